Context: an optimization exercise on an open-source flow, tuned for small area and a short achievable clock period. The choices shown serve that exercise and are no tape-out recipe. Where RTL was checked, it was by simulation tests only, not by an equivalence proof against the original. Runs are listed by start time; runs that overlapped did not see each other's results, and the first one shown may already differ from the original design. Some runs may be left out. An edit can pass the tests and still lose a function that they never use. Only the layout flow was run in runs 1 and 6 to 11; the RTL was not checked for function there. The flow treats the clock pin as an ideal source, which a real chip does not have.

--- flow/design.v ---
module spi(
    input clk,
    input rst,
    input ss,
    input mosi,
    output miso,
    input sck,
    output done,
    input [7:0] din,
    output [7:0] dout
    );
reg mosi_d, mosi_q;
reg ss_d, ss_q;
reg sck_d, sck_q;
reg sck_old_d, sck_old_q;
reg [7:0] data_d, data_q;
reg done_d, done_q;
reg [2:0] bit_ct_d, bit_ct_q;
reg [7:0] dout_d, dout_q;
reg miso_d, miso_q;
assign miso = miso_q;
assign done = done_q;
assign dout = dout_q;
always @(*) begin
    ss_d = ss;
    mosi_d = mosi;
    miso_d = miso_q;
    sck_d = sck;
    sck_old_d = sck_q;
    data_d = data_q;
    done_d = 1'b0;
    bit_ct_d = bit_ct_q;
    dout_d = dout_q;
    if (ss_q) begin
        bit_ct_d = 3'b0;
        data_d = din;
        miso_d = data_q[7];
    end else begin
        if (!sck_old_q && sck_q) begin  
            data_d = {data_q[6:0], mosi_q};
            bit_ct_d = bit_ct_q + 1'b1;
            if (bit_ct_q == 3'b111) begin
                dout_d = {data_q[6:0], mosi_q};
                done_d = 1'b1;
                data_d = din;
            end
        end else if (sck_old_q && !sck_q) begin  
            miso_d = data_q[7];
        end
    end
end
always @(posedge clk) begin
    if (!rst) begin
        done_q <= 1'b0;
        bit_ct_q <= 3'b0;
        dout_q <= 8'b0;
        miso_q <= 1'b1;
    end else begin
        done_q <= done_d;
        bit_ct_q <= bit_ct_d;
        dout_q <= dout_d;
        miso_q <= miso_d;
    end
    sck_q <= sck_d;
    mosi_q <= mosi_d;
    ss_q <= ss_d;
    data_q <= data_d;
    sck_old_q <= sck_old_d;
end
endmodule
module Edge(
	input wire			nReset,                                                       
	input wire			Clk,    
   input wire        en,
	input wire 	[7:0]	PixelIn,	
	output reg	[7:0]	PixelOut
);
	parameter WIDTH   = 1000;
   parameter WIDTH2  = WIDTH*2;
   parameter BUFF    = WIDTH*2 + 10;
	reg [5:0] 	pixelDelay	[BUFF:0];
	generate
		genvar j;
		for (j=0; j < BUFF; j = j + 1) begin : delay_pixel
	      always @(posedge Clk) begin
				if(en) pixelDelay[j+1] <= 	pixelDelay[j];
         end
	    end
	endgenerate
   reg [4:0]      horz_bottom;
   reg [5:0]      horz_middle;
   reg [4:0]      horz_top;
   reg [4:0]      vert_left;
   reg [5:0]      vert_middle;
   reg [4:0]      vert_right;
   always @ (posedge Clk) begin
      if(en) begin
         pixelDelay[0] <= PixelIn >> 2; 
         if(pixelDelay[BUFF] > pixelDelay[BUFF-2])                horz_bottom <=    (pixelDelay[BUFF]          -     pixelDelay[BUFF-2])              >> 1; 
         else                                                     horz_bottom <=    (pixelDelay[BUFF-2]        -     pixelDelay[BUFF])                >> 1; 
         if(pixelDelay[BUFF-WIDTH] > pixelDelay[BUFF-WIDTH-2])    horz_middle <=    (pixelDelay[BUFF-WIDTH]    -     pixelDelay[BUFF-WIDTH-2])        >> 0; 
         else                                                     horz_middle <=    (pixelDelay[BUFF-WIDTH-2]  -     pixelDelay[BUFF-WIDTH])          >> 0; 
         if(pixelDelay[BUFF-WIDTH2] > pixelDelay[BUFF-WIDTH2-2])  horz_top <=       (pixelDelay[BUFF-WIDTH2]   -     pixelDelay[BUFF-WIDTH2-2])       >> 1; 
         else                                                     horz_top <=       (pixelDelay[BUFF-WIDTH2-2] -     pixelDelay[BUFF-WIDTH2])         >> 1; 
         if(pixelDelay[BUFF] > pixelDelay[BUFF-WIDTH2])           vert_right <=     (pixelDelay[BUFF]          -     pixelDelay[BUFF-WIDTH2])         >> 1; 
         else                                                     vert_right <=     (pixelDelay[BUFF-WIDTH2]   -     pixelDelay[BUFF])                >> 1;
         if(pixelDelay[BUFF-1] > pixelDelay[BUFF-WIDTH2-1])       vert_middle <=    (pixelDelay[BUFF-1]        -     pixelDelay[BUFF-WIDTH2-1])       >> 0;
         else                                                     vert_middle <=    (pixelDelay[BUFF-WIDTH2-1] -     pixelDelay[BUFF-1])              >> 0;    
         if(pixelDelay[BUFF-2] > pixelDelay[BUFF-WIDTH2-2])       vert_left <=      (pixelDelay[BUFF-2]        -     pixelDelay[BUFF-WIDTH2-2])       >> 1; 
         else                                                     vert_left <=      (pixelDelay[BUFF-WIDTH2-2] -     pixelDelay[BUFF-2])              >> 1; 
         PixelOut <= horz_bottom + horz_middle + horz_top + vert_left + vert_middle + vert_right;      
      end
   end
endmodule
module mojo_top(
   input          clk,               
   input          rst_n,             
   input          mosi,
   output         miso,
   input          sclk,
   input          cs
);
   wire  [7:0] din;
   wire  [7:0] dout;
   wire        done;
   spi spi(
      .clk  (clk     ),
      .rst  (rst_n   ),
      .ss   (cs      ),
      .mosi (mosi    ),
      .miso (miso    ),
      .sck  (sclk    ),
      .done (done    ),
      .din  (din     ),
      .dout (dout    )
   );
   Edge Edge(
      .nReset     (rst_n   ),
      .Clk        (clk     ),
      .en         (done    ),
      .PixelIn    (dout    ),
      .PixelOut   (din     )
   );
endmodule
--- flow/run.sh ---
#!/bin/bash
# synth_recipe.tcl (not shown) runs the flow's synth.tcl, then flattens the netlist and writes it again
# the make line also repeats each setting of config.mk as NAME=value (left out here)
make -C /OpenROAD-flow-scripts/flow DESIGN_CONFIG=/design/flow/config.mk WORK_HOME=/design/flow/orfs CLKGATE_MAP_FILE= SYNTH_SCRIPT=/design/flow/synth_recipe.tcl finish
--- flow/config.mk ---
export PLATFORM = sky130hd
export DESIGN_NAME = mojo_top
export DESIGN_NICKNAME = mojo_top
export VERILOG_FILES = /design/flow/design.v
export SDC_FILE = /design/flow/constraint.sdc
export NUM_CORES = 4
export LEC_CHECK = 0
export CAP_MARGIN = 20
export CORE_MARGIN = 2
export CORE_UTILIZATION = 50
export SLEW_MARGIN = 20
--- flow/constraint.sdc ---
create_clock -name core_clock -period 5.0 [get_ports {clk}]
set_input_delay 1.0000 -clock core_clock [delete_from_list [all_inputs] [get_ports {clk}]]
set_output_delay 1.0000 -clock core_clock [all_outputs]
set_load 0.01 [all_outputs]
==> summary.md, run 1 <==
| Metric | Value |
|---|---|
| Area Growth Syn to Fin | `14.3%` |
| Layout cells sized above 1 | `0.125` |
| Mux contribution to synthesized area | `0.00131` |
| Most common cell on crit path | `fa_1` |
| CP arrival | `5.33 ns` |
| DRC Markers | `0` |
| Slew margin rel. | `0.289` |
| Worst slack at placement | `0.533 ns` |
| CP max FO | `3` |
| Worst setup endpoint | `Edge.PixelOut[7]` |
| Avg Inst Size Synth | `29.3 um^2` |
| Grt ovf | `0` |
| Simple-gate share of the synthesized area | `0.00129` |
| GRT Util Overall | `0.118` |
| Post-Synth Adder-Cell Area | `0.00441` |
| Via count | `119,000` |
| Tmin final | `4.45 ns` |
| Synth Register Bits | `12,100` |
| R2R Path Start | `Edge.horz_bottom[0]` |
| Setup Skew | `0.0499 ns` |
| H-tree depth | `7` |
| Hold Vio Cnt, Final | `0` |
| Worst-path clk slew | `0.06 ns` |
| R2r worst-path depth | `14` |
| Largest net degree at the start of global routing | `191` |
| Initial antenna violation count | `12` |
| Fill count | `51,400` |
| Post-CTS Setup Bufs | `0` |
| Fin cells | `24,800` |
| Mapped Nets | `12,700` |
| Synth Area in Compound Gates | `0.00187` |
| Area of placed instances | `383,000 um^2` |
| Startpoint class of the critical path | `flip-flop` |
| Io pins | `6` |
| Pins Over Slew Limit | `0` |
| Cell Rows | `315` |
| Vias per cell | `4.80` |
| Post_cts resized | `0` |
| Critical Path Start | `Edge.horz_bottom[0]` |
| # port buffers | `5` |
| Fmax | `224 MHz` |
| Flop2flop setup slack | `0.55 ns` |
| Die area | `743,000 um^2` |
| R2R Path End | `Edge.PixelOut[7]` |
| Max_cap viols | `0` |
| Clk sinks | `12,100` |
| DPL Wire Length | `185,000 um` |
| Die Height | `862 um` |
| Leading cell type in the layout, fill and taps excluded | `edfxtp_1` |
| Most frequent cells in the layout | `edfxtp_1 (12,100), clkbuf_16 (1,275), clkinv_1 (255)` |
| Worst EP required | `5.88 ns` |
| RSZ-0062 raised after global routing | `false` |
| Post-Layout Inst Area | `421,000 um^2` |
| Final antenna-violating net count | `0` |
| Final setup viols | `0` |
| Nets@finish | `14,200` |
| WS Path Type | `flip-flop to flip-flop` |
| Register area | `364,000 um^2` |
| TritonCTS Buffers | `1,239` |
| Setup crit end kind | `flip-flop` |
| Post-synthesis cell area | `368,000 um^2` |
| Drt first pass iters | `5` |
| Tcrit/Tclk final | `0.891` |
| Library cells used by synthesis | `35` |
| Core area | `735,000 um^2` |
| WL per Instance | `17.8 um` |
| Clock Path Buffers | `5` |
| Largest family of logic cells by synthesized area | `adder cells` |
| Post-synthesis cell count | `12,600` |
| Slowest stage cell, crit path | `fa_1` |
| CP Cell Sequence | `ha_1, fa_1, buf_4, xor2_1, fa_1, fa_1, inv_1, fa_1, fa_1, nor2b_1, o21ai_1, a21boi_0, or4_1, nand3_1` |
| CTS tree | `done` |
| Final WL | `439,000 um` |
| Vias in the first global route | `120,000` |
| Register area share after synthesis | `0.989` |
| Initial core utilization | `0.501` |
| CTS Root Cell | `clkbuf_16` |
| Clk Latency, worst-skew pair | `1.19 ns` |
| DR iter-0 viols | `11,600` |
| Synth Area in XOR/XNOR | `0.000762` |
| Placed cell count | `22,700` |
| Highest cell delay on the worst timing path | `0.52 ns` |
| First-pass GRT wire length | `697,000 um` |
| Yosys warning total | `3` |
| Setup ws final | `0.545 ns` |
| Horiz. Die Dim | `862 um` |
| Status | `timing/DRC/antenna clean` |
| Hold crit path type | `input port to flip-flop` |
| CTS Hold Bufs | `0` |
| Multi-input gate area | `3550 um^2` |
| Setup TNS | `0 ns` |
| Routability Congestion | `0.718` |
| Worst-Margin Slew | `1.07 ns` |
==> stage by stage <==
stage	util	hold slack (ns)
6_report	0.573	0.303
5_1_grt	0.573	0.199
4_1_cts	0.573	0.145
3_5_place_dp	0.522	0.344
3_3_place_gp	0.522	0.347
2_1_floorplan	-	0.331
==> how the worst min path moves through the flow <==
| stage | startpoint | end | slack, ns | cells after the start |
|---|---|---|---|---|
| floorplan | spi.sck_q | spi.sck_old_q | 0.33 | 0 |
| global placement | spi.sck_q | spi.sck_old_q | 0.35 | 0 |
| detailed placement | spi.sck_q | spi.sck_old_q | 0.34 | 0 |
| CTS | cs | spi.ss_q | 0.15 | 1 |
| global route | cs | spi.ss_q | 0.20 | 1 |
| finish | cs | spi.ss_q | 0.30 | 1 |
==> layout make-up <==
| class | instances | share of cell area |
|---|---|---|
| diodes | 3 | 0.0000178 |
| clock buffers | 1526 | 0.0781 |
| clock inverters | 577 | 0.0107 |
| inverters | 84 | 0.000749 |
| multi-input cells | 359 | 0.00843 |
| flip-flops and latches | 12100 | 0.865 |
| well taps | 9827 | 0.0292 |
| repair buffers | 252 | 0.00752 |
==> worst max-delay path: cells and delay by family, from the launching register on <==
kind / cells / cell delay (ns)
AO/OA/AOI/OAI: 2 / 0.42
XOR/XNOR: 1 / 0.21
adder cells (fa/ha/maj): 6 / 2.58
buffers and inverters: 2 / 0.20
flip-flops: 1 / 0.41
AND/OR/NAND/NOR: 3 / 0.37
==> sequential cells by signal (all words and copies together), names as in the netlist, 3 cells and up <==
name / cells
Edge.vert_middle: 6
spi.bit_ct_q: 3
Edge.vert_right: 5
Edge.horz_bottom: 5
Edge.vert_left: 5
Edge.horz_top: 5
Edge.pixelDelay: 12066
spi.dout_q: 6
spi.data_q: 8
Edge.horz_middle: 6
Edge.PixelOut: 8
==> layer usage <==
| layer | track usage | wire length (um) |
|---|---|---|
| met1 | 0.197 | 231000 |
| met2 | 0.146 | 176000 |
| met3 | 0.0284 | 17000 |
| met4 | 0.0523 | 15600 |
| met5 | 0 | 0 |
==> cell usage after synthesis <==
cell / instances / area, um^2
dfxtp_1: 15 / 300
a221oi_1: 12 / 105
edfxtp_1: 12100 / 364000
nand2b_1: 1 / 6.26
o21ai_0: 2 / 10.0
o21bai_1: 1 / 7.51
a21oi_4: 6 / 97.6
ha_1: 85 / 1060
o22ai_1: 6 / 37.5
nand3b_1: 11 / 82.6
nand2_1: 20 / 75.1
buf_6: 6 / 67.6
fa_1: 28 / 561
xnor2_1: 13 / 114
nor2b_2: 6 / 52.6
a21o_1: 8 / 60.1
nor2_1: 21 / 78.8
nor2b_1: 8 / 50.1
mux2_2: 8 / 90.1
nand4_1: 6 / 37.5
a21boi_0: 1 / 7.51
o211ai_1: 1 / 7.51
nand3_1: 1 / 5.00
nor3_1: 1 / 5.00
inv_1: 84 / 315
o31ai_4: 6 / 128
or2_2: 1 / 6.26
mux2i_1: 39 / 390
nor4b_4: 1 / 23.8
a21oi_1: 25 / 125
and2_1: 7 / 43.8
xor2_1: 19 / 166
or4_1: 1 / 7.51
o21ai_1: 1 / 5.00
o21a_1: 13 / 97.6
==> logic make-up after synthesis <==
family,count (synthesis)
multiplexers,47
adder cells (fa/ha/maj),113
AO/OA/AOI/OAI,82
AND/OR/NAND/NOR,85
flip-flops,12100
XOR/XNOR,32
buffers and inverters,90
Power of run 1 is not shown: the default activity estimate is doubtful for this run.
==> run 2, diff against run 1 <==
==> flow/design.v (replaced) <==
module spi(
    input clk,
    input rst,
    input ss,
    input mosi,
    output miso,
    input sck,
    output done,
    output done_next,
    input [7:0] din,
    output [7:0] dout
    );
reg mosi_d, mosi_q;
reg ss_d, ss_q;
reg sck_d, sck_q;
reg sck_old_d, sck_old_q;
reg [7:0] data_d, data_q;
reg done_d, done_q;
reg [2:0] bit_ct_d, bit_ct_q;
reg [7:0] dout_d, dout_q;
reg miso_d, miso_q;
assign miso = miso_q;
assign done = done_q;
assign done_next = done_d;
assign dout = dout_q;
always @(*) begin
    ss_d = ss;
    mosi_d = mosi;
    miso_d = miso_q;
    sck_d = sck;
    sck_old_d = sck_q;
    data_d = data_q;
    done_d = 1'b0;
    bit_ct_d = bit_ct_q;
    dout_d = dout_q;
    if (ss_q) begin
        bit_ct_d = 3'b0;
        data_d = din;
        miso_d = data_q[7];
    end else begin
        if (!sck_old_q && sck_q) begin  
            data_d = {data_q[6:0], mosi_q};
            bit_ct_d = bit_ct_q + 1'b1;
            if (bit_ct_q == 3'b111) begin
                dout_d = {data_q[6:0], mosi_q};
                done_d = 1'b1;
                data_d = din;
            end
        end else if (sck_old_q && !sck_q) begin  
            miso_d = data_q[7];
        end
    end
end
always @(posedge clk) begin
    if (!rst) begin
        done_q <= 1'b0;
        bit_ct_q <= 3'b0;
        dout_q <= 8'b0;
        miso_q <= 1'b1;
    end else begin
        done_q <= done_d;
        bit_ct_q <= bit_ct_d;
        dout_q <= dout_d;
        miso_q <= miso_d;
    end
    sck_q <= sck_d;
    mosi_q <= mosi_d;
    ss_q <= ss_d;
    data_q <= data_d;
    sck_old_q <= sck_old_d;
end
endmodule
module Edge(
   input wire        nReset,
   input wire        Clk,
   input wire        en,         
   input wire        en_next,    
   input wire [7:0]  PixelIn,
   output reg [7:0]  PixelOut
);
   parameter WIDTH  = 1000;
   parameter WIDTH2 = WIDTH*2;
   parameter BUFF   = WIDTH*2 + 10;
   parameter P      = 30;                  
   localparam NR    = BUFF / P;            
   reg [4:0] c;
   reg       pend;
   reg       sh;                           
   wire      req  = en | pend;
   wire [4:0] c_n = (sh || c == P-1) ? 5'd0 : c + 5'd1;
   always @(posedge Clk) begin
      if (!nReset) begin
         c    <= 5'd0;
         pend <= 1'b0;
         sh   <= 1'b0;
      end else begin
         c    <= c_n;
         pend <= req & ~sh;
         sh   <= (en_next | (req & ~sh)) & (c_n == 5'd0);
      end
   end
   reg [6*(BUFF+1)-1:0] pd;
   generate
      genvar i;
      for (i = 0; i <= BUFF; i = i + 1) begin : slot
         if (i == 0) begin : first
            always @(posedge Clk)
               pd[5:0] <= sh ? PixelIn[7:2] : pd[6*(P-1) +: 6];
         end else if (i == BUFF) begin : last
            always @(posedge Clk)
               pd[6*i +: 6] <= sh ? pd[6*(i-1) +: 6] : pd[6*i +: 6];
         end else if (i % P == 0) begin : head
            always @(posedge Clk)
               pd[6*i +: 6] <= sh ? pd[6*(i-1) +: 6] : pd[6*(i+P-1) +: 6];
         end else begin : body
            always @(posedge Clk)
               pd[6*i +: 6] <= pd[6*(i-1) +: 6];
         end
      end
   endgenerate
   wire [5:0] b0 = pd[6*(BUFF)          +: 6];
   wire [5:0] b1 = pd[6*(BUFF-1)        +: 6];
   wire [5:0] b2 = pd[6*(BUFF-2)        +: 6];
   wire [5:0] m0 = pd[6*(BUFF-WIDTH)    +: 6];
   wire [5:0] m2 = pd[6*(BUFF-WIDTH-2)  +: 6];
   wire [5:0] t0 = pd[6*(BUFF-WIDTH2)   +: 6];
   wire [5:0] t1 = pd[6*(BUFF-WIDTH2-1) +: 6];
   wire [5:0] t2 = pd[6*(BUFF-WIDTH2-2) +: 6];
   function [5:0] absd;
      input [5:0] a;
      input [5:0] b;
      absd = (a > b) ? a - b : b - a;
   endfunction
   reg [4:0] horz_bottom, horz_top, vert_left, vert_right;
   reg [5:0] horz_middle, vert_middle;
   always @(posedge Clk) begin
      if (sh) begin
         horz_bottom <= absd(b0, b2) >> 1;
         horz_middle <= absd(m0, m2);
         horz_top    <= absd(t0, t2) >> 1;
         vert_right  <= absd(b0, t0) >> 1;
         vert_middle <= absd(b1, t1);
         vert_left   <= absd(b2, t2) >> 1;
      end
   end
   reg [6:0] s_a, s_b;
   reg [5:0] s_c;
   always @(posedge Clk) begin
      s_a <= horz_bottom + horz_middle;
      s_b <= vert_middle + vert_left;
      s_c <= horz_top + vert_right;
      if (en) PixelOut <= s_a + s_b + s_c;
   end
endmodule
module mojo_top(
   input          clk,               
   input          rst_n,             
   input          mosi,
   output         miso,
   input          sclk,
   input          cs
);
   wire  [7:0] din;
   wire  [7:0] dout;
   wire        done;
   wire        done_next;
   spi spi(
      .clk  (clk     ),
      .rst  (rst_n   ),
      .ss   (cs      ),
      .mosi (mosi    ),
      .miso (miso    ),
      .sck  (sclk    ),
      .done (done    ),
      .done_next (done_next),
      .din  (din     ),
      .dout (dout    )
   );
   Edge Edge(
      .nReset     (rst_n   ),
      .Clk        (clk     ),
      .en         (done    ),
      .en_next    (done_next),
      .PixelIn    (dout    ),
      .PixelOut   (din     )
   );
endmodule
==> summary.md, run 2 <==
| Metric | Value |
|---|---|
| Worst path bufs/invs | `1` |
| Initial antenna violation count | `5` |
| Final WL | `277,000 um` |
| Yosys warning total | `2` |
| Grt ovf | `0` |
| Max_cap viols | `0` |
| Post-CTS Setup Bufs | `0` |
| CP arrival | `2.03 ns` |
| Startpoint class of the critical path | `flip-flop` |
| Max reg flops | `12,100` |
| Core area | `504,000 um^2` |
| Routability Congestion | `0.782` |
| Highest cell delay on the worst timing path | `0.58 ns` |
| Setup crit end kind | `primary output` |
| DRC Markers | `0` |
| Mapped Nets | `13,200` |
| Slew margin rel. | `0.397` |
| Tcrit/Tclk final | `0.606` |
| CTS Hold Bufs | `0` |
| Io pins | `6` |
| Post_cts resized | `0` |
| Fmax | `330 MHz` |
| GRT Util Overall | `0.112` |
| Area Growth Syn to Fin | `17.5%` |
| Final setup viols | `0` |
| DPL Wire Length | `127,000 um` |
| Layout cells sized above 1 | `0.139` |
| CTS tree | `done` |
| Synth cell count leaders | `dfxtp_1 (12,100), mux2_2 (405), ha_1 (92)` |
| Post-synth ARST share | `0` |
| Avg Inst Size Synth | `19.3 um^2` |
| Via count | `85,900` |
| Clk Latency, worst-skew pair | `1.12 ns` |
| Register area share after synthesis | `0.965` |
| Nets@finish | `14,300` |
| Worst-path clk slew | `0.07 ns` |
| EDFF count, synth | `54` |
| Initial core utilization | `0.501` |
| WS Path Type | `flip-flop to primary output` |
| Post-synthesis cell count | `13,100` |
| Cell Rows | `261` |
| Worst-Margin Slew | `0.905 ns` |
| Leading cell type in the layout, fill and taps excluded | `dfxtp_1` |
| Clock Path Buffers | `5` |
| Biggest register | `Edge.pd` |
| Drt first pass iters | `7` |
| Hold crit path type | `flip-flop to flip-flop` |
| Die area | `511,000 um^2` |
| Most frequent cells in the layout | `dfxtp_1 (12,100), clkbuf_16 (1,161), mux2_2 (405)` |
| Setup TNS | `0 ns` |
| Most frequent cell after synthesis | `dfxtp_1` |
| CTS Root Cell | `clkbuf_16` |
| Worst EP required | `4.00 ns` |
| Library cells used by synthesis | `42` |
| # port buffers | `5` |
| Tmin final | `3.03 ns` |
| Vias in the first global route | `92,000` |
| Die Height | `715 um` |
| H-tree depth | `7` |
| DR iter-0 viols | `3,154` |
| WL per Instance | `12.8 um` |
| First-pass GRT wire length | `474,000 um` |
| Synth Register Bits | `12,200` |
| Horiz. Die Dim | `715 um` |
| Setup Skew | `0.0475 ns` |
| Post-synthesis cell area | `253,000 um^2` |
| Largest net degree at the start of global routing | `100` |
| Vias per cell | `3.97` |
| Hold Vio Cnt, Final | `0` |
| CP max FO | `2` |
| Ys flop type | `dfxtp_1` |
| Top delay family on crit path | `buffers and inverters` |
| Pins Over Slew Limit | `0` |
| Clk sinks | `12,200` |
| RSZ-0062 raised after global routing | `false` |
| CP Cell Sequence | `clkdlybuf4s50_1` |
| TritonCTS Buffers | `1,127` |
| Share of the synthesized area in the top cell type | `0.959` |
| Synth area leader | `dfxtp_1` |
| Fill count | `36,400` |
| Biggest regs | `Edge.pd x12066, Edge.PixelOut x8, spi.data_q x8` |
| Status | `timing/DRC/antenna clean` |
| Slowest stage cell, crit path | `clkdlybuf4s50_1` |
| Final antenna-violating net count | `0` |
| Synth top area cells | `dfxtp_1 (96%), mux2_2 (1.8%), edfxtp_1 (0.64%)` |
## run 2: cell types whose count changed in the layout (fill, tap and decap cells not counted), sizes merged, moves of 9 or more
cell	change
clkbuf	+97
inv	-20
clkinv	-309
edfxtp	-12100
dfxtp	+12100
buf	-239
o21ai	+9
mux2	+397
## run 2: logic make-up after synthesis
| family | share of synthesized area |
|---|---|
| fa+ha+maj | 0.00630 |
| simple gates | 0.00195 |
| flops | 0.965 |
| mux | 0.0196 |
| compound gates | 0.00334 |
| xor+xnor | 0.00159 |
| buf+inv | 0.00200 |
## run 2: layer usage
| layer | track usage | vias to the layer above | routed length [um] |
|---|---|---|---|
| met3 | 0.0317 | 1053 | 12100 |
| li1 | - | 43100 | - |
| met1 | 0.159 | 40200 | 143000 |
| met4 | 0.0662 | 0 | 12100 |
| met2 | 0.154 | 1505 | 111000 |
| met5 | 0 | - | 0 |
## run 2: final timing paths
check	slack, ns	startpoint	to	cells past startpoint
max	1.97	spi.miso_q	miso	1
min	0.28	Edge.pd[11430]	Edge.pd[11436]	0
max reg2reg	2.32	Edge.pd[12049]	Edge.vert_left[3]	7
min reg2reg	0.28	Edge.pd[11430]	Edge.pd[11436]	0
## run 2: final cells by class
| type | count | area, um^2 | area share |
|---|---|---|---|
| Multi-Input combinational cell | 803 | 8280 | 0.0279 |
| Clock buffer | 1623 | 32900 | 0.111 |
| Tap cell | 6706 | 8390 | 0.0283 |
| Clock inverter | 252 | 2950 | 0.00993 |
| Inverter | 64 | 240 | 0.000809 |
| Sequential cell | 12200 | 244000 | 0.822 |
| Antenna cell | 3 | 7.51 | 0.0000253 |
| Timing Repair Buffer | 13 | 148 | 0.000497 |
## run 2: metrics by stage
stage / instance area, um^2 / instances / hold WS, ns / util / worst slack (ns)
4_1_cts: 297000 / 21600 / 0.187 / 0.589 / 1.81
2_1_floorplan: 253000 / 13100 / 0.310 / - / 2.71
3_3_place_gp: 261000 / 19700 / 0.310 / 0.518 / 2.45
6_report: 297000 / 21600 / 0.283 / 0.589 / 1.97
3_5_place_dp: 261000 / 19700 / 0.312 / 0.518 / 2.42
5_1_grt: 297000 / 21600 / 0.234 / 0.589 / 1.85
Power of run 2 is not shown: the default activity estimate is doubtful for this run.
==> run 3, diff against run 2 <==
--- a/flow/config.mk
+++ b/flow/config.mk
@@ -9,3 +9,6 @@
 export CORE_MARGIN = 2
-export CORE_UTILIZATION = 50
+export CORE_UTILIZATION = 65
+export CTS_CLUSTER_DIAMETER = 80
+export CTS_CLUSTER_SIZE = 30
+export PLACE_DENSITY = 0.75
 export SLEW_MARGIN = 20
==> summary.md, run 3 <==
| Metric | Value |
|---|---|
| Setup TNS | `0 ns` |
| Post_cts resized | `0` |
| CP max FO | `2` |
| R2r worst-path depth | `7` |
| Max_cap viols | `0` |
| Cell Rows | `228` |
| Worst-Margin Slew | `0.869 ns` |
| Horiz. Die Dim | `627 um` |
| Slew margin rel. | `0.421` |
| WS Path Type | `flip-flop to primary output` |
| Clk sinks | `12,200` |
| Worst path bufs/invs | `1` |
| Critical Path Start | `spi.miso_q` |
| Share of the synthesized area in the top cell type | `0.959` |
| Tcrit/Tclk final | `0.586` |
| Io pins | `6` |
| Fmax | `342 MHz` |
| Most frequent cell after synthesis | `dfxtp_1` |
| Status | `timing/DRC/antenna clean` |
| Synth cell count leaders | `dfxtp_1 (12,100), mux2_2 (405), ha_1 (92)` |
| Layout cells sized above 1 | `0.0679` |
| Largest net degree at the start of global routing | `124` |
| Initial antenna violation count | `2` |
| Yosys warning total | `2` |
| Core area | `386,000 um^2` |
| Synth area leader | `dfxtp_1` |
| Global route hottest layer | `met2` |
| Post-synthesis cell count | `13,100` |
| Highest cell delay on the worst timing path | `0.61 ns` |
| Setup crit end kind | `primary output` |
| CTS Hold Bufs | `0` |
| Final setup viols | `0` |
| CTS tree | `done` |
| Startpoint class of the critical path | `flip-flop` |
| Most frequent cells in the layout | `dfxtp_1 (12,100), clkbuf_16 (450), mux2_2 (405)` |
| Worst EP required | `4.00 ns` |
| Drt first pass iters | `5` |
| CP Cell Sequence | `clkdlybuf4s50_1` |
| Clock Path Buffers | `4` |
| Max reg flops | `12,100` |
| Mapped Nets | `13,200` |
| # port buffers | `5` |
| Worst setup endpoint | `miso` |
| M1 GR Usage | `0.210` |
| Synth Register Bits | `12,200` |
| Post-CTS Setup Bufs | `0` |
| Die area | `394,000 um^2` |
| Met2 Use GR | `0.218` |
| Area Growth Syn to Fin | `7.14%` |
| CTS Root Cell | `clkbuf_16` |
| Nets@finish | `13,600` |
| GR met3 Demand/Resource | `0.0194` |
| Top delay family on crit path | `buffers and inverters` |
| Worst path depth | `1` |
| First-pass GRT wire length | `458,000 um` |
| Ys flop type | `dfxtp_1` |
| Tmin final | `2.93 ns` |
| Biggest regs | `Edge.pd x12066, Edge.PixelOut x8, spi.data_q x8` |
| Vias in the first global route | `85,600` |
| Avg Inst Size Synth | `19.3 um^2` |
| CP arrival | `1.93 ns` |
| TritonCTS Buffers | `444` |
| Grt ovf | `0` |
| Post-synth ARST share | `0` |
| DPL Wire Length | `133,000 um` |
| GRT Util Overall | `0.141` |
| Initial core utilization | `0.654` |
| WL per Instance | `14.7 um` |
| Post-synthesis cell area | `253,000 um^2` |
| Leading cell type in the layout, fill and taps excluded | `dfxtp_1` |
| Slowest stage cell, crit path | `clkdlybuf4s50_1` |
| Biggest register | `Edge.pd` |
| Die Height | `627 um` |
| DR iter-0 viols | `3,590` |
| RSZ-0062 raised after global routing | `false` |
| Worst-path clk slew | `0.10 ns` |
| Clk Latency, worst-skew pair | `0.98 ns` |
| R2R Path Start | `Edge.pd[12049]` |
| Final WL | `274,000 um` |
| Via count | `80,600` |
| Flop2flop setup slack | `2.43 ns` |
| Vias per cell | `4.31` |
| Pins Over Slew Limit | `0` |
| Routability Congestion | `0.834` |
| H-tree depth | `5` |
| R2R Path End | `Edge.vert_left[2]` |
| Register area share after synthesis | `0.965` |
| Final antenna-violating net count | `0` |
| EDFF count, synth | `54` |
| DRC Markers | `0` |
| Synth top area cells | `dfxtp_1 (96%), mux2_2 (1.8%), edfxtp_1 (0.64%)` |
| Hold Vio Cnt, Final | `0` |
| Library cells used by synthesis | `42` |
| Hold crit path type | `flip-flop to flip-flop` |
| Setup Skew | `0.0221 ns` |
-- run 3: cell counts after synthesis --
No cell type changed its count.
-- run 3: worst min path at each step --
stage / start / to / depth (start not counted)
CTS: Edge.pd[423] / Edge.pd[429] / 0
global placement: Edge.pd[169] / Edge.pd[175] / 0
finish: Edge.pd[4952] / Edge.pd[4958] / 0
global route: Edge.pd[8377] / Edge.pd[8383] / 0
floorplan: Edge.pd[9994] / Edge.pd[10000] / 0
detailed placement: Edge.pd[10091] / Edge.pd[10097] / 0
-- run 3: per-layer routing --
metal  vias to the layer above  share of wire
met1                     38300           0.51
met4                         0          0.027
met2                       792           0.43
li1                      41000              -
met3                       573          0.028
met5                         -              0
-- run 3: cell type report --
type | instances | area (um^2)
fillers | 22900 | 116000
multi-input cells | 803 | 8280
well taps | 5175 | 6470
clock buffers | 457 | 11300
clock inverters | 28 | 363
flip-flops and latches | 12200 | 244000
repair buffers | 12 | 153
diodes | 1 | 2.50
inverters | 64 | 240
-- run 3: cell families (layout without fill, tap and decap cells) --
kind of cell,Yosys count,in the layout,synth area share
adder cells (fa/ha/maj),114,114,0.00630
AO/OA/AOI/OAI,106,106,0.00334
buffers and inverters,117,561,0.00200
multiplexers,444,444,0.0196
XOR/XNOR,46,46,0.00159
flip-flops,12200,12200,0.965
other,0,1,0
AND/OR/NAND/NOR,93,93,0.00195
-- run 3: metrics by stage --
stage | utilization | std cells | instance area [um^2] | worst slack (ns) | hold WS, ns
floorplan | - | 13100 | 253000 | 2.71 | 0.310
global placement | 0.671 | 18200 | 259000 | 2.50 | 0.310
detailed placement | 0.671 | 18200 | 259000 | 2.50 | 0.312
CTS | 0.701 | 18700 | 271000 | 1.95 | 0.319
global route | 0.701 | 18700 | 271000 | 1.99 | 0.318
finish | 0.701 | 18700 | 271000 | 2.07 | 0.315
Power of run 3 is not shown: the default activity estimate is doubtful for this run.
==> run 4, diff against run 3 <==
--- a/flow/config.mk
+++ b/flow/config.mk
@@ -13,2 +13,3 @@
 export PLACE_DENSITY = 0.75
+export SETUP_SLACK_MARGIN = 2.5
 export SLEW_MARGIN = 20
==> summary.md, run 4 <==
| Metric | Value |
|---|---|
| Status | `timing/DRC/antenna clean` |
| Final WL | `274,000 um` |
| Slew margin rel. | `0.430` |
| First-pass GRT wire length | `458,000 um` |
| Yosys warning total | `2` |
| CTS Hold Bufs | `0` |
| Startpoint class of the critical path | `flip-flop` |
| Core area | `386,000 um^2` |
| Setup crit end kind | `flip-flop` |
| Avg Inst Size Synth | `19.3 um^2` |
| Clk Latency, worst-skew pair | `0.98 ns` |
| Most frequent cell after synthesis | `dfxtp_1` |
| Leading cell type in the layout, fill and taps excluded | `dfxtp_1` |
| Ys flop type | `dfxtp_1` |
| DRC Markers | `0` |
| Share of the synthesized area in the top cell type | `0.959` |
| CTS Root Cell | `clkbuf_16` |
| Drt first pass iters | `5` |
| Io pins | `6` |
| Most frequent cells in the layout | `dfxtp_1 (12,100), clkbuf_16 (450), mux2_2 (405)` |
| WS Path Type | `flip-flop to flip-flop` |
| Worst-path clk slew | `0.11 ns` |
| Setup TNS | `0 ns` |
| Biggest regs | `Edge.pd x12066, Edge.PixelOut x8, spi.data_q x8` |
| Tmin final | `2.45 ns` |
| WL per Instance | `14.7 um` |
| Initial core utilization | `0.654` |
| Hold crit path type | `flip-flop to flip-flop` |
| DR iter-0 viols | `3,596` |
| EDFF count, synth | `54` |
| Max_cap viols | `0` |
| Vias per cell | `4.31` |
| Post-synthesis cell count | `13,100` |
| Cell Rows | `228` |
| Mapped Nets | `13,200` |
| Library cells used by synthesis | `42` |
| Clk sinks | `12,200` |
| Die Height | `627 um` |
| Largest net degree at the start of global routing | `124` |
| GRT Util Overall | `0.141` |
| Hold Vio Cnt, Final | `0` |
| Tcrit/Tclk final | `0.489` |
| Fmax | `409 MHz` |
| Clock Path Buffers | `4` |
| Layout cells sized above 1 | `0.0685` |
| CTS tree | `done` |
| Max reg flops | `12,100` |
| Setup Skew | `0.0231 ns` |
| TritonCTS Buffers | `444` |
| Post-synthesis cell area | `253,000 um^2` |
| Via count | `80,600` |
| Register area share after synthesis | `0.965` |
| Biggest register | `Edge.pd` |
| CP max FO | `5` |
| Synth top area cells | `dfxtp_1 (96%), mux2_2 (1.8%), edfxtp_1 (0.64%)` |
| Die area | `394,000 um^2` |
| Grt ovf | `0` |
| Pins Over Slew Limit | `0` |
| Area Growth Syn to Fin | `7.14%` |
| Worst EP required | `5.72 ns` |
| H-tree depth | `5` |
| Nets@finish | `13,600` |
| CP arrival | `3.17 ns` |
| # port buffers | `5` |
| Horiz. Die Dim | `627 um` |
| DPL Wire Length | `133,000 um` |
| Initial antenna violation count | `2` |
| Worst-Margin Slew | `0.855 ns` |
| Routability Congestion | `0.834` |
| Synth area leader | `dfxtp_1` |
| Post-synth ARST share | `0` |
| RSZ-0062 raised after global routing | `true` |
| Synth Register Bits | `12,200` |
| Final antenna-violating net count | `0` |
| Final setup viols | `0` |
| Vias in the first global route | `85,600` |
| Synth cell count leaders | `dfxtp_1 (12,100), mux2_2 (405), ha_1 (92)` |
run 4: cell counts after synthesis:
No cell type changed its count.
run 4: layout make-up:
cell class | count | area [um^2]
diodes | 2 | 5.00
clock buffers | 457 | 11300
clock inverters | 28 | 363
fillers | 22900 | 116000
inverters | 64 | 240
multi-input cells | 803 | 8290
flip-flops and latches | 12200 | 244000
well taps | 5175 | 6470
repair buffers | 13 | 161
run 4: metal layers:
| layer | part of all wire | routed length, um | up-vias | track usage |
|---|---|---|---|---|
| li1 | - | - | 41000 | - |
| met5 | 0 | 0 | - | 0 |
| met4 | 0.027 | 7390 | 0 | 0.0410 |
| met2 | 0.43 | 119000 | 797 | 0.218 |
| met3 | 0.028 | 7790 | 573 | 0.0194 |
| met1 | 0.51 | 141000 | 38200 | 0.210 |
run 4: critical path, cell delays in order, from the launching register on:
cell and delay (ns):
dfxtp_1 0.40, inv_1 0.10, ha_1 0.25, fa_1 0.41
nor2b_2 0.20, o31ai_4 0.08, a21oi_4 0.28, mux2i_1 0.34
xor2_1 0.13
run 4: kinds of logic (layout without fill, tap and decap cells):
| kind of cell | count (synthesis) | after routing | share of synthesized area |
|---|---|---|---|
| other cells | 0 | 2 | 0 |
| flops | 12200 | 12200 | 0.965 |
| fa+ha+maj | 114 | 114 | 0.00630 |
| mux | 444 | 444 | 0.0196 |
| compound gates | 106 | 106 | 0.00334 |
| buf+inv | 117 | 562 | 0.00200 |
| xor+xnor | 46 | 46 | 0.00159 |
| simple gates | 93 | 93 | 0.00195 |
run 4: per-stage QoR:
step	setup slack, ns	cells	hold WS (ns)	area, um^2	utilization
5_1_grt	2.48	18700	0.318	271000	0.701
3_5_place_dp	2.50	18200	0.312	259000	0.671
3_3_place_gp	2.50	18200	0.310	259000	0.671
2_1_floorplan	2.71	13100	0.310	253000	-
6_report	2.55	18700	0.314	271000	0.701
4_1_cts	2.45	18700	0.319	271000	0.701
run 4: path summary, 6_finish.rpt:
check | startpoint | to | slack (ns) | depth (start not counted)
max reg2reg | Edge.pd[12054] | Edge.vert_middle[5] | 2.55 | 8
min | Edge.pd[4952] | Edge.pd[4958] | 0.31 | 0
min reg2reg | Edge.pd[4952] | Edge.pd[4958] | 0.31 | 0
max | Edge.pd[12054] | Edge.vert_middle[5] | 2.55 | 8
run 4: what timing repair did:
item / 4_1_cts / 5_1_grt
endpoints found under the setup margin: 3 / 13
gates resized for setup: 9 / 3
pin swaps: 0 / 0
setup buffers: 0 / 1
endpoints found under the hold margin: 0 / 0
Power of run 4 is not shown: the default activity estimate is doubtful for this run.
==> run 5, diff against run 4 <==
--- a/flow/config.mk
+++ b/flow/config.mk
@@ -9,6 +9,6 @@
 export CORE_MARGIN = 2
-export CORE_UTILIZATION = 65
+export CORE_UTILIZATION = 55
 export CTS_CLUSTER_DIAMETER = 80
 export CTS_CLUSTER_SIZE = 30
-export PLACE_DENSITY = 0.75
+export PLACE_DENSITY = 0.65
 export SETUP_SLACK_MARGIN = 2.5
==> summary.md, run 5 <==
| Metric | Value |
|---|---|
| Clk Latency, worst-skew pair | `1.01 ns` |
| Worst path bufs/invs | `1` |
| Horiz. Die Dim | `682 um` |
| Clk sinks | `12,200` |
| Die Height | `682 um` |
| Largest net degree at the start of global routing | `111` |
| Endpoint, Worst Hold | `Edge.pd[9167]` |
| H-tree depth | `5` |
| Most frequent cell after synthesis | `dfxtp_1` |
| CTS Hold Bufs | `0` |
| Hold crit path type | `flip-flop to flip-flop` |
| Pins Over Slew Limit | `0` |
| CTS Root Cell | `clkbuf_16` |
| Setup Skew | `0.0412 ns` |
| Hold Vio Cnt, Final | `0` |
| Yosys warning total | `2` |
| Vias in the first global route | `83,800` |
| Mapped Nets | `13,200` |
| Worst slack at placement | `2.48 ns` |
| Grt ovf | `0` |
| Status | `timing/DRC/antenna clean` |
| Area Growth Syn to Fin | `7.70%` |
| Register area share after synthesis | `0.965` |
| Slew margin rel. | `0.402` |
| WL per Instance | `13.2 um` |
| CP Cell Sequence | `buf_6` |
| Biggest regs | `Edge.pd x12066, Edge.PixelOut x8, spi.data_q x8` |
| Worst-Margin Slew | `0.897 ns` |
| Initial core utilization | `0.553` |
| Tmin final | `2.44 ns` |
| CP arrival | `1.44 ns` |
| Initial antenna violation count | `4` |
| Max_cap viols | `0` |
| CP max FO | `2` |
| Hold Crit Start | `Edge.pd[9161]` |
| Worst-path clk slew | `0.11 ns` |
| Synth Register Bits | `12,200` |
| Clock Path Buffers | `4` |
| Share of the synthesized area in the top cell type | `0.959` |
| Hold Path Stages | `0` |
| Layout cells sized above 1 | `0.0691` |
| Die area | `465,000 um^2` |
| Cell Rows | `248` |
| Vias per cell | `4.08` |
| DPL Wire Length | `129,000 um` |
| Synth top area cells | `dfxtp_1 (96%), mux2_2 (1.8%), edfxtp_1 (0.64%)` |
| Core area | `457,000 um^2` |
| WS Path Type | `flip-flop to primary output` |
| Nets@finish | `13,600` |
| Biggest register | `Edge.pd` |
| Synth area leader | `dfxtp_1` |
| Worst EP required | `4.00 ns` |
| M1 GR Usage | `0.171` |
| Fin cells | `19,700` |
| GR met3 Demand/Resource | `0.0182` |
| Library cells used by synthesis | `42` |
| Via count | `80,300` |
| Highest cell delay on the worst timing path | `0.34 ns` |
| CTS tree | `done` |
| DR iter-0 viols | `3,329` |
| Met2 Use GR | `0.162` |
| Final setup viols | `0` |
| Post-synth ARST share | `0` |
| Io pins | `6` |
| Top delay family on crit path | `flip-flops` |
| Ys flop type | `dfxtp_1` |
| GRT Util Overall | `0.112` |
| WHS | `0.296 ns` |
| TritonCTS Buffers | `446` |
| Final antenna-violating net count | `0` |
| Post-synthesis cell area | `253,000 um^2` |
| Leading cell type in the layout, fill and taps excluded | `dfxtp_1` |
| Synth cell count leaders | `dfxtp_1 (12,100), mux2_2 (405), ha_1 (92)` |
| Setup crit end kind | `primary output` |
| EDFF count, synth | `54` |
| DRC Markers | `0` |
| Flop2flop setup slack | `2.59 ns` |
| Global route hottest layer | `met1` |
| R2r worst-path depth | `7` |
| # port buffers | `5` |
| Final WL | `259,000 um` |
| Post-synthesis cell count | `13,100` |
| Fmax | `409 MHz` |
| Max reg flops | `12,100` |
| Slowest stage cell, crit path | `dfxtp_2` |
| Routability Congestion | `0.789` |
| RSZ-0062 raised after global routing | `true` |
| Placed cell count | `19,200` |
| Tcrit/Tclk final | `0.489` |
| First-pass GRT wire length | `438,000 um` |
| Drt first pass iters | `5` |
| Register area | `244,000 um^2` |
| Startpoint class of the critical path | `flip-flop` |
| Multi-input gate area | `8290 um^2` |
| Setup ws final | `2.56 ns` |
| R2R Path End | `Edge.vert_left[4]` |
| Fill count | `32,600` |
| R2R Path Start | `Edge.pd[12049]` |
| Avg Inst Size Synth | `19.3 um^2` |
| Setup TNS | `0 ns` |
| Most frequent cells in the layout | `dfxtp_1 (12,100), clkbuf_16 (450), mux2_2 (405)` |
[run 5: changes by cell type in the layout (fill, tap and decap cells not counted), sizes merged]
cell      delta
clkbuf       +2
clkinv       +4
inv          +1
buf          +3
clkinvlp     +1
[run 5: worst max path at each step]
stage / endpoint / slack, ns / depth (start not counted) / from
after CTS: miso / 2.43 / 1 / spi.miso_q
after global routing: miso / 2.44 / 1 / spi.miso_q
after floorplan: Edge.PixelOut[7] / 2.71 / 8 / Edge.s_c[1]
after global placement: Edge.PixelOut[7] / 2.46 / 8 / Edge.s_c[1]
final: miso / 2.56 / 1 / spi.miso_q
after detailed placement: Edge.vert_left[4] / 2.48 / 7 / Edge.pd[12049]
[run 5: cell families after synthesis]
family / synth area share
xor gates and xnor gates: 0.00159
and+or+nand+nor: 0.00195
AOI/OAI and AO/OA: 0.00334
buffers and inverters: 0.00200
adders and majority gates: 0.00630
muxes: 0.0196
DFF: 0.965
[run 5: cell type report]
type,instances,share of cell area
Sequential cell,12200,0.896
Clock buffer,459,0.0415
Multi-Input combinational cell,803,0.0305
Tap cell,6125,0.0282
Clock inverter,34,0.00199
Inverter,64,0.000883
Timing Repair Buffer,16,0.000676
Antenna cell,2,0.0000184
[run 5: repair_timing]
action | CTS | global route
resized for setup | 8 | 3
endpoints found under the setup margin | 6 | 10
setup buffers | 0 | 4
pin swaps | 0 | 2
[run 5: routing by layer]
| layer | up-vias | wire [um] |
|---|---|---|
| met2 | 754 | 104000 |
| met4 | 0 | 7700 |
| met3 | 566 | 8300 |
| met1 | 38000 | 139000 |
| li1 | 41000 | - |
| met5 | - | 0 |
[run 5: per-stage QoR]
stage	util	area, um^2
after detailed placement	0.570	260000
after CTS	0.596	272000
after floorplan	-	253000
final	0.596	272000
after global placement	0.570	260000
after global routing	0.596	272000
Power of run 5 is not shown: the default activity estimate is doubtful for this run.
==> run 6, diff against run 5 <==
--- a/flow/design.v
+++ b/flow/design.v
@@ -88,4 +88,6 @@
    reg       sh;                           
+   reg       shn;                          
    wire      req  = en | pend;
    wire [4:0] c_n = (sh || c == P-1) ? 5'd0 : c + 5'd1;
+   wire      sh_n = (en_next | (req & ~sh)) & (c_n == 5'd0);
    always @(posedge Clk) begin
@@ -95,2 +97,3 @@
          sh   <= 1'b0;
+         shn  <= 1'b1;
       end else begin
@@ -98,3 +101,4 @@
          pend <= req & ~sh;
-         sh   <= (en_next | (req & ~sh)) & (c_n == 5'd0);
+         sh   <=  sh_n;
+         shn  <= ~sh_n;
       end
@@ -102,2 +106,9 @@
    reg [6*(BUFF+1)-1:0] pd;
+   function [5:0] ringin;
+      input [5:0] prev;
+      input [5:0] tail;
+      input       take;
+      input       keep;
+      ringin = (prev & {6{take}}) | (tail & {6{keep}});
+   endfunction
    generate
@@ -107,3 +118,3 @@
             always @(posedge Clk)
-               pd[5:0] <= sh ? PixelIn[7:2] : pd[6*(P-1) +: 6];
+               pd[5:0] <= ringin(PixelIn[7:2], pd[6*(P-1) +: 6], sh, shn);
          end else if (i == BUFF) begin : last
@@ -113,3 +124,3 @@
             always @(posedge Clk)
-               pd[6*i +: 6] <= sh ? pd[6*(i-1) +: 6] : pd[6*(i+P-1) +: 6];
+               pd[6*i +: 6] <= ringin(pd[6*(i-1) +: 6], pd[6*(i+P-1) +: 6], sh, shn);
          end else begin : body
--- a/flow/config.mk
+++ b/flow/config.mk
@@ -11,3 +11,3 @@
 export CTS_CLUSTER_DIAMETER = 80
-export CTS_CLUSTER_SIZE = 30
+export CTS_CLUSTER_SIZE = 34
 export PLACE_DENSITY = 0.65
==> summary.md, run 6 <==
| Metric | Value |
|---|---|
| Largest net degree at the start of global routing | `92` |
| CTS Root Cell | `clkbuf_16` |
| Status | `timing/DRC/antenna clean` |
| Cell Rows | `248` |
| Setup crit end kind | `flip-flop` |
| Horiz. Die Dim | `681 um` |
| Worst slack at placement | `2.48 ns` |
| GRT Util Overall | `0.115` |
| RSZ-0062 raised after global routing | `true` |
| Most frequent cell after synthesis | `dfxtp_1` |
| Vias per cell | `4.17` |
| First-pass GRT wire length | `445,000 um` |
| Post-synthesis cell count | `13,100` |
| H-tree depth | `5` |
| Top delay family on crit path | `adder cells` |
| Fmax | `400 MHz` |
| CP max FO | `5` |
| Clock Path Buffers | `4` |
| Synth Register Bits | `12,200` |
| Pins Over Slew Limit | `0` |
| # port buffers | `5` |
| Most frequent cells in the layout | `dfxtp_1 (12,100), clkbuf_16 (410), a22o_1 (402)` |
| WS Path Type | `flip-flop to flip-flop` |
| Register area share after synthesis | `0.969` |
| Avg Inst Size Synth | `19.2 um^2` |
| Vias in the first global route | `82,800` |
| Worst-Margin Slew | `0.940 ns` |
| Biggest register | `Edge.pd` |
| Core area | `456,000 um^2` |
| Slowest stage cell, crit path | `fa_2` |
| CP Cell Sequence | `inv_1, ha_1, fa_2, nor2b_4, o31ai_4, a21oi_4, mux2i_1, xor2_1` |
| Startpoint class of the critical path | `flip-flop` |
| Max reg flops | `12,100` |
| Initial core utilization | `0.552` |
| Final antenna-violating net count | `0` |
| Via count | `81,400` |
| Die area | `463,000 um^2` |
| Drt first pass iters | `7` |
| Worst-path clk slew | `0.12 ns` |
| Hold crit path type | `flip-flop to flip-flop` |
| Hold Vio Cnt, Final | `0` |
| Synth area leader | `dfxtp_1` |
| Area Growth Syn to Fin | `7.37%` |
| Setup ws final | `2.50 ns` |
| Clk Latency, worst-skew pair | `0.99 ns` |
| Biggest regs | `Edge.pd x12066, Edge.PixelOut x8, spi.data_q x8` |
| DR iter-0 viols | `3,922` |
| Library cells used by synthesis | `42` |
| Layout cells sized above 1 | `0.0389` |
| Ys flop type | `dfxtp_1` |
| Io pins | `6` |
| Fin cells | `19,500` |
| EDFF count, synth | `54` |
| Setup TNS | `0 ns` |
| Post-synth ARST share | `0` |
| Synth cell count leaders | `dfxtp_1 (12,100), a22o_1 (402), ha_1 (92)` |
| Tcrit/Tclk final | `0.500` |
| Initial antenna violation count | `8` |
| Nets@finish | `13,600` |
| Final setup viols | `0` |
| Slew margin rel. | `0.373` |
| Worst path bufs/invs | `1` |
| WHS | `0.288 ns` |
| Die Height | `681 um` |
| Final WL | `269,000 um` |
| Synth top area cells | `dfxtp_1 (96%), a22o_1 (1.4%), edfxtp_1 (0.64%)` |
| Max_cap viols | `0` |
| Leading cell type in the layout, fill and taps excluded | `dfxtp_1` |
| CTS Hold Bufs | `0` |
| DPL Wire Length | `133,000 um` |
| Fill count | `32,700` |
| Yosys warning total | `2` |
| Placed cell count | `19,000` |
| Grt ovf | `0` |
| Highest cell delay on the worst timing path | `0.47 ns` |
| Share of the synthesized area in the top cell type | `0.962` |
| TritonCTS Buffers | `402` |
| Routability Congestion | `0.811` |
| Post-synthesis cell area | `252,000 um^2` |
| CTS tree | `done` |
| Clk sinks | `12,200` |
| CP arrival | `3.24 ns` |
| Tmin final | `2.50 ns` |
| Worst EP required | `5.74 ns` |
| Mapped Nets | `13,200` |
| WL per Instance | `13.8 um` |
| Setup Skew | `0.0465 ns` |
| DRC Markers | `0` |
[run 6: cell count changes after synthesis, sizes merged, moves of 2 or more]
cell,before,now
mux2,405,8
o21ai,12,8
buf,46,8
inv,64,67
a22o,0,402
clkbuf,7,91
nor2,27,25
nand2,25,23
[run 6: cell type report]
| class | count | area [um^2] | area share |
|---|---|---|---|
| diodes | 3 | 7.51 | 0.0000278 |
| clock buffers | 422 | 10300 | 0.0382 |
| clock inverters | 39 | 691 | 0.00255 |
| inverters | 67 | 251 | 0.000930 |
| multi-input cells | 800 | 7340 | 0.0271 |
| flip-flops and latches | 12200 | 244000 | 0.902 |
| well taps | 6000 | 7510 | 0.0278 |
| repair buffers | 27 | 329 | 0.00122 |
[run 6: worst register-to-register path, cell delays in order, from the launching register on]
cell	delay, ns
edfxtp_1	0.40
inv_1	0.10
ha_1	0.25
fa_2	0.47
nor2b_4	0.20
o31ai_4	0.08
a21oi_4	0.27
mux2i_1	0.34
xor2_1	0.13
[run 6: cells by family after synthesis]
kind of cell,synth area share
AOI/OAI and AO/OA,0.0172
xor gates and xnor gates,0.00160
adders and majority gates,0.00632
buffers and inverters,0.00254
DFF,0.969
muxes,0.00191
and+or+nand+nor,0.00182
[run 6: per-layer routing]
metal / up-vias / wire length, um / track usage
li1: 41300 / - / -
met1: 38800 / 147000 / 0.182
met2: 772 / 105000 / 0.161
met3: 556 / 8360 / 0.0180
met4: 0 / 8580 / 0.0374
met5: - / 0 / 0
[run 6: stage by stage]
stage | instance area [um^2] | util
after global placement | 259000 | 0.568
final | 270000 | 0.593
after CTS | 270000 | 0.592
after floorplan | 252000 | -
after global routing | 270000 | 0.593
after detailed placement | 259000 | 0.568
[run 6: path summary, 6_finish.rpt]
| kind | cells after the start | startpoint | slack, ns | end |
|---|---|---|---|---|
| min | 0 | Edge.pd[8178] | 0.29 | Edge.pd[8184] |
| max reg2reg | 8 | Edge.pd[12060] | 2.50 | Edge.vert_right[1] |
| max | 8 | Edge.pd[12060] | 2.50 | Edge.vert_right[1] |
| min reg2reg | 0 | Edge.pd[8178] | 0.29 | Edge.pd[8184] |
[run 6: repair_timing]
| action | 4_1_cts | 5_1_grt |
|---|---|---|
| cloned | 0 | 0 |
| pin swaps | 1 | 5 |
| setup buffers | 2 | 8 |
| resized for setup | 8 | 18 |
| setup endpoints to repair | 2 | 13 |
Power of run 6 is not shown: the default activity estimate is doubtful for this run.
==> run 7, diff against run 6 <==
--- a/flow/config.mk
+++ b/flow/config.mk
@@ -9,6 +9,6 @@
 export CORE_MARGIN = 2
-export CORE_UTILIZATION = 55
+export CORE_UTILIZATION = 45
 export CTS_CLUSTER_DIAMETER = 80
 export CTS_CLUSTER_SIZE = 34
-export PLACE_DENSITY = 0.65
+export PLACE_DENSITY = 0.55
 export SETUP_SLACK_MARGIN = 2.5
==> summary.md, run 7 <==
| Metric | Value |
|---|---|
| Status | `timing/DRC/antenna clean` |
| Register area share after synthesis | `0.969` |
| DRC Markers | `0` |
| Tcrit/Tclk final | `0.513` |
| CP Cell Sequence | `buf_6` |
| Most frequent cells in the layout | `dfxtp_1 (12,100), clkbuf_16 (424), a22o_1 (402)` |
| Slowest stage cell, crit path | `dfxtp_4` |
| Final antenna-violating net count | `0` |
| Vias in the first global route | `77,400` |
| Worst path depth | `1` |
| Io pins | `6` |
| Die Height | `752 um` |
| Routability Congestion | `0.675` |
| WL per Instance | `12.1 um` |
| Layout cells sized above 1 | `0.0467` |
| Hold Crit Start | `Edge.pd[9123]` |
| GRT Util Overall | `0.0894` |
| CTS Hold Bufs | `0` |
| H-tree depth | `5` |
| Startpoint class of the critical path | `flip-flop` |
| Yosys warning total | `2` |
| Worst path bufs/invs | `1` |
| TritonCTS Buffers | `422` |
| Clk Latency, worst-skew pair | `1.03 ns` |
| Max_cap viols | `0` |
| Setup crit end kind | `primary output` |
| Flop2flop setup slack | `2.64 ns` |
| Pins Over Slew Limit | `0` |
| Most frequent cell after synthesis | `dfxtp_1` |
| Setup TNS | `0 ns` |
| Horiz. Die Dim | `752 um` |
| Post-synthesis cell area | `252,000 um^2` |
| CP arrival | `1.57 ns` |
| Cell Rows | `274` |
| Initial antenna violation count | `8` |
| Hold Vio Cnt, Final | `0` |
| Synth top area cells | `dfxtp_1 (96%), a22o_1 (1.4%), edfxtp_1 (0.64%)` |
| Worst EP required | `4.00 ns` |
| DR iter-0 viols | `3,843` |
| Core area | `557,000 um^2` |
| Worst-Margin Slew | `0.759 ns` |
| Hold Path Stages | `0` |
| Slew margin rel. | `0.494` |
| CP max FO | `2` |
| Drt first pass iters | `4` |
| Library cells used by synthesis | `42` |
| Synth cell count leaders | `dfxtp_1 (12,100), a22o_1 (402), ha_1 (92)` |
| Highest cell delay on the worst timing path | `0.42 ns` |
| R2R Path End | `Edge.horz_top[2]` |
| Clk sinks | `12,200` |
| RSZ-0062 raised after global routing | `true` |
| R2r worst-path depth | `9` |
| Initial core utilization | `0.452` |
| Area Growth Syn to Fin | `8.76%` |
| Leading cell type in the layout, fill and taps excluded | `dfxtp_1` |
| Fill count | `45,700` |
| Vias per cell | `3.81` |
| WS Path Type | `flip-flop to primary output` |
| Synth Register Bits | `12,200` |
| CTS Root Cell | `clkbuf_16` |
| Fmax | `390 MHz` |
| Grt ovf | `0` |
| Synth area leader | `dfxtp_1` |
| EDFF count, synth | `54` |
| Clock Path Buffers | `4` |
| Largest net degree at the start of global routing | `110` |
| R2R Path Start | `Edge.pd[60]` |
| Top delay family on crit path | `flip-flops` |
| Hold crit path type | `flip-flop to flip-flop` |
| First-pass GRT wire length | `420,000 um` |
| Final WL | `254,000 um` |
| Setup Skew | `0.0561 ns` |
| Max reg flops | `12,100` |
| Share of the synthesized area in the top cell type | `0.962` |
| Mapped Nets | `13,200` |
| Biggest register | `Edge.pd` |
| Die area | `566,000 um^2` |
| CTS tree | `done` |
| Via count | `80,400` |
| Post-synthesis cell count | `13,100` |
| Endpoint, Worst Hold | `Edge.pd[9129]` |
| Post-synth ARST share | `0` |
| Final setup viols | `0` |
| Nets@finish | `13,600` |
| Avg Inst Size Synth | `19.2 um^2` |
| Ys flop type | `dfxtp_1` |
| Worst-path clk slew | `0.11 ns` |
| Biggest regs | `Edge.pd x12066, Edge.PixelOut x8, spi.data_q x8` |
| DPL Wire Length | `119,000 um` |
| Tmin final | `2.57 ns` |
| # port buffers | `5` |
## run 7: cell count changes in the layout (fill, tap and decap cells not counted), sizes merged
cell / delta
clkinvlp: +17
clkinv: +45
diode: -2
bufinv: +10
inv: +29
clkbuf: +27
buf: -3
## run 7: cell families (layout without fill, tap and decap cells)
kind of cell,Yosys count,after routing,share of synthesized area
xor gates and xnor gates,46,46,0.00160
AOI/OAI and AO/OA,504,504,0.0172
adders and majority gates,114,114,0.00632
and+or+nand+nor,89,89,0.00182
muxes,47,47,0.00191
other,0,1,0
DFF,12200,12200,0.969
buffers and inverters,166,680,0.00254
## run 7: per-layer routing
| metal | GRT usage | vias up | part of all wire |
|---|---|---|---|
| met5 | 0 | - | 0.00010 |
| met4 | 0.0290 | 4 | 0.032 |
| met3 | 0.0161 | 558 | 0.036 |
| met2 | 0.115 | 568 | 0.35 |
| met1 | 0.149 | 37800 | 0.58 |
| li1 | - | 41500 | - |
## run 7: worst reg2reg max path, cell delays in order, from the launching register on
cell,delay (ns)
dfxtp_4,0.39
inv_1,0.06
ha_1,0.21
fa_1,0.46
and2b_1,0.26
o31ai_2,0.09
a21oi_4,0.22
buf_4,0.16
mux2i_1,0.21
xnor2_1,0.09
## run 7: what timing repair did
item / CTS / global route
resized for setup: 8 / 10
hold endpoints to repair: 0 / 0
endpoints found under the setup margin: 2 / 17
buffers inserted: 1 / 6
pin swaps: 0 / 5
## run 7: worst max-delay path by stage
stage | slack (ns) | to | from
6_report | 2.43 | miso | spi.miso_q
5_1_grt | 2.30 | miso | spi.miso_q
4_1_cts | 2.26 | miso | spi.miso_q
3_3_place_gp | 2.51 | Edge.vert_right[1] | Edge.pd[12060]
2_1_floorplan | 2.71 | Edge.PixelOut[7] | Edge.s_c[1]
3_5_place_dp | 2.49 | Edge.horz_bottom[1] | Edge.pd[12060]
## run 7: layout make-up
type / instances / area, um^2 / area share
Antenna cell: 1 / 2.50 / 0.00000914
Clock buffer: 449 / 10800 / 0.0395
Clock inverter: 140 / 2000 / 0.00729
Inverter: 67 / 251 / 0.000918
Multi-Input combinational cell: 800 / 7290 / 0.0266
Sequential cell: 12200 / 244000 / 0.891
Tap cell: 7452 / 9320 / 0.0340
Timing Repair Buffer: 24 / 282 / 0.00103
## run 7: metrics by stage
step / std cells / worst slack (ns) / hold WS, ns / utilization / cell area, um^2
6_report: 21100 / 2.43 / 0.285 / 0.492 / 274000
2_1_floorplan: 13100 / 2.71 / 0.310 / - / 252000
5_1_grt: 21100 / 2.30 / 0.293 / 0.492 / 274000
4_1_cts: 21100 / 2.26 / 0.276 / 0.492 / 274000
3_5_place_dp: 20500 / 2.49 / 0.312 / 0.468 / 261000
3_3_place_gp: 20500 / 2.51 / 0.310 / 0.468 / 261000
Power of run 7 is not shown: the default activity estimate is doubtful for this run.
==> run 8, diff against run 7 <==
--- a/flow/design.v
+++ b/flow/design.v
@@ -131,10 +131,21 @@
    endgenerate
-   wire [5:0] b0 = pd[6*(BUFF)          +: 6];
-   wire [5:0] b1 = pd[6*(BUFF-1)        +: 6];
-   wire [5:0] b2 = pd[6*(BUFF-2)        +: 6];
-   wire [5:0] m0 = pd[6*(BUFF-WIDTH)    +: 6];
-   wire [5:0] m2 = pd[6*(BUFF-WIDTH-2)  +: 6];
-   wire [5:0] t0 = pd[6*(BUFF-WIDTH2)   +: 6];
-   wire [5:0] t1 = pd[6*(BUFF-WIDTH2-1) +: 6];
-   wire [5:0] t2 = pd[6*(BUFF-WIDTH2-2) +: 6];
+   reg [5:0] b0, b1, b2, m0, m2, t0, t1, t2;
+   always @(posedge Clk) begin
+      if (sh_n) begin
+         b0 <= pd[6*tapi(BUFF) +: 6];
+         b1 <= pd[6*tapi(BUFF-1) +: 6];
+         b2 <= pd[6*tapi(BUFF-2) +: 6];
+         m0 <= pd[6*tapi(BUFF-WIDTH) +: 6];
+         m2 <= pd[6*tapi(BUFF-WIDTH-2) +: 6];
+         t0 <= pd[6*tapi(BUFF-WIDTH2) +: 6];
+         t1 <= pd[6*tapi(BUFF-WIDTH2-1) +: 6];
+         t2 <= pd[6*tapi(BUFF-WIDTH2-2) +: 6];
+      end
+   end
+   function integer tapi;
+      input integer k;
+      if (k == BUFF)        tapi = k;            
+      else if (k % P == 0)  tapi = k + P - 1;    
+      else                  tapi = k - 1;
+   endfunction
    function [5:0] absd;
@@ -147,10 +158,8 @@
    always @(posedge Clk) begin
-      if (sh) begin
-         horz_bottom <= absd(b0, b2) >> 1;
-         horz_middle <= absd(m0, m2);
-         horz_top    <= absd(t0, t2) >> 1;
-         vert_right  <= absd(b0, t0) >> 1;
-         vert_middle <= absd(b1, t1);
-         vert_left   <= absd(b2, t2) >> 1;
-      end
+      horz_bottom <= absd(b0, b2) >> 1;
+      horz_middle <= absd(m0, m2);
+      horz_top    <= absd(t0, t2) >> 1;
+      vert_right  <= absd(b0, t0) >> 1;
+      vert_middle <= absd(b1, t1);
+      vert_left   <= absd(b2, t2) >> 1;
    end
--- a/flow/config.mk
+++ b/flow/config.mk
@@ -9,7 +9,7 @@
 export CORE_MARGIN = 2
-export CORE_UTILIZATION = 45
+export CORE_UTILIZATION = 50
 export CTS_CLUSTER_DIAMETER = 80
-export CTS_CLUSTER_SIZE = 34
-export PLACE_DENSITY = 0.55
-export SETUP_SLACK_MARGIN = 2.5
+export CTS_CLUSTER_SIZE = 30
+export PLACE_DENSITY = 0.6
+export SETUP_SLACK_MARGIN = 2.6
 export SLEW_MARGIN = 20
==> summary.md, run 8 <==
| Metric | Value |
|---|---|
| CP Cell Sequence | `buf_6` |
| Hold Vio Cnt, Final | `0` |
| Vias in the first global route | `78,100` |
| Library cells used by synthesis | `48` |
| Synth cell count leaders | `dfxtp_1 (12,100), a22o_1 (402), ha_1 (92)` |
| Most frequent cell after synthesis | `dfxtp_1` |
| Flop2flop setup slack | `2.74 ns` |
| Synth top area cells | `dfxtp_1 (96%), a22o_1 (1.4%), edfxtp_1 (0.83%)` |
| Highest cell delay on the worst timing path | `0.36 ns` |
| Grt ovf | `0` |
| Post-synth ARST share | `0` |
| RSZ-0062 raised after global routing | `true` |
| CP max FO | `2` |
| Ys flop type | `dfxtp_1` |
| Setup Skew | `0.0427 ns` |
| Largest net degree at the start of global routing | `106` |
| Post-synthesis cell area | `253,000 um^2` |
| Most frequent cells in the layout | `dfxtp_1 (12,100), clkbuf_16 (459), a22o_1 (402)` |
| Biggest register | `Edge.pd` |
| Synth area leader | `dfxtp_1` |
| Setup crit end kind | `primary output` |
| CTS tree | `done` |
| Clk sinks | `12,200` |
| Post-synthesis cell count | `13,200` |
| Layout cells sized above 1 | `0.0405` |
| Final antenna-violating net count | `0` |
| Avg Inst Size Synth | `19.2 um^2` |
| Tcrit/Tclk final | `0.500` |
| GRT Util Overall | `0.0983` |
| WL per Instance | `12.4 um` |
| DPL Wire Length | `123,000 um` |
| Biggest regs | `Edge.pd x12066, Edge.PixelOut x8, spi.data_q x8` |
| Pins Over Slew Limit | `0` |
| Fmax | `400 MHz` |
| WS Path Type | `flip-flop to primary output` |
| Worst path bufs/invs | `1` |
| Yosys warning total | `2` |
| EDFF count, synth | `70` |
| Share of the synthesized area in the top cell type | `0.960` |
| Hold crit path type | `flip-flop to flip-flop` |
| Horiz. Die Dim | `715 um` |
| Setup TNS | `0 ns` |
| Clk Latency, worst-skew pair | `1.03 ns` |
| Worst EP required | `4.00 ns` |
| Core area | `505,000 um^2` |
| Register area share after synthesis | `0.968` |
| Mapped Nets | `13,300` |
| DRC Markers | `0` |
| Worst-Margin Slew | `0.910 ns` |
| Synth Register Bits | `12,200` |
| Max_cap viols | `0` |
| Nets@finish | `13,700` |
| Slew margin rel. | `0.393` |
| Final setup viols | `0` |
| First-pass GRT wire length | `417,000 um` |
| Cell Rows | `261` |
| Worst-path clk slew | `0.10 ns` |
| H-tree depth | `5` |
| Status | `timing/DRC/antenna clean` |
| TritonCTS Buffers | `450` |
| # port buffers | `5` |
| Die area | `512,000 um^2` |
| Max reg flops | `12,100` |
| Drt first pass iters | `4` |
| Vias per cell | `3.98` |
| Via count | `80,900` |
| Io pins | `6` |
| Startpoint class of the critical path | `flip-flop` |
| CP arrival | `1.50 ns` |
| Slowest stage cell, crit path | `dfxtp_2` |
| Initial core utilization | `0.501` |
| Leading cell type in the layout, fill and taps excluded | `dfxtp_1` |
| Routability Congestion | `0.705` |
| Final WL | `253,000 um` |
| Tmin final | `2.50 ns` |
| Die Height | `715 um` |
| Top delay family on crit path | `flip-flops` |
| Clock Path Buffers | `4` |
| CTS Root Cell | `clkbuf_16` |
| DR iter-0 viols | `3,804` |
| Area Growth Syn to Fin | `8.02%` |
| Initial antenna violation count | `6` |
run 8: final timing paths:
path                 from                to  cells after the start
max            spi.miso_q              miso                      1
min          Edge.pd[267]      Edge.pd[273]                      0
min reg2reg  Edge.pd[267]      Edge.pd[273]                      0
max reg2reg   Edge.s_c[1]  Edge.PixelOut[7]                      8
run 8: per-layer routing:
| metal | GRT usage | part of all wire | up-vias |
|---|---|---|---|
| met5 | 0 | 0 | - |
| met1 | 0.162 | 0.58 | 38100 |
| met3 | 0.0176 | 0.037 | 511 |
| li1 | - | - | 41600 |
| met4 | 0.0318 | 0.030 | 0 |
| met2 | 0.128 | 0.35 | 630 |
run 8: cell families after synthesis:
logic type,after synthesis,share of synthesized area
mux,47,0.00190
buf+inv,164,0.00272
xor+xnor,44,0.00152
flops,12200,0.968
simple gates,87,0.00184
compound gates,508,0.0173
fa+ha+maj,114,0.00629
run 8: cell type report:
cell class | instances | area (um^2)
multi-input combinational | 800 | 7340
sequential | 12200 | 245000
clock inverter | 30 | 462
tap | 6706 | 8390
timing repair buffer | 18 | 226
inverter | 65 | 244
clock buffer | 476 | 11600
fill | 39100 | 231000
antenna | 15 | 37.5
run 8: through the flow:
| step | cell area, um^2 | hold WS, ns | cells | util | setup slack, ns |
|---|---|---|---|---|---|
| finish | 273000 | 0.300 | 20300 | 0.542 | 2.50 |
| global route | 273000 | 0.293 | 20300 | 0.542 | 2.38 |
| CTS | 273000 | 0.289 | 20300 | 0.542 | 2.36 |
| detailed placement | 261000 | 0.312 | 19800 | 0.518 | 2.55 |
| global placement | 261000 | 0.310 | 19800 | 0.518 | 2.55 |
| floorplan | 253000 | 0.310 | 13200 | - | 2.27 |
run 8: what timing repair did:
action                                  4_1_cts  5_1_grt
endpoints found under the hold margin         0        0
endpoints found under the setup margin       88       53
buffers inserted                              0        0
gates resized for setup                      12        3
hold buffers                                  0        0
cloned                                        0        0
pin swaps                                     0        1
Power of run 8 is not shown: the default activity estimate is doubtful for this run.
==> run 9, diff against run 8 <==
--- a/flow/config.mk
+++ b/flow/config.mk
@@ -9,7 +9,7 @@
 export CORE_MARGIN = 2
-export CORE_UTILIZATION = 50
+export CORE_UTILIZATION = 55
 export CTS_CLUSTER_DIAMETER = 80
 export CTS_CLUSTER_SIZE = 30
-export PLACE_DENSITY = 0.6
-export SETUP_SLACK_MARGIN = 2.6
+export PLACE_DENSITY = 0.65
+export SETUP_SLACK_MARGIN = 2.5
 export SLEW_MARGIN = 20
==> summary.md, run 9 <==
| Metric | Value |
|---|---|
| Die area | `465,000 um^2` |
| Leading cell type in the layout, fill and taps excluded | `dfxtp_1` |
| Drt first pass iters | `5` |
| Nets@finish | `13,700` |
| Library cells used by synthesis | `48` |
| RSZ-0062 raised after global routing | `true` |
| Clock Path Buffers | `4` |
| H-tree depth | `5` |
| Register area share after synthesis | `0.968` |
| Biggest regs | `Edge.pd x12066, Edge.PixelOut x8, spi.data_q x8` |
| CP max FO | `2` |
| Worst EP required | `4.00 ns` |
| GRT Util Overall | `0.116` |
| DPL Wire Length | `135,000 um` |
| DR iter-0 viols | `3,532` |
| Fmax | `408 MHz` |
| Share of the synthesized area in the top cell type | `0.960` |
| Hold Vio Cnt, Final | `0` |
| Core area | `459,000 um^2` |
| Final WL | `271,000 um` |
| DRC Markers | `0` |
| EDFF count, synth | `70` |
| Status | `timing/DRC/antenna clean` |
| Initial antenna violation count | `2` |
| Post-synthesis cell count | `13,200` |
| Layout cells sized above 1 | `0.0405` |
| Largest net degree at the start of global routing | `137` |
| Top delay family on crit path | `flip-flops` |
| Clk Latency, worst-skew pair | `1.00 ns` |
| CP arrival | `1.45 ns` |
| Synth Register Bits | `12,200` |
| Critical Path Start | `spi.miso_q` |
| Avg Inst Size Synth | `19.2 um^2` |
| Worst-path clk slew | `0.10 ns` |
| Setup ws final | `2.55 ns` |
| CTS Root Cell | `clkbuf_16` |
| Setup TNS | `0 ns` |
| Vias per cell | `4.12` |
| R2R Path Start | `Edge.s_c[1]` |
| Startpoint class of the critical path | `flip-flop` |
| Max reg flops | `12,100` |
| CP Cell Sequence | `buf_6` |
| Die Height | `682 um` |
| Pins Over Slew Limit | `0` |
| Setup Skew | `0.0481 ns` |
| WL per Instance | `13.7 um` |
| Post-synthesis cell area | `253,000 um^2` |
| WS Path Type | `flip-flop to primary output` |
| Hold crit path type | `flip-flop to flip-flop` |
| CTS tree | `done` |
| Synth top area cells | `dfxtp_1 (96%), a22o_1 (1.4%), edfxtp_1 (0.83%)` |
| Post-synth ARST share | `0` |
| Tcrit/Tclk final | `0.491` |
| Synth cell count leaders | `dfxtp_1 (12,100), a22o_1 (402), ha_1 (92)` |
| Grt ovf | `0` |
| Yosys warning total | `2` |
| Setup crit end kind | `primary output` |
| Final setup viols | `0` |
| Ys flop type | `dfxtp_1` |
| Cell Rows | `249` |
| Area Growth Syn to Fin | `7.73%` |
| Most frequent cells in the layout | `dfxtp_1 (12,100), clkbuf_16 (457), a22o_1 (402)` |
| Most frequent cell after synthesis | `dfxtp_1` |
| Worst path bufs/invs | `1` |
| Highest cell delay on the worst timing path | `0.34 ns` |
| Initial core utilization | `0.551` |
| Clk sinks | `12,200` |
| Biggest register | `Edge.pd` |
| Hold Crit Start | `Edge.pd[5693]` |
| TritonCTS Buffers | `451` |
| Via count | `81,400` |
| Slowest stage cell, crit path | `dfxtp_2` |
| Post-layout util | `0.594` |
| Worst-Margin Slew | `0.989 ns` |
| Slew margin rel. | `0.341` |
| Horiz. Die Dim | `682 um` |
| First-pass GRT wire length | `450,000 um` |
| Routability Congestion | `0.740` |
| Max_cap viols | `0` |
| Final antenna-violating net count | `0` |
| Tmin final | `2.45 ns` |
| Vias in the first global route | `84,100` |
| CTS Hold Bufs | `0` |
| Io pins | `6` |
| Worst slack at placement | `2.50 ns` |
| Mapped Nets | `13,300` |
| Synth area leader | `dfxtp_1` |
| # port buffers | `5` |
==> run 9: cell counts after synthesis <==
No cell type changed its count.
==> run 9: path summary, 6_finish.rpt <==
path	end	depth (start not counted)	slack [ns]
worst max-delay path	miso	1	2.55
worst min-delay path	Edge.pd[5699]	0	0.30
worst max register to register	Edge.PixelOut[7]	8	2.56
worst min register to register	Edge.pd[5699]	0	0.30
==> run 9: cells by family after synthesis <==
family                   synth area share
XOR/XNOR                          0.00152
AND/OR/NAND/NOR                   0.00184
flip-flops                          0.968
adder cells (fa/ha/maj)           0.00629
AO/OA/AOI/OAI                      0.0173
buffers and inverters             0.00272
multiplexers                      0.00190
==> run 9: cell type report <==
cell class / count / area (um^2)
repair buffers: 20 / 243
fillers: 32800 / 186000
inverters: 65 / 244
flip-flops and latches: 12200 / 245000
clock inverters: 33 / 534
diodes: 3 / 7.51
clock buffers: 468 / 11500
multi-input cells: 800 / 7340
well taps: 6149 / 7690
==> run 9: stage by stage <==
| step | cells | area (um^2) | hold WS [ns] |
|---|---|---|---|
| floorplan | 13200 | 253000 | 0.310 |
| global placement | 19200 | 261000 | 0.310 |
| detailed placement | 19200 | 261000 | 0.312 |
| CTS | 19700 | 273000 | 0.293 |
| global route | 19700 | 273000 | 0.301 |
| finish | 19700 | 273000 | 0.298 |
==> run 9: what timing repair did <==
action / CTS / global route
cloned: 0 / 0
endpoints found under the hold margin: 0 / 0
setup endpoints to repair: 2 / 38
setup buffers: 0 / 1
pin swaps: 0 / 1
resized for setup: 7 / 2
==> run 9: routing by layer <==
layer,routed length (um),part of all wire,global-route usage,up-vias
li1,-,-,-,41500
met1,146000,0.54,0.180,38700
met2,109000,0.40,0.168,616
met3,7990,0.029,0.0179,534
met4,7680,0.028,0.0358,0
met5,0,0,0,-
Power of run 9 is not shown: the default activity estimate is doubtful for this run.
==> run 10, diff against run 9 <==
--- a/flow/design.v
+++ b/flow/design.v
@@ -131,21 +131,10 @@
    endgenerate
-   reg [5:0] b0, b1, b2, m0, m2, t0, t1, t2;
-   always @(posedge Clk) begin
-      if (sh_n) begin
-         b0 <= pd[6*tapi(BUFF) +: 6];
-         b1 <= pd[6*tapi(BUFF-1) +: 6];
-         b2 <= pd[6*tapi(BUFF-2) +: 6];
-         m0 <= pd[6*tapi(BUFF-WIDTH) +: 6];
-         m2 <= pd[6*tapi(BUFF-WIDTH-2) +: 6];
-         t0 <= pd[6*tapi(BUFF-WIDTH2) +: 6];
-         t1 <= pd[6*tapi(BUFF-WIDTH2-1) +: 6];
-         t2 <= pd[6*tapi(BUFF-WIDTH2-2) +: 6];
-      end
-   end
-   function integer tapi;
-      input integer k;
-      if (k == BUFF)        tapi = k;            
-      else if (k % P == 0)  tapi = k + P - 1;    
-      else                  tapi = k - 1;
-   endfunction
+   wire [5:0] b0 = pd[6*(BUFF)          +: 6];
+   wire [5:0] b1 = pd[6*(BUFF-1)        +: 6];
+   wire [5:0] b2 = pd[6*(BUFF-2)        +: 6];
+   wire [5:0] m0 = pd[6*(BUFF-WIDTH)    +: 6];
+   wire [5:0] m2 = pd[6*(BUFF-WIDTH-2)  +: 6];
+   wire [5:0] t0 = pd[6*(BUFF-WIDTH2)   +: 6];
+   wire [5:0] t1 = pd[6*(BUFF-WIDTH2-1) +: 6];
+   wire [5:0] t2 = pd[6*(BUFF-WIDTH2-2) +: 6];
    function [5:0] absd;
@@ -158,8 +147,10 @@
    always @(posedge Clk) begin
-      horz_bottom <= absd(b0, b2) >> 1;
-      horz_middle <= absd(m0, m2);
-      horz_top    <= absd(t0, t2) >> 1;
-      vert_right  <= absd(b0, t0) >> 1;
-      vert_middle <= absd(b1, t1);
-      vert_left   <= absd(b2, t2) >> 1;
+      if (sh) begin
+         horz_bottom <= absd(b0, b2) >> 1;
+         horz_middle <= absd(m0, m2);
+         horz_top    <= absd(t0, t2) >> 1;
+         vert_right  <= absd(b0, t0) >> 1;
+         vert_middle <= absd(b1, t1);
+         vert_left   <= absd(b2, t2) >> 1;
+      end
    end
--- a/flow/config.mk
+++ b/flow/config.mk
@@ -9,6 +9,6 @@
 export CORE_MARGIN = 2
-export CORE_UTILIZATION = 55
+export CORE_UTILIZATION = 60
 export CTS_CLUSTER_DIAMETER = 80
 export CTS_CLUSTER_SIZE = 30
-export PLACE_DENSITY = 0.65
+export PLACE_DENSITY = 0.7
 export SETUP_SLACK_MARGIN = 2.5
==> summary.md, run 10 <==
| Metric | Value |
|---|---|
| Status | `timing/DRC/antenna clean` |
| Largest net degree at the start of global routing | `133` |
| Most frequent cell after synthesis | `dfxtp_1` |
| TritonCTS Buffers | `446` |
| Setup crit end kind | `flip-flop` |
| Biggest register | `Edge.pd` |
| Clk Latency, worst-skew pair | `0.98 ns` |
| Layout cells sized above 1 | `0.0401` |
| Register area share after synthesis | `0.969` |
| Drt first pass iters | `6` |
| Post-synthesis cell area | `252,000 um^2` |
| Max_cap viols | `0` |
| Flop2flop setup slack | `2.56 ns` |
| GR met3 Demand/Resource | `0.0186` |
| Final WL | `273,000 um` |
| Area Growth Syn to Fin | `7.37%` |
| Yosys warning total | `2` |
| Global route hottest layer | `met1` |
| Core area | `417,000 um^2` |
| Worst-Margin Slew | `0.982 ns` |
| Leading cell type in the layout, fill and taps excluded | `dfxtp_1` |
| Ys flop type | `dfxtp_1` |
| Library cells used by synthesis | `42` |
| Grt ovf | `0` |
| Tcrit/Tclk final | `0.488` |
| Horiz. Die Dim | `652 um` |
| Tmin final | `2.44 ns` |
| CTS Root Cell | `clkbuf_16` |
| Initial antenna violation count | `4` |
| Synth cell count leaders | `dfxtp_1 (12,100), a22o_1 (402), ha_1 (92)` |
| Worst-path clk slew | `0.11 ns` |
| Via count | `81,700` |
| Die area | `425,000 um^2` |
| Clock Path Buffers | `4` |
| H-tree depth | `5` |
| M1 GR Usage | `0.200` |
| Final antenna-violating net count | `0` |
| Io pins | `6` |
| Final setup viols | `0` |
| Pins Over Slew Limit | `0` |
| DPL Wire Length | `134,000 um` |
| Initial core utilization | `0.604` |
| CP arrival | `3.25 ns` |
| Vias in the first global route | `84,700` |
| Hold crit path type | `flip-flop to flip-flop` |
| Avg Inst Size Synth | `19.2 um^2` |
| Share of the synthesized area in the top cell type | `0.962` |
| GRT Util Overall | `0.129` |
| Die Height | `652 um` |
| RSZ-0062 raised after global routing | `true` |
| Max reg flops | `12,100` |
| WS Path Type | `flip-flop to flip-flop` |
| Slew margin rel. | `0.345` |
| WL per Instance | `14.3 um` |
| Routability Congestion | `0.828` |
| Fmax | `410 MHz` |
| Most frequent cells in the layout | `dfxtp_1 (12,100), clkbuf_16 (454), a22o_1 (402)` |
| Post-synthesis cell count | `13,100` |
| Nets@finish | `13,600` |
| DRC Markers | `0` |
| Synth Register Bits | `12,200` |
| Setup TNS | `0 ns` |
| Worst EP required | `5.81 ns` |
| First-pass GRT wire length | `456,000 um` |
| CP max FO | `5` |
| EDFF count, synth | `54` |
| Biggest regs | `Edge.pd x12066, Edge.PixelOut x8, spi.data_q x8` |
| DR iter-0 viols | `3,930` |
| Post-synth ARST share | `0` |
| Met2 Use GR | `0.187` |
| Synth top area cells | `dfxtp_1 (96%), a22o_1 (1.4%), edfxtp_1 (0.64%)` |
| Synth area leader | `dfxtp_1` |
| Mapped Nets | `13,200` |
| Setup Skew | `0.0412 ns` |
| CTS tree | `done` |
| Startpoint class of the critical path | `flip-flop` |
| # port buffers | `5` |
| Clk sinks | `12,200` |
| Hold Vio Cnt, Final | `0` |
| Cell Rows | `237` |
| CTS Hold Bufs | `0` |
| Vias per cell | `4.29` |
## run 10: final cells by class
type,instances,area (um^2)
Sequential cell,12200,244000
Fill cell,27400,147000
Clock buffer,466,11400
Multi-Input combinational cell,800,7310
Tap cell,5497,6880
Clock inverter,22,334
Timing Repair Buffer,22,267
Inverter,67,251
Antenna cell,1,2.50
## run 10: cells by family (layout without fill, tap and decap cells)
kind of cell | count (synthesis) | in the layout | share of synthesized area
multiplexers | 47 | 47 | 0.00191
flip-flops | 12200 | 12200 | 0.969
other | 0 | 1 | 0
AO/OA/AOI/OAI | 504 | 504 | 0.0172
adder cells (fa/ha/maj) | 114 | 114 | 0.00632
XOR/XNOR | 46 | 46 | 0.00160
buffers and inverters | 166 | 577 | 0.00254
AND/OR/NAND/NOR | 89 | 89 | 0.00182
## run 10: routing by layer
metal | share of wire | up-vias
met1 | 0.54 | 38900
met2 | 0.40 | 828
met4 | 0.030 | 0
met3 | 0.030 | 608
li1 | - | 41400
met5 | 0 | -
## run 10: critical path, cell delays in order (launching register included)
cell and delay (ns):
dfxtp_1 0.41, inv_1 0.10, ha_1 0.25, fa_2 0.46
nor2b_4 0.18, o31ai_4 0.08, a21oi_4 0.29, mux2i_1 0.30
xor2_1 0.22
## run 10: metrics by stage
step / area, um^2 / hold slack, ns / worst slack, ns / instances / utilization
2_1_floorplan: 252000 / 0.310 / 2.71 / 13100 / -
3_3_place_gp: 259000 / 0.310 / 2.46 / 18500 / 0.620
3_5_place_dp: 259000 / 0.312 / 2.48 / 18500 / 0.620
4_1_cts: 270000 / 0.293 / 2.45 / 19000 / 0.648
5_1_grt: 270000 / 0.290 / 2.45 / 19000 / 0.648
6_report: 270000 / 0.294 / 2.56 / 19000 / 0.648
## run 10: repair_timing
action / in CTS / in global routing
gates resized for setup: 8 / 13
pin swaps: 0 / 5
setup buffers: 0 / 8
setup endpoints to repair: 3 / 18
## run 10: final timing paths
| check | start | endpoint | cells past startpoint |
|---|---|---|---|
| min | Edge.pd[4587] | Edge.pd[4593] | 0 |
| min reg2reg | Edge.pd[4587] | Edge.pd[4593] | 0 |
| max | Edge.pd[12048] | Edge.vert_left[1] | 8 |
| max reg2reg | Edge.pd[12048] | Edge.vert_left[1] | 8 |
Power of run 10 is not shown: the default activity estimate is doubtful for this run.
==> run 11, diff against run 10 <==
--- a/flow/config.mk
+++ b/flow/config.mk
@@ -9,6 +9,6 @@
 export CORE_MARGIN = 2
-export CORE_UTILIZATION = 60
+export CORE_UTILIZATION = 55
 export CTS_CLUSTER_DIAMETER = 80
 export CTS_CLUSTER_SIZE = 30
-export PLACE_DENSITY = 0.7
+export PLACE_DENSITY = 0.65
 export SETUP_SLACK_MARGIN = 2.5
==> summary.md, run 11 <==
| Metric | Value |
|---|---|
| Status | `timing/DRC/antenna clean` |
| Biggest register | `Edge.pd` |
| Vias per cell | `4.18` |
| DR iter-0 viols | `3,738` |
| Setup Skew | `0.0350 ns` |
| GRT Util Overall | `0.115` |
| CTS tree | `done` |
| Clock Path Buffers | `4` |
| Grt ovf | `0` |
| Core area | `456,000 um^2` |
| Worst-path clk slew | `0.11 ns` |
| Initial core utilization | `0.552` |
| Top delay family on crit path | `adder cells` |
| Library cells used by synthesis | `42` |
| Clk Latency, worst-skew pair | `0.98 ns` |
| Fmax | `403 MHz` |
| Most frequent cells in the layout | `dfxtp_1 (12,100), clkbuf_16 (456), a22o_1 (402)` |
| Drt first pass iters | `5` |
| Ys flop type | `dfxtp_1` |
| Vias in the first global route | `83,400` |
| Final WL | `269,000 um` |
| WS Path Type | `flip-flop to flip-flop` |
| Slew margin rel. | `0.383` |
| Most frequent cell after synthesis | `dfxtp_1` |
| DPL Wire Length | `133,000 um` |
| Register area share after synthesis | `0.969` |
| Tmin final | `2.48 ns` |
| Io pins | `6` |
| Cell Rows | `248` |
| Die area | `463,000 um^2` |
| Routability Congestion | `0.811` |
| Hold Vio Cnt, Final | `0` |
| Tcrit/Tclk final | `0.496` |
| Synth Register Bits | `12,200` |
| Die Height | `681 um` |
| Slowest stage cell, crit path | `fa_2` |
| Synth top area cells | `dfxtp_1 (96%), a22o_1 (1.4%), edfxtp_1 (0.64%)` |
| CP max FO | `3` |
| Share of the synthesized area in the top cell type | `0.962` |
| Post-synth ARST share | `0` |
| Highest cell delay on the worst timing path | `0.45 ns` |
| CTS Hold Bufs | `0` |
| Worst-Margin Slew | `0.925 ns` |
| Leading cell type in the layout, fill and taps excluded | `dfxtp_1` |
| WL per Instance | `13.8 um` |
| Setup TNS | `0 ns` |
| Mapped Nets | `13,200` |
| Final setup viols | `0` |
| Horiz. Die Dim | `681 um` |
| Biggest regs | `Edge.pd x12066, Edge.PixelOut x8, spi.data_q x8` |
| Largest net degree at the start of global routing | `92` |
| Setup crit end kind | `flip-flop` |
| Via count | `81,600` |
| TritonCTS Buffers | `447` |
| Max_cap viols | `0` |
| CP Cell Sequence | `inv_1, ha_1, fa_2, nor2b_4, o31ai_4, a21oi_4, buf_4, mux2i_1, xor2_1` |
| Area Growth Syn to Fin | `7.70%` |
| Max reg flops | `12,100` |
| Yosys warning total | `2` |
| Post-synthesis cell count | `13,100` |
| Nets@finish | `13,600` |
| Initial antenna violation count | `7` |
| Startpoint class of the critical path | `flip-flop` |
| H-tree depth | `5` |
| Worst EP required | `5.72 ns` |
| Synth area leader | `dfxtp_1` |
| Fill count | `32,600` |
| Final antenna-violating net count | `0` |
| Post-synthesis cell area | `252,000 um^2` |
| Worst path bufs/invs | `2` |
| Clk sinks | `12,200` |
| Synth cell count leaders | `dfxtp_1 (12,100), a22o_1 (402), ha_1 (92)` |
| Pins Over Slew Limit | `0` |
| CTS Root Cell | `clkbuf_16` |
| Layout cells sized above 1 | `0.0413` |
| CP arrival | `3.21 ns` |
| # port buffers | `5` |
| DRC Markers | `0` |
| RSZ-0062 raised after global routing | `true` |
| First-pass GRT wire length | `447,000 um` |
| EDFF count, synth | `54` |
| Avg Inst Size Synth | `19.2 um^2` |
| Hold crit path type | `flip-flop to flip-flop` |
==> run 11: repair_timing <==
| action | CTS | global route |
|---|---|---|
| resized for setup | 8 | 20 |
| cloned | 0 | 0 |
| pin swaps | 1 | 5 |
| endpoints found under the setup margin | 2 | 15 |
| hold endpoints to repair | 0 | 0 |
| setup buffers | 1 | 9 |
==> run 11: cells by family after synthesis <==
logic type,count (synthesis),share of synthesized area
mux,47,0.00191
flops,12200,0.969
xor+xnor,46,0.00160
compound gates,504,0.0172
simple gates,89,0.00182
fa+ha+maj,114,0.00632
buf+inv,166,0.00254
==> run 11: path summary, 6_finish.rpt <==
check | startpoint | to | slack, ns | cells past startpoint
worst max-delay path | Edge.pd[12060] | Edge.vert_right[1] | 2.52 | 9
worst max register to register | Edge.pd[12060] | Edge.vert_right[1] | 2.52 | 9
worst min register to register | Edge.pd[8178] | Edge.pd[8184] | 0.31 | 0
worst min-delay path | Edge.pd[8178] | Edge.pd[8184] | 0.31 | 0
==> run 11: layer usage <==
| layer | track usage | wire length, um | vias up | part of all wire |
|---|---|---|---|---|
| li1 | - | - | 41400 | - |
| met1 | 0.181 | 146000 | 38800 | 0.54 |
| met2 | 0.161 | 105000 | 805 | 0.39 |
| met3 | 0.0190 | 8600 | 620 | 0.032 |
| met4 | 0.0384 | 8930 | 0 | 0.033 |
| met5 | 0 | 0 | - | 0 |
==> run 11: final cells by class <==
type	instances	area, um^2	area share
clock inverter	28	397	0.00146
tap	6000	7510	0.0277
antenna	2	5.00	0.0000185
multi-input combinational	800	7350	0.0271
sequential	12200	244000	0.899
timing repair buffer	27	329	0.00121
clock buffer	467	11500	0.0423
inverter	67	251	0.000927
==> run 11: through the flow <==
step | hold slack, ns | area (um^2) | util | worst slack, ns | instances
global route | 0.302 | 271000 | 0.595 | 2.47 | 19500
CTS | 0.310 | 271000 | 0.594 | 2.45 | 19500
detailed placement | 0.312 | 259000 | 0.568 | 2.48 | 19000
finish | 0.308 | 271000 | 0.595 | 2.52 | 19500
global placement | 0.310 | 259000 | 0.568 | 2.46 | 19000
floorplan | 0.310 | 252000 | - | 2.71 | 13100
==> run 11: worst register-to-register path: cells and delay by family, from the launching register on <==
kind / cells / cell delay (ns)
adder cells (fa/ha/maj): 2 / 0.70
flip-flops: 1 / 0.42
buffers and inverters: 2 / 0.27
multiplexers: 1 / 0.26
AO/OA/AOI/OAI: 2 / 0.25
AND/OR/NAND/NOR: 1 / 0.20
XOR/XNOR: 1 / 0.11
Power of run 11 is not shown: the default activity estimate is doubtful for this run.

-- re-timing with driven ports --
The flow's constraints put no driver on any port. The routed layouts listed below were extracted and timed again, unchanged, in two steps.
Step 1: set_driving_cell puts a clkbuf_16 on clk and a buf_2 on each other input, an assumption about the parent block.
Step 2 also shifts input and output timing later by t, the mid clock arrival at the registers, as if the neighbouring blocks saw the same clock.
Slacks: ideal / step 1 / step 2; pairs: ideal / step 1.
| run | shift t [ns] | slack for setup (ns) | hold WS [ns] | clock arrival spread, ns |
|---|---|---|---|---|
| run 1 | 1.278 | 0.545 / 0.545 / 0.545 | 0.303 / 0.210 / 0.353 | 0.072 / 0.072 |
| run 2 | 1.214 | 1.970 / 1.858 / 2.325 | 0.283 / 0.236 / 0.283 | 0.057 / 0.058 |
| run 3 | 1.070 | 2.072 / 1.970 / 2.424 | 0.315 / 0.315 / 0.315 | 0.038 / 0.037 |
| run 4 | 1.069 | 2.554 / 2.468 / 2.456 | 0.314 / 0.314 / 0.314 | 0.037 / 0.036 |
| run 5 | 1.094 | 2.557 / 2.449 / 2.594 | 0.296 / 0.296 / 0.296 | 0.063 / 0.064 |
| run 6 | 1.079 | 2.500 / 2.460 / 2.500 | 0.288 / 0.288 / 0.288 | 0.073 / 0.073 |
| run 7 | 1.114 | 2.434 / 2.324 / 2.639 | 0.285 / 0.285 / 0.285 | 0.068 / 0.068 |
| run 8 | 1.110 | 2.500 / 2.390 / 2.440 | 0.300 / 0.300 / 0.300 | 0.063 / 0.063 |
| run 9 | 1.090 | 2.547 / 2.444 / 2.563 | 0.298 / 0.298 / 0.298 | 0.075 / 0.076 |
| run 10 | 1.069 | 2.560 / 2.468 / 2.560 | 0.294 / 0.294 / 0.294 | 0.066 / 0.066 |
| run 11 | 1.071 | 2.519 / 2.472 / 2.519 | 0.308 / 0.308 / 0.308 | 0.056 / 0.056 |
After both steps setup and hold are still met in every run listed. For run 4, which loses most, drivers alone change the setup slack by -0.086 ns; drivers and shift together by -0.098 ns.
